This design comes from an exercise in tuning for small area and few clock cycles per item on the open sky130 flow, not from production work.
RTL that was checked went through simulation tests only; none was proved equivalent to the original.
The runs stand in the order in which they began. Some may have run side by side, so a run need not build on the results above it, and the first need not be the original design.
Some runs may be left out. An edit can pass the tests and still lose a function that they never use.
The RTL of run 11 was laid out without a check of its function.
No activity file was given, so power comes from the tool's default toggle rates.

--- design/flow/config.mk ---
export PLATFORM = sky130hd
export DESIGN_NAME = encrypt_v2
export DESIGN_NICKNAME = encrypt_v2
export VERILOG_FILES = /design/flow/design.v
export SDC_FILE = /design/flow/constraint.sdc
export NUM_CORES = 4
export LEC_CHECK = 0
export CAP_MARGIN = 20
export CORE_MARGIN = 2
export CORE_UTILIZATION = 40
export PLACE_DENSITY = 0.6
export SLEW_MARGIN = 20
--- design/flow/constraint.sdc ---
create_clock -name core_clock -period 5.0 [get_ports {clk}]
set_input_delay 1.0000 -clock core_clock [delete_from_list [all_inputs] [get_ports {clk}]]
set_output_delay 1.0000 -clock core_clock [all_outputs]
set_load 0.01 [all_outputs]
--- design/flow/design.v ---
module split_0( output wire [  3 : 0 ] r0,
                output wire [  3 : 0 ] r1,
                output wire [  3 : 0 ] r2,
                output wire [  3 : 0 ] r3,
                output wire [  3 : 0 ] r4,
                output wire [  3 : 0 ] r5,
                output wire [  3 : 0 ] r6,
                output wire [  3 : 0 ] r7,
		output wire [  3 : 0 ] r8,
                output wire [  3 : 0 ] r9,
                output wire [  3 : 0 ] rA,
                output wire [  3 : 0 ] rB,
                output wire [  3 : 0 ] rC,
                output wire [  3 : 0 ] rD,
                output wire [  3 : 0 ] rE,
                output wire [  3 : 0 ] rF,
                 input wire [ 63 : 0 ]  x );
  assign { rF, rE, rD, rC, rB, rA, r9, r8,
           r7, r6, r5, r4, r3, r2, r1, r0 } = x;
endmodule
module merge_0( output wire [ 63 : 0 ]  r,
                 input wire [  3 : 0 ] x0,
                 input wire [  3 : 0 ] x1,
                 input wire [  3 : 0 ] x2,
                 input wire [  3 : 0 ] x3,
                 input wire [  3 : 0 ] x4,
                 input wire [  3 : 0 ] x5,
                 input wire [  3 : 0 ] x6,
                 input wire [  3 : 0 ] x7,
                 input wire [  3 : 0 ] x8,
                 input wire [  3 : 0 ] x9,
                 input wire [  3 : 0 ] xA,
                 input wire [  3 : 0 ] xB,
                 input wire [  3 : 0 ] xC,
                 input wire [  3 : 0 ] xD,
                 input wire [  3 : 0 ] xE,
                 input wire [  3 : 0 ] xF );
  assign r = { xF, xE, xD, xC, xB, xA, x9, x8,
               x7, x6, x5, x4, x3, x2, x1, x0 };
endmodule
module key_addition( output wire [ 63 : 0 ] r,
		      input wire [ 63 : 0 ] x,
		      input wire [ 79 : 0 ] k );
  assign r = x ^ k[ 79 : 16 ];
endmodule
module perm( output wire [ 63 : 0 ] r,
              input wire [ 63 : 0 ] x );
  assign r = { x[ 63 ], x[ 59 ], x[ 55 ], x[ 51 ], 
               x[ 47 ], x[ 43 ], x[ 39 ], x[ 35 ],
               x[ 31 ], x[ 27 ], x[ 23 ], x[ 19 ],
               x[ 15 ], x[ 11 ], x[  7 ], x[  3 ], 
               x[ 62 ], x[ 58 ], x[ 54 ], x[ 50 ], 
               x[ 46 ], x[ 42 ], x[ 38 ], x[ 34 ], 
               x[ 30 ], x[ 26 ], x[ 22 ], x[ 18 ], 
               x[ 14 ], x[ 10 ], x[  6 ], x[  2 ], 
               x[ 61 ], x[ 57 ], x[ 53 ], x[ 49 ], 
               x[ 45 ], x[ 41 ], x[ 37 ], x[ 33 ], 
               x[ 29 ], x[ 25 ], x[ 21 ], x[ 17 ], 
               x[ 13 ], x[  9 ], x[  5 ], x[  1 ], 
               x[ 60 ], x[ 56 ], x[ 52 ], x[ 48 ], 
               x[ 44 ], x[ 40 ], x[ 36 ], x[ 32 ], 
               x[ 28 ], x[ 24 ], x[ 20 ], x[ 16 ], 
               x[ 12 ], x[  8 ], x[  4 ], x[  0 ] };
endmodule
module sbox( output wire [ 3 : 0 ] r,
              input wire [ 3 : 0 ] x );
  assign r[3] = (~x [ 3 ] & ~x [ 1 ] & ~x [ 0 ]) | (~x [ 3 ] & x [ 1 ] & x [ 0 ]) | 
                (~x [ 3 ] & x [ 2 ] & x [ 1 ]) | (x [ 3 ] & ~x [ 2 ] & x [ 1 ]) | 
                (x [ 3 ] & ~x [ 2 ] & x [ 0 ]);
  assign r[2] = (~x [ 3 ] & ~x [ 2 ] & ~x [ 1 ]) | (~x [ 2 ] & x [ 1 ] & ~x [ 0 ]) | 
                (x [ 3 ] & x [ 2 ] & ~x [ 1 ]) | (x [ 3 ] & ~x [ 1 ] & x [ 0 ]) | 
                (~x [ 3 ] & x [ 2 ] & x [ 1 ] & x [ 0 ]);             
  assign r[1] = (~x [ 3 ] & ~x [ 2 ] & x [ 1 ]) | (~x [ 3 ] & x [ 1 ] & ~x [ 0 ]) | 
                (x [ 3 ] & x [ 2 ] & x [ 0 ]) | (x [ 3 ] & ~x [ 2 ] & ~x [ 1 ]) | 
                (~x [ 2 ] & x [ 1 ] & ~x [ 0 ]);            
  assign r[0] = (~x [ 3 ] & ~x [ 2 ] & x [ 0 ]) | (~x [ 3 ] & x [ 1 ] & x [ 0 ]) | 
                (x [ 3 ] & x [ 2 ] & ~x [ 1 ] & x [ 0 ]) | (x [ 3 ] & ~x [ 2 ] & ~x [ 1 ] & ~x [ 0 ]) | 
                (~x [ 3 ] & x [ 2 ] & ~x [ 1 ] & ~x [ 0 ]) | (x [ 3 ] & x [ 1 ] & ~x [ 0 ]);  
endmodule
module round( output wire [ 63 : 0 ] r, 
               input wire [ 63 : 0 ] x, 
               input wire [ 79 : 0 ] k );
  wire [ 63 : 0 ] k1;   
  wire [  3 : 0 ] sl0;   
  wire [  3 : 0 ] sl1;   
  wire [  3 : 0 ] sl2;   
  wire [  3 : 0 ] sl3;   
  wire [  3 : 0 ] sl4;   
  wire [  3 : 0 ] sl5;   
  wire [  3 : 0 ] sl6;   
  wire [  3 : 0 ] sl7;   
  wire [  3 : 0 ] sl8;   
  wire [  3 : 0 ] sl9;   
  wire [  3 : 0 ] slA;   
  wire [  3 : 0 ] slB;   
  wire [  3 : 0 ] slC;   
  wire [  3 : 0 ] slD;   
  wire [  3 : 0 ] slE;   
  wire [  3 : 0 ] slF;   
  wire [  3 : 0 ] x0;   
  wire [  3 : 0 ] x1;   
  wire [  3 : 0 ] x2;   
  wire [  3 : 0 ] x3;   
  wire [  3 : 0 ] x4;   
  wire [  3 : 0 ] x5;   
  wire [  3 : 0 ] x6;   
  wire [  3 : 0 ] x7;   
  wire [  3 : 0 ] x8;   
  wire [  3 : 0 ] x9;   
  wire [  3 : 0 ] xA;   
  wire [  3 : 0 ] xB;   
  wire [  3 : 0 ] xC;   
  wire [  3 : 0 ] xD;   
  wire [  3 : 0 ] xE;   
  wire [  3 : 0 ] xF;   
  wire [ 63 : 0 ] m1;    
  key_addition ka( .r( k1 ), .x( x ), .k( k ) );    
  split_0 sl( .r0( sl0 ), .r1( sl1 ), .r2( sl2 ), .r3( sl3 ), .r4( sl4 ), .r5( sl5 ),
              .r6( sl6 ), .r7( sl7 ), .r8( sl8 ), .r9( sl9 ), .rA( slA ), .rB( slB ),
              .rC( slC ), .rD( slD ), .rE( slE ), .rF( slF ), .x( k1 ) );    
  sbox s0( .x( sl0 ), .r( x0 ) );   
  sbox s1( .x( sl1 ), .r( x1 ) );   
  sbox s2( .x( sl2 ), .r( x2 ) );   
  sbox s3( .x( sl3 ), .r( x3 ) );   
  sbox s4( .x( sl4 ), .r( x4 ) );   
  sbox s5( .x( sl5 ), .r( x5 ) );   
  sbox s6( .x( sl6 ), .r( x6 ) );   
  sbox s7( .x( sl7 ), .r( x7 ) );   
  sbox s8( .x( sl8 ), .r( x8 ) );   
  sbox s9( .x( sl9 ), .r( x9 ) );   
  sbox sA( .x( slA ), .r( xA ) );   
  sbox sB( .x( slB ), .r( xB ) );   
  sbox sC( .x( slC ), .r( xC ) );   
  sbox sD( .x( slD ), .r( xD ) );   
  sbox sE( .x( slE ), .r( xE ) );   
  sbox sF( .x( slF ), .r( xF ) );    
  merge_0 m( .r( m1 ), .x0( x0 ), .x1( x1 ), .x2( x2 ), .x3( x3 ), .x4( x4 ),
             .x5( x5 ), .x6( x6 ), .x7( x7 ), .x8( x8 ), .x9( x9 ), .xA( xA ),
             .xB( xB ), .xC( xC ), .xD( xD ), .xE( xE ), .xF( xF ) );    
  perm p( .r( r ), .x( m1 ) );
endmodule
module key_schedule( output wire [ 79 : 0 ] r,
                      input wire [ 79 : 0 ] x,
                      input wire [  4 : 0 ] i );
  wire [ 79 : 0 ] t0, t1;   
  wire [ 3 : 0 ] sOut;    
  assign t0 = { x [ 18 : 0 ], x [ 79 : 19 ] };    
  sbox s( .x( t0 [ 79 : 76 ] ), .r( sOut ) );   
  assign t1 = { sOut, t0 [ 75 : 0 ] };    
  assign r = { t1 [ 79 : 20 ], t1 [ 19 : 15 ]^i, t1 [ 14 : 0 ] };
endmodule
module encrypt_v2(  input wire [ 80 - 1 : 0 ]   k,
                    input wire [ 64 - 1 : 0 ]   m,
                   output wire [ 64 - 1 : 0 ]   c,
                    input wire                  clk,
                    input wire                  req,
                   output wire                  ack );
  reg [ 63 : 0 ] current_r;        
  reg [ 79 : 0 ] current_key;      
  reg [ 4 : 0 ] round_counter;     
  reg [ 1 : 0 ] state, nextstate; 
  parameter S0 = 2'b00; 
  parameter S1 = 2'b01; 
  parameter S2 = 2'b10; 
  always @( posedge clk ) begin 
    if ( req == 0 ) 
      state <= S0; 
    else 
      state <= nextstate; 
  end 
  always @( * ) begin 
    if ( req == 1 ) begin 
      case ( state ) 
        S0: nextstate = S1; 
        S1: nextstate = ( round_counter == 31 ) ? S2 : S1; 
        S2: nextstate = S2; 
        default: nextstate = S0; 
      endcase 
    end 
    else
      nextstate = S0; 
  end 
  wire [ 63 : 0 ] rd_output;       
  wire [ 79 : 0 ] key_output;      
  wire [ 63 : 0 ] final_result;
  always @( posedge clk ) begin
    case ( state )
      S0: begin
        round_counter <= 1;
        current_r <= m;            
        current_key <= k;          
      end
      S1: begin
        current_r <= rd_output;           
        current_key <= key_output;        
        round_counter <= round_counter + 1;
      end
      default: ;
  endcase
  end
  key_addition ka( .r( final_result ),
                   .x( current_r ),
                   .k( current_key ) );
  round rd( .r( rd_output ),
            .x( current_r ),
            .k( current_key ) );
  key_schedule ks( .r( key_output ),             
                   .x( current_key ),
                   .i( round_counter ) );
  assign ack = ( state == S2 ) ? 1'b1 : 1'b0;       
  assign c = ( state == S2 ) ? final_result : 64'b0;
endmodule
--- design/flow/run.sh ---
#!/bin/bash
# synth_recipe.tcl (not shown) runs the flow's synth.tcl, then flattens the netlist and writes it again
# the make line also repeats each setting of config.mk as NAME=value (left out here)
make -C /OpenROAD-flow-scripts/flow DESIGN_CONFIG=/design/flow/config.mk WORK_HOME=/design/flow/orfs CLKGATE_MAP_FILE= SYNTH_SCRIPT=/design/flow/synth_recipe.tcl finish
==> implementation parameters, run 1 <==
Parameter                              Value

Status
  Outcome    complete, no violations

Floorplanning
  Width of the chip    154.3 um
  Initial core utilization    41.01%
  FP Rows    54
  Overall die area    23800 sq um
  Die H    154.3 um
  Count of pins on the block boundary    211
  Std-Cell Core Area    22030 sq um

Timing
  Max-slew violation count    0
  Clock period minus final worst setup slack    3694 ps
  Final hold slack    509.0 ps
  Fin. Hold Viols    0
  Worst path setup slack after routing    1306 ps
  Final Cycle Share    73.88%
  Final sum of negative setup slack    0 ps
  Worst slew margin relative to its limit    31.48%
  Actual slew at the worst max-slew pin    1028 ps
  Worst-case clock skew    8.142 ps
  Total setup violations reported at the end of the flow    0
  Highest Clock Rate    0.2707 GHz
  RSZ-0062 raised after global routing    false

Yosys
  Mapped cell area    9034 sq um
  Synth Instances    945
  Number of flip-flops and latches in the synthesized netlist    151
  Share of the yosys chip area belonging to registers    49.97%
  Post-synth EDFFs    149
  Synth warn    1
  Share of synthesized registers carrying an async set or reset    0%
  Synth Net Count    1093
  Post-synth top flop    edfxtp_1
  Syn_area_per_cell    9.559 sq um
  Count of cell types in the netlist    51

CTS
  CTS tree    done
  Clock latency of the later-clocked register in the worst-skew pair    420 ps
  CTS max path bufs    2
  CTS hold repair buffers    0
  # clock sinks    151
  Number of gates resized after cts    0
  Clock root buffer    clkbuf_16
  Number of H-tree levels    4
  Buffers inserted by post-CTS timing repair    0
  Clk pin slew, worst setup/hold paths    70 ps
  Clock buffer count from CTS    17

Finish
  Final Net Count    1287
  Most common cell after layout, fill and taps aside    nand2_1
  Area growth from synthesis to final layout    32.91%
  Most used cells in the layout excluding fill and tap cells    nand2_1 (288), clkdlybuf4s50_1 (210), edfxtp_1 (149)
  Share of layout cells above drive strength 1    6.510%

Power
  Sequential power share    34.3%
  Fraction of power consumed by combinational cells    44.9%
  Cell internal pwr    3.683 mW
  Power density relative to cell area    512.9 nW/um^2
  Clock network fraction of total power    20.8%
  Total net switching power    2.476 mW
  Leakage Power    4.703 nW
  IR drop worst, VDD    0.2464 mV
  Switching part of the total    40.20%

Worst hold path
  Path category of the worst min-delay check    flip-flop to flip-flop

Global route
  Total global-route track usage    21.75%
  Maximum number of pins on one net before global-route repair    101
  Antenna violations before repair    3
  Vias in the first global route    6897
  Total gr overflow    0
  First-pass GRT wire length    38990 um

Detailed routing
  WL per Instance    18.31 um
  Total wire length after detailed routing    26230 um
  Routed via count    7375
  DR vias/cell    5.147
  Number of iterations in the first detailed-routing pass    5
  DRC violation total after the first TritonRoute iteration    527
  DRC violations left    0
  Number of antenna-violating nets in the routed design    0

Placement
  GP Congestion    0.8538
  Number of port buffers    210
  Post-Place Setup Slack    1722 ps
  Detailed placer's ending HPWL    19270 um

Critical path
  Crit start category    flip-flop
  Largest fanout on the critical path    47
  Data required time at the worst endpoint    4000 ps
  Worst EP arrival    2690 ps
  Worst Path Class, Setup    flip-flop to output port
  Crit. End Element    output port

Job
  Number of max-capacitance violations reported    0
-- flip-flops by register name, summed over array words and instances (netlist names) --
| name | count |
|---|---|
| current_key | 80 |
| round_counter | 5 |
| state | 2 |
| current_r | 64 |
-- kinds of logic (layout without fill, tap and decap cells) --
family | Yosys count | count (layout) | synth area share, %
AND/OR/NAND/NOR | 450 | 450 | 20.53
AO/OA/AOI/OAI | 152 | 152 | 10.08
flip-flops | 151 | 151 | 49.97
XOR/XNOR | 130 | 130 | 14.60
buffers and inverters | 44 | 251 | 1.925
multiplexers | 16 | 16 | 2.618
adder cells (fa/ha/maj) | 2 | 2 | 0.2770
other | 0 | 1 | 0
-- power by group through the flow --
stage	clock network (mW)	logic, mW	registers (mW)
floorplan	0	2.00	2.06
global placement	0	2.74	2.13
detailed placement	0	2.75	2.14
CTS	1.30	2.77	2.12
global route	1.35	3.03	2.15
finish	1.28	2.77	2.11
-- routing by layer --
| metal | part of all wire (%) | GRT usage [%] | vias up |
|---|---|---|---|
| met2 | 45 | 34.04 | 254 |
| met5 | 0.091 | 0 | - |
| li1 | - | - | 3679 |
| met1 | 46 | 30.71 | 3417 |
| met4 | 1.6 | 5.556 | 4 |
| met3 | 7.1 | 4.987 | 21 |
-- cell usage after synthesis (4+ instances only) --
cell type	number	share of area, %
o21ai_0	6	0.33
buf_1	9	0.37
xor2_1	43	4.2
o211ai_1	6	0.50
a32oi_1	4	0.39
nand3_1	21	1.2
mux4_2	5	1.2
a31oi_1	13	0.90
o21a_1	5	0.42
o21ai_1	62	3.4
o31ai_1	4	0.33
nand4_1	12	0.83
nand2_1	289	12
mux2i_1	6	0.66
nor2_1	88	3.7
o221ai_1	11	1.1
nor2b_1	15	1.0
buf_2	7	0.39
edfxtp_1	149	50
xnor2_2	16	2.9
clkbuf_1	25	1.0
a21oi_1	29	1.6
xnor2_1	66	6.4
nand2b_1	7	0.48
-- layout make-up --
| class | count | area [sq um] |
|---|---|---|
| Multi-Input combinational cell | 750 | 4363 |
| Clock inverter | 15 | 155.1 |
| Timing Repair Buffer | 216 | 2180 |
| Antenna cell | 1 | 2.502 |
| Inverter | 3 | 16.27 |
| Tap cell | 280 | 350.3 |
| Fill cell | 2007 | 10020 |
| Clock buffer | 17 | 425.4 |
| Sequential cell | 151 | 4514 |
-- worst max-delay path, stage by stage (launching register included) --
cell,delay (ps)
dfxtp_1,500
nand2b_2,610
buf_4,450
nor2b_1,130
clkdlybuf4s50_1,540
-- final timing paths --
path / to / start / slack, ps / cells past startpoint
worst max-delay path: c[55] / state[1] / 1310 / 4
worst min-delay path: current_key[67] / current_key[6] / 510 / 2
worst max register to register: current_r[63] / state[1] / 2470 / 5
worst min register to register: current_key[67] / current_key[6] / 510 / 2
-- metrics by stage --
| stage | utilization (%) | instances | instance area (sq um) | total power, mW |
|---|---|---|---|---|
| 6_report | 54.51 | 1433 | 12010 | 6.159 |
| 5_1_grt | 54.51 | 1433 | 12010 | 6.530 |
| 4_1_cts | 54.37 | 1431 | 11980 | 6.190 |
| 3_5_place_dp | 51.74 | 1399 | 11400 | 4.896 |
| 3_3_place_gp | 51.74 | 1399 | 11400 | 4.873 |
| 2_1_floorplan | - | 945 | 9034 | 4.053 |
Testbench counts, summed over its fixed seeds: cycles 16,888, items 512.
==> run 2: changes to the inputs <==
==> design/flow/design.v (replaced) <==
module perm( output wire [ 63 : 0 ] r,
              input wire [ 63 : 0 ] x );
  genvar j;
  generate
    for ( j = 0; j < 63; j = j + 1 ) begin : g
      assign r[ ( 16 * j ) % 63 ] = x[ j ];
    end
  endgenerate
  assign r[ 63 ] = x[ 63 ];
endmodule
module sbox( output wire [ 3 : 0 ] r,
              input wire [ 3 : 0 ] x );
  assign r[3] = (~x [ 3 ] & ~x [ 1 ] & ~x [ 0 ]) | (~x [ 3 ] & x [ 1 ] & x [ 0 ]) | 
                (~x [ 3 ] & x [ 2 ] & x [ 1 ]) | (x [ 3 ] & ~x [ 2 ] & x [ 1 ]) | 
                (x [ 3 ] & ~x [ 2 ] & x [ 0 ]);
  assign r[2] = (~x [ 3 ] & ~x [ 2 ] & ~x [ 1 ]) | (~x [ 2 ] & x [ 1 ] & ~x [ 0 ]) | 
                (x [ 3 ] & x [ 2 ] & ~x [ 1 ]) | (x [ 3 ] & ~x [ 1 ] & x [ 0 ]) | 
                (~x [ 3 ] & x [ 2 ] & x [ 1 ] & x [ 0 ]);             
  assign r[1] = (~x [ 3 ] & ~x [ 2 ] & x [ 1 ]) | (~x [ 3 ] & x [ 1 ] & ~x [ 0 ]) | 
                (x [ 3 ] & x [ 2 ] & x [ 0 ]) | (x [ 3 ] & ~x [ 2 ] & ~x [ 1 ]) | 
                (~x [ 2 ] & x [ 1 ] & ~x [ 0 ]);            
  assign r[0] = (~x [ 3 ] & ~x [ 2 ] & x [ 0 ]) | (~x [ 3 ] & x [ 1 ] & x [ 0 ]) | 
                (x [ 3 ] & x [ 2 ] & ~x [ 1 ] & x [ 0 ]) | (x [ 3 ] & ~x [ 2 ] & ~x [ 1 ] & ~x [ 0 ]) | 
                (~x [ 3 ] & x [ 2 ] & ~x [ 1 ] & ~x [ 0 ]) | (x [ 3 ] & x [ 1 ] & ~x [ 0 ]);  
endmodule
module sp_layer( output wire [ 63 : 0 ] r,
                  input wire [ 63 : 0 ] x );
  wire [ 63 : 0 ] s;
  genvar j;
  generate
    for ( j = 0; j < 16; j = j + 1 ) begin : g
      sbox sb( .r( s[ 4 * j +: 4 ] ), .x( x[ 4 * j +: 4 ] ) );
    end
  endgenerate
  perm p( .r( r ), .x( s ) );
endmodule
module key_schedule( output wire [ 79 : 0 ] r,
                      input wire [ 79 : 0 ] x,
                      input wire [  4 : 0 ] i );
  wire [ 79 : 0 ] t0;
  wire [  3 : 0 ] s;
  assign t0 = { x[ 18 : 0 ], x[ 79 : 19 ] };
  sbox sb( .r( s ), .x( t0[ 79 : 76 ] ) );
  assign r = { s, t0[ 75 : 20 ], t0[ 19 : 15 ] ^ i, t0[ 14 : 0 ] };
endmodule
module encrypt_v2(  input wire [ 80 - 1 : 0 ]   k,
                    input wire [ 64 - 1 : 0 ]   m,
                   output wire [ 64 - 1 : 0 ]   c,
                    input wire                  clk,
                    input wire                  req,
                   output wire                  ack );
  localparam LR = 2;             
  localparam R  = 1 << LR;
  localparam PW = 5 - LR;        
  reg [ 63 : 0 ]     state;      
  reg [ 79 : 0 ]     key;        
  reg [ PW - 1 : 0 ] phase;      
  reg                done;
  reg                load;       
  wire [ 79 : 0 ] kc [ 0 : R ];
  wire [ 63 : 0 ] xs [ 1 : R ];
  wire [ 63 : 0 ] sp0;
  wire [ PW - 1 : 0 ] phase_n = phase + 1'b1;
  assign kc[ 0 ] = load ? k : key;
  sp_layer sp( .r( sp0 ), .x( state ) );
  assign xs[ 1 ] = ( load ? m : sp0 ) ^ kc[ 0 ][ 79 : 16 ];
  genvar j;
  generate
    for ( j = 1; j < R; j = j + 1 ) begin : stage
      wire [ 63 : 0 ] t;
      key_schedule ks( .r( kc[ j ] ), .x( kc[ j - 1 ] ), .i( { phase, j[ LR - 1 : 0 ] } ) );
      sp_layer sp( .r( t ), .x( xs[ j ] ) );
      assign xs[ j + 1 ] = t ^ kc[ j ][ 79 : 16 ];
    end
  endgenerate
  key_schedule ksl( .r( kc[ R ] ), .x( kc[ R - 1 ] ), .i( { phase_n, { LR { 1'b0 } } } ) );
  always @( posedge clk ) begin
    if ( !done )
      state <= xs[ R ];
    key  <= kc[ R ];
    load <= !req;
    if ( !req ) begin
      phase <= 0;
      done  <= 1'b0;
    end else if ( !done ) begin
      phase <= phase_n;
      done  <= ( phase == { PW { 1'b1 } } );
    end
  end
  assign ack = done;
  assign c   = state;
endmodule
==> run 2 against run 1 <==
  * Fmax is 22% lower
  * Sequential cell count is 2 lower
  * Routed wire length grew to 2.5 times the previous value
  * Area after synthesis is 92% higher
  * Count of clock-buffer cells in the layout is 1 higher
  * Die area is 89% higher
  * Via count is 120% higher
  * Register-to-register slack worse by 2200 ps
  * Critical endpoint is now state[50]
  * Highest routed layer unchanged
==> implementation parameters, run 2 <==
Parameter                              Value

Status
  Outcome    complete, no violations (unchanged)

Yosys
  Synth Net Count    2019 (was 1093)
  Compound-cell area share of the yosys netlist    19.19% (was 10.08%)
  Fraction of synthesized cell area taken by the top area cell type    13.98% (was 49.53%)
  Most area-consuming cells after synthesis    xnor2_1 (14%), edfxtp_1 (11%), dfxtp_1 (9.8%), mux2i_1 (6.1%), xnor2_2 (5.7%) (was edfxtp_1 (50%), nand2_1 (12%), xnor2_1 (6.4%), xor2_1 (4.2%), nor2_1 (3.7%))
  Synth Instances    1871 (was 945)
  Post-synth EDFFs    64 (was 149)
  Library cell with the highest instance count after synthesis    xnor2_1 (was nand2_1)
  Mapped cell area    17360 sq um (was 9034 sq um)
  Syn_area_per_cell    9.277 sq um (was 9.559 sq um)
  Cell types with the highest counts after synthesis    xnor2_1 (277), nor2_1 (150), mux2i_1 (106) (was nand2_1 (289), edfxtp_1 (149), nor2_1 (88))
  Post-synth top flop    dfxtp_1 (was edfxtp_1)
  Count of cell types in the netlist    114 (was 51)
  Library cell with the largest summed area after synthesis    xnor2_1 (was edfxtp_1)
  Largest family of logic cells by synthesized area    XOR/XNOR gates (was simple AND/OR/NAND/NOR gates)
  Share of synthesized registers carrying an async set or reset    0% (unchanged)
  Number of flip-flops and latches in the synthesized netlist    149 (was 151)
  Area share of and/or/nand/nor cells after synthesis    17.29% (was 20.53%)
  Multiplexer share of the synthesized area    10.98% (was 2.618%)
  Synthesized-area fraction occupied by adder cells    0.1442% (was 0.2770%)
  Share of the yosys chip area belonging to registers    20.88% (was 49.97%)
  Synth warn    1 (unchanged)
  Xor-xnor portion of the synthesized cell area    27.06% (was 14.60%)

Finish
  Reg area    3627 sq um (was 4514 sq um)
  Antenna diode instance count    0 (was 1)
  Most used cells in the layout excluding fill and tap cells    xnor2_1 (276), buf_4 (238), clkdlybuf4s50_1 (210) (was nand2_1 (288), clkdlybuf4s50_1 (210), edfxtp_1 (149))
  Number of cells in the finished layout apart from fillers    2889 (was 1433)
  Final Net Count    2439 (was 1287)
  Number of filler cells placed in the layout    4028 (was 2007)
  Area growth from synthesis to final layout    28.26% (was 32.91%)
  Largest Register    key (was current_key)
  Most common cell after layout, fill and taps aside    xnor2_1 (was nand2_1)
  Number of flip-flops under the largest register name    80 (unchanged)
  Area used by multi-input combinational logic    12970 sq um (was 4363 sq um)
  Util after Layout    51.79% (was 54.51%)
  Layout Cell Area excl Fill    22260 sq um (was 12010 sq um)
  Share of layout cells above drive strength 1    20.96% (was 6.510%)
  Largest registers    key: 80 flops, state: 64 flops, phase: 3 flops (was current_key: 80 flops, current_r: 64 flops, round_counter: 5 flops)

Worst hold path
  Endpoint, Worst Hold    key[12] (was current_key[67])
  Startpoint of the most critical hold path    key[8] (was current_key[6])
  Path category of the worst min-delay check    flip-flop to flip-flop (unchanged)
  Hold Path Depth    2 (unchanged)

Floorplanning
  FP Rows    76 (was 54)
  Count of pins on the block boundary    211 (unchanged)
  Initial core utilization    40.38% (was 41.01%)
  Std-Cell Core Area    42980 sq um (was 22030 sq um)
  Width of the chip    212.3 um (was 154.3 um)
  Die H    212.3 um (was 154.3 um)
  Overall die area    45070 sq um (was 23800 sq um)

Critical path
  Worst setup slack for register-to-register paths    280 ps (was 2470 ps)
  Worst Path Class, Setup    flip-flop to flip-flop (was flip-flop to output port)
  Crit. End Element    flip-flop (was output port)
  Data required time at the worst endpoint    5200 ps (was 4000 ps)
  Cell count of the worst reg-to-reg path    17 (was 5)
  Largest fanout on the critical path    7 (was 47)
  Crit start category    flip-flop (unchanged)
  Worst r2r dst    state[50] (was current_r[63])
  Reg2Reg Launch Point    state[0] (was state[1])
  Worst EP arrival    4930 ps (was 2690 ps)

Placement
  Area post-placement    21620 sq um (was 11400 sq um)
  Number of port buffers    210 (unchanged)
  Detailed placer's ending HPWL    54250 um (was 19270 um)
  Post-Place Setup Slack    -95.43 ps (was 1722 ps)
  GP Congestion    0.9466 (was 0.8538)
  Dpl cells    2854 (was 1399)

Timing
  Highest Clock Rate    0.2118 GHz (was 0.2707 GHz)
  Fin. Hold Viols    0 (unchanged)
  Actual slew at the worst max-slew pin    820.8 ps (was 1028 ps)
  Worst-case clock skew    14.58 ps (was 8.142 ps)
  Max-slew violation count    0 (unchanged)
  Clock period minus final worst setup slack    4722 ps (was 3694 ps)
  Worst path setup slack after routing    278.2 ps (was 1306 ps)
  Final Cycle Share    94.44% (was 73.88%)
  RSZ-0062 raised after global routing    false (unchanged)
  Worst slew margin relative to its limit    44.88% (was 31.48%)
  Total setup violations reported at the end of the flow    0 (unchanged)

CTS
  CTS tree    done (unchanged)
  Clock root buffer    clkbuf_16 (unchanged)
  Clock latency of the later-clocked register in the worst-skew pair    460 ps (was 420 ps)
  Number of H-tree levels    4 (unchanged)
  CTS max path bufs    2 (unchanged)
  # clock sinks    149 (was 151)
  Clk pin slew, worst setup/hold paths    70 ps (about the same)
  CTS hold repair buffers    0 (unchanged)
  Clock buffer count from CTS    17 (unchanged)

Detailed routing
  DRC violation total after the first TritonRoute iteration    1212 (was 527)
  Total wire length after detailed routing    65630 um (was 26230 um)
  DR vias/cell    5.552 (was 5.147)
  Routed via count    16041 (was 7375)
  Number of antenna-violating nets in the routed design    0 (unchanged)
  Number of iterations in the first detailed-routing pass    5 (unchanged)
  DRC violations left    0 (unchanged)
  WL per Instance    22.72 um (was 18.31 um)

Global route
  Total global-route track usage    29.02% (was 21.75%)
  Met2 demand-to-capacity share in global routing    46.23% (was 34.04%)
  Met3 routing resource usage after global routing    3.220% (was 4.987%)
  Total gr overflow    0 (unchanged)
  Antenna violations before repair    1 (was 3)
  Vias in the first global route    14809 (was 6897)
  Met1 GRT Util    39.87% (was 30.71%)
  Busiest metal layer after global routing    met2 (unchanged)
  Maximum number of pins on one net before global-route repair    60 (was 101)
  First-pass GRT wire length    93950 um (was 38990 um)

Job
  Number of max-capacitance violations reported    0 (unchanged)
-- run 2: changes by cell type after synthesis, sizes merged, moves of 33 or more --
cell and delta:
xnor2 +261, inv +92, a21oi +46, mux2i +135
nor3 +39, dfxtp +83, nor2 +63, o211ai +33
edfxtp -85, nand2 -189
-- run 2: cell type report --
cell class,instances,area share [%]
clock buffer,18,1.928
clock inverter,14,0.7812
inverter,95,1.602
multi-input combinational,1576,58.25
sequential,149,16.29
tap,585,3.288
timing repair buffer,452,17.86
-- run 2: per-stage QoR --
step | setup TNS [ps] | hold slack, ps
after floorplan | 0 | 496.3
after global placement | -193.5 | 492.3
after detailed placement | -253.6 | 471.7
after CTS | 0 | 502.1
after global routing | 0 | 518.5
final | 0 | 498.3
-- run 2: worst max-delay path by stage --
stage / startpoint / endpoint / slack, ps / cells after the start
6_report: state[0] / state[50] / 280 / 17
5_1_grt: load / state[22] / 9 / 15
4_1_cts: state[0] / state[41] / 270 / 17
3_5_place_dp: k[52] / state[22] / -100 / 15
3_3_place_gp: k[35] / state[50] / -100 / 17
2_1_floorplan: k[40] / state[54] / 890 / 14
-- run 2: cell families after synthesis --
group | count (synthesis)
compound gates | 428
xor+xnor | 426
fa+ha+maj | 2
buf+inv | 146
flops | 149
mux | 159
simple gates | 561
-- run 2: layer usage --
layer | part of all wire [%] | routed length, um | vias to the layer above
li1 | - | - | 7646
met3 | 6.4 | 4213 | 86
met2 | 45 | 29330 | 585
met5 | 0.011 | 7 | -
met1 | 45 | 29230 | 7722
met4 | 4.4 | 2855 | 2
-- run 2: critical path, stage by stage, from the launching register on --
cell and delay [ps]:
edfxtp_1 580, buf_4 290, and3_1 160, o31a_1 420
xnor2_1 390, a21oi_1 140, o32ai_2 290, buf_4 190
xnor2_1 220, xnor3_1 540, xnor2_1 320, buf_4 180
buf_4 120, nor3_1 50, a211oi_1 210, a21oi_1 90
buf_4 160, xnor2_1 120
-- run 2: timing repair --
| action | in CTS | in global routing |
|---|---|---|
| gates resized for setup | 0 | 2 |
| endpoints found under the setup margin | 0 | 2 |
| endpoints found under the hold margin | 0 | 0 |
| buffers inserted | 0 | 3 |
Testbench counts for the RTL of run 2, summed over its fixed seeds: cycles 4,600, items 512.
Power of run 2 is not shown: default switching activity piles up to over one toggle a cycle in this logic, so the estimate is an artifact.
==> run 3: changes to the inputs <==
==> design/flow/flow/run.sh (new file) <==
#!/bin/bash
# Layout flow: the standard synthesis, then the combinational logic between the
# registers is re-mapped by ABC for area (the registers, their names and cell types stay
# as the standard synthesis made them), then the standard layout with 1x port buffers.
set -euo pipefail
W=$(pwd)
F=$W/flow
YOSYS=yosys
if [[ -x $FLOW_HOME/../tools/install/yosys/bin/yosys ]]; then
  YOSYS=$FLOW_HOME/../tools/install/yosys/bin/yosys
fi
LIB=$FLOW_HOME/platforms/$FLOW_PLATFORM/lib/sky130_fd_sc_hd__tt_025C_1v80.lib
R=$W/orfs/results/$FLOW_PLATFORM/encrypt_v2/base

bash standard.sh synth > $W/synth.log 2>&1
cp $R/1_2_yosys.v $W/standard_synth.v

# flip-flop cell types in the standard netlist stay black boxes
FFS=$(grep -oE 'sky130_fd_sc_hd__(dfxtp|edfxtp|dfrtp|dfstp|dfbbp|sdfxtp|dlxtp|conb)[a-z0-9_]*' $W/standard_synth.v | sort -u | tr '\n' ' ')
printf 'set_driving_cell sky130_fd_sc_hd__buf_1\nset_load 5\n' > $W/abc.constr
cat > $W/resyn.ys <<EOT
read_liberty -ignore_miss_func $LIB
setattr -mod -set keep_hierarchy 1 $FFS
read_verilog $W/standard_synth.v
hierarchy -top $FLOW_TOP
flatten
opt_clean
abc -script $F/resyn.abc -liberty $LIB -D 4000 -constr $W/abc.constr -dont_use sky130_fd_sc_hd__probe_p_8 -dont_use sky130_fd_sc_hd__probec_p_8 -dont_use sky130_fd_sc_hd__lpflow_*
opt_clean -purge
hierarchy -top $FLOW_TOP
stat -liberty $LIB
write_verilog -noattr -noexpr -nohex -nodec -selected $W/resyn_all.v
EOT
$YOSYS -s $W/resyn.ys > $W/resyn.log 2>&1
awk -v top="$FLOW_TOP" '$1=="module" && $2 ~ "^"top"\\(" {p=1} p{print} p && /^endmodule/{p=0}' $W/resyn_all.v > $W/resyn.v
grep -q "^module $FLOW_TOP(" $W/resyn.v
cp $W/resyn.v $R/1_2_yosys.v

bash standard.sh finish "BUFFER_PORTS_ARGS=-buffer_cell sky130_fd_sc_hd__buf_1" > $W/layout.log 2>&1
==> design/flow/flow/resyn.abc (new file) <==
strash
&get -n
&st
&dch
&nf -R 1000
&st
&dch
&nf -R 1000
&put
topo
stime -c
buffer -c
upsize -c
dnsize -c
==> design/flow/standard.sh (new file) <==
#!/bin/bash
# synth_recipe.tcl (not shown) runs the flow's synth.tcl, then flattens the netlist and writes it again
# the make line also repeats each setting of config.mk as NAME=value (left out here)
make -C /OpenROAD-flow-scripts/flow DESIGN_CONFIG=/design/flow/config.mk WORK_HOME=/design/flow/orfs CLKGATE_MAP_FILE= SYNTH_SCRIPT=/design/flow/synth_recipe.tcl "${@:-finish}"
removed: design/flow/run.sh
==> run 3 against run 2 <==
  * Global-route usage shrank 0.30 points
  * Non-clock buffer count is 76 lower
  * Clock skew rose by 3.9 ps
  * Routed wire length is 15% lower
  * Count of clock-buffer cells in the layout grew 1
  * Synthesized cell count is 2.6% lower
==> implementation parameters, run 3 <==
Parameter                              Value

Timing
  Highest Clock Rate    0.2100 GHz (was 0.2118 GHz)
  Max-slew violation count    0 (unchanged)
  RSZ-0062 raised after global routing    false (unchanged)
  Final Cycle Share    95.25% (was 94.44%)
  Worst-case clock skew    18.51 ps (was 14.58 ps)
  Fin. Hold Viols    0 (unchanged)
  Worst slew margin relative to its limit    40.81% (was 44.88%)
  Final sum of negative setup slack    0 ps (unchanged)
  Actual slew at the worst max-slew pin    878.5 ps (was 820.8 ps)
  Total setup violations reported at the end of the flow    0 (unchanged)
  Clock period minus final worst setup slack    4763 ps (was 4722 ps)

Finish
  Number of flip-flops under the largest register name    80 (unchanged)
  Most used cells in the layout excluding fill and tap cells    xnor2_1 (355), buf_1 (210), nor2_1 (183) (was xnor2_1 (276), buf_4 (238), clkdlybuf4s50_1 (210))
  Largest Register    key (unchanged)
  Most common cell after layout, fill and taps aside    xnor2_1 (unchanged)
  Antenna diode instance count    0 (unchanged)
  Area growth from synthesis to final layout    21.23% (was 28.26%)
  Share of layout cells above drive strength 1    10.87% (was 20.96%)
  Largest registers    key: 80 flops, state: 64 flops, phase: 3 flops (unchanged)
  Number of filler cells placed in the layout    3491 (was 4028)
  Final Net Count    2331 (was 2439)

Critical path
  Worst setup slack for register-to-register paths    240 ps (was 280 ps)
  Largest fanout on the critical path    58 (was 7)
  Worst Path Class, Setup    flip-flop to flip-flop (unchanged)
  Critical Path Slowest Stage Cell    or4_1 (was edfxtp_1)
  Worst path top cell family by delay    XOR/XNOR gates (unchanged)
  Cell chain of the critical path    buf_12, buf_12, mux2i_1, inv_1, xnor2_1, nand2_1, xnor2_1, xnor2_2, or4_1, o21ai_0, a21oi_1, xnor2_1, nor2_1, o211ai_1, o21ai_0, xnor2_1 (was buf_4, and3_1, o31a_1, xnor2_1, a21oi_1, o32ai_2, buf_4, xnor2_1, xnor3_1, xnor2_1, buf_4, buf_4, nor3_1, a211oi_1, a21oi_1, buf_4, xnor2_1)
  Data required time at the worst endpoint    5180 ps (was 5200 ps)
  Crit start category    flip-flop (unchanged)
  Count of buffering cells on the critical path with inverters included    3 (was 5)
  Crit. End Element    flip-flop (unchanged)
  Most Frequent Cell on Critical Path    xnor2_1 (was buf_4)
  Max incr delay on CP    490 ps (was 580 ps)
  Worst EP arrival    4940 ps (was 4930 ps)

CTS
  CTS tree    done (unchanged)
  CTS max path bufs    2 (unchanged)
  Number of H-tree levels    4 (unchanged)
  Clock latency of the later-clocked register in the worst-skew pair    460 ps (about the same)
  # clock sinks    149 (unchanged)
  Clock root buffer    clkbuf_16 (unchanged)
  Clk pin slew, worst setup/hold paths    60 ps (was 70 ps)
  Clock buffer count from CTS    17 (unchanged)

Global route
  Maximum number of pins on one net before global-route repair    59 (was 60)
  Vias in the first global route    13229 (was 14809)
  Total gr overflow    0 (unchanged)
  Total global-route track usage    28.72% (was 29.02%)
  First-pass GRT wire length    80780 um (was 93950 um)
  Antenna violations before repair    1 (unchanged)

Floorplanning
  Width of the chip    194.8 um (was 212.3 um)
  FP Rows    69 (was 76)
  Count of pins on the block boundary    211 (unchanged)
  Die H    194.8 um (was 212.3 um)
  Initial core utilization    40.72% (was 40.38%)
  Std-Cell Core Area    35740 sq um (was 42980 sq um)
  Overall die area    37930 sq um (was 45070 sq um)

Yosys
  Mapped cell area    14550 sq um (was 17360 sq um)
  Syn_area_per_cell    7.984 sq um (was 9.277 sq um)
  Synth warn    1 (unchanged)
  Synth Instances    1823 (was 1871)
  Synth Net Count    1969 (was 2019)

Placement
  Number of port buffers    210 (unchanged)
  GP Congestion    1.013 (was 0.9466)
  Detailed placer's ending HPWL    45750 um (was 54250 um)

Detailed routing
  DRC violations left    0 (unchanged)
  WL per Instance    20.96 um (was 22.72 um)
  Total wire length after detailed routing    55720 um (was 65630 um)
  Number of antenna-violating nets in the routed design    0 (unchanged)
  Routed via count    14591 (was 16041)
  Number of iterations in the first detailed-routing pass    6 (was 5)
  DRC violation total after the first TritonRoute iteration    1374 (was 1212)
  DR vias/cell    5.487 (was 5.552)

Job
  Number of max-capacitance violations reported    0 (unchanged)

Status
  Outcome    complete, no violations (unchanged)

Worst hold path
  Path category of the worst min-delay check    flip-flop to flip-flop (unchanged)
run 3: cell type report:
class	instances	area (sq um)	area share, %
clock buffers	19	432.9	2.454
clock inverters	13	181.4	1.028
inverters	127	476.7	2.702
multi-input cells	1514	10260	58.17
flip-flops and latches	149	3627	20.56
well taps	461	576.8	3.269
repair buffers	376	2085	11.81
run 3: what timing repair did:
action | 4_1_cts | 5_1_grt
resized for setup | 0 | 6
setup buffers | 0 | 0
endpoints found under the setup margin | 0 | 11
hold buffers | 0 | 0
run 3: path summary, 6_finish.rpt:
path | startpoint | to | cells after the start
max | load | state[60] | 16
min | done | phase[0] | 1
max reg2reg | load | state[60] | 16
min reg2reg | done | phase[0] | 1
run 3: stage by stage:
step                      setup slack, ps  utilization (%)  area, sq um  hold slack (ps)  instances
after floorplan                     859.4                -        14550            500.4       1823
after global placement              298.6            47.53        16990            512.2       2627
after detailed placement            214.6            47.53        16990            517.6       2627
after CTS                           243.0            49.25        17600            533.3       2659
after global routing                15.24            49.36        17640            561.0       2659
final                               237.4            49.36        17640            528.1       2659
run 3: routing by layer:
| metal | track usage [%] | up-vias | part of all wire [%] |
|---|---|---|---|
| met3 | 3.870 | 84 | 6.7 |
| met2 | 45.79 | 562 | 44 |
| met5 | 0 | - | 0.023 |
| met4 | 10.80 | 2 | 3.7 |
| li1 | - | 7063 | - |
| met1 | 39.53 | 6880 | 45 |
Power of run 3 is left out for the same reason.
==> run 4: changes to the inputs <==
--- a/design/flow/design.v
+++ b/design/flow/design.v
@@ -57,12 +57,15 @@
   reg [ PW - 1 : 0 ] phase;      
   reg                done;
-  reg                load;       
+  reg                load_s;     
+  reg                load_k0;    
+  reg                load_k1;    
   wire [ 79 : 0 ] kc [ 0 : R ];
   wire [ 63 : 0 ] xs [ 1 : R ];
   wire [ 63 : 0 ] sp0;
   wire [ PW - 1 : 0 ] phase_n = phase + 1'b1;
-  assign kc[ 0 ] = load ? k : key;
+  assign kc[ 0 ] = { load_k0 ? k[ 79 : 40 ] : key[ 79 : 40 ],
+                     load_k1 ? k[ 39 :  0 ] : key[ 39 :  0 ] };
   sp_layer sp( .r( sp0 ), .x( state ) );
-  assign xs[ 1 ] = ( load ? m : sp0 ) ^ kc[ 0 ][ 79 : 16 ];
+  assign xs[ 1 ] = ( load_s ? m : sp0 ) ^ kc[ 0 ][ 79 : 16 ];
   genvar j;
   generate
@@ -79,5 +82,7 @@
       state <= xs[ R ];
     key  <= kc[ R ];
-    load <= !req;
+    load_s  <= !req;
+    load_k0 <= !req | done;
+    load_k1 <= !req | ( phase == { PW { 1'b1 } } );
     if ( !req ) begin
       phase <= 0;
==> design/flow/flow/run.sh (replaced) <==
#!/bin/bash
# Layout flow: the standard synthesis, then the combinational logic between the
# registers is re-mapped by ABC for area (the registers, their names and cell types stay
# as the standard synthesis made them), then the standard layout with 1x port buffers.
set -euo pipefail
W=$(pwd)
F=$W/flow
YOSYS=yosys
if [[ -x $FLOW_HOME/../tools/install/yosys/bin/yosys ]]; then
  YOSYS=$FLOW_HOME/../tools/install/yosys/bin/yosys
fi
LIB=$FLOW_HOME/platforms/$FLOW_PLATFORM/lib/sky130_fd_sc_hd__tt_025C_1v80.lib
R=$W/orfs/results/$FLOW_PLATFORM/encrypt_v2/base
EXTRA=${EXTRA_MAKE_VARS:-}

bash standard.sh synth > $W/synth.log 2>&1
cp $R/1_2_yosys.v $W/standard_synth.v

# flip-flop cell types in the standard netlist stay black boxes
FFS=$(grep -oE 'sky130_fd_sc_hd__(dfxtp|edfxtp|dfrtp|dfstp|dfbbp|sdfxtp|dlxtp|conb)[a-z0-9_]*' $W/standard_synth.v | sort -u | tr '\n' ' ')
printf 'set_driving_cell sky130_fd_sc_hd__buf_1\nset_load 5\n' > $W/abc.constr

# resyn IN OUT SCRIPT: one ABC pass over the combinational logic of netlist IN
resyn() {
  local in=$1 out=$2 script=$3
  cat > $out.ys <<EOT
read_liberty -ignore_miss_func $LIB
setattr -mod -set keep_hierarchy 1 $FFS
read_verilog $in
hierarchy -top $FLOW_TOP
flatten
opt_clean
abc -script $F/$script.abc -liberty $LIB -D 4000 -constr $W/abc.constr -dont_use sky130_fd_sc_hd__probe_p_8 -dont_use sky130_fd_sc_hd__probec_p_8 -dont_use sky130_fd_sc_hd__lpflow_*
opt_clean -purge
hierarchy -top $FLOW_TOP
tee -o $out.area stat -liberty $LIB
write_verilog -noattr -noexpr -nohex -nodec -selected $out.all
EOT
  $YOSYS -s $out.ys > $out.log 2>&1
  awk -v top="$FLOW_TOP" '$1=="module" && $2 ~ "^"top"\\(" {p=1} p{print} p && /^endmodule/{p=0}' $out.all > $out
  grep -q "^module $FLOW_TOP(" $out
}
area() { grep "Chip area for top module" $1.area | awk '{print $NF}'; }

# pick the smallest of several ABC scripts, twice
best=$W/standard_synth.v
for round in 1 2; do
  if [[ $round == 1 ]]; then scripts="b1 d2 c2 a2"; else scripts="d2 e1 e4"; fi
  for s in $scripts; do resyn $best $W/resyn_${round}_$s.v $s & done
  wait
  cand=$best; carea=1e12
  [[ $round == 2 ]] && carea=$(area $best)
  for s in $scripts; do
    a=$(area $W/resyn_${round}_$s.v)
    echo "round $round script $s area $a" >> $W/resyn_choice.log
    if awk -v a=$a -v b=$carea 'BEGIN{exit !(a<b)}'; then cand=$W/resyn_${round}_$s.v; carea=$a; fi
  done
  best=$cand
  echo "round $round best $best $carea" >> $W/resyn_choice.log
done
cp $best $W/resyn.v
cp $W/resyn.v $R/1_2_yosys.v

bash standard.sh finish "BUFFER_PORTS_ARGS=-buffer_cell sky130_fd_sc_hd__buf_1" $EXTRA > $W/layout.log 2>&1
==> design/flow/flow/a2.abc (new file) <==
strash
&get -n
&st
&dch
&nf -R 1000
&put
topo
stime -c
buffer -c
upsize -c
dnsize -c
==> design/flow/flow/b1.abc (new file) <==
strash
&get -n
&st
&dch
&nf -R 1000
&st
&dch
&nf -R 1000
&put
topo
stime -c
buffer -c
upsize -c
dnsize -c
==> design/flow/flow/c2.abc (new file) <==
strash
&get -n
&st
&dch -x
&nf -R 2000 -E 3
&st
&dch -x
&nf -R 2000 -E 3
&st
&dch -x
&nf -R 2000 -E 3
&put
topo
stime -c
buffer -c
upsize -c
dnsize -c
==> design/flow/flow/d2.abc (new file) <==
strash
&get -n
&st
&dch
&nf -R 1000
&put
strash
dch -f
amap
topo
stime -c
buffer -c
upsize -c
dnsize -c
==> design/flow/flow/e1.abc (new file) <==
strash
dch -f
amap
strash
dch -f
amap
topo
stime -c
buffer -c
upsize -c
dnsize -c
==> design/flow/flow/e4.abc (new file) <==
strash
&get -n
&st
&dch
&nf -R 1000
&put
strash
dch -f
amap -m
topo
stime -c
buffer -c
upsize -c
dnsize -c
removed: design/flow/flow/resyn.abc
==> run 4 against run 3 <==
  * Sequential share of layout area fell by 0.83 points
  * Hold slack improved by 6.6 ps
  * Non-clock buffer count rose by 147
  * Final area rose by 5.3%
  * Via count rose by 26%
  * Die area fell by 2.3%
  * Sequential cell count rose by 2
  * Critical path type unchanged
  * Largest cell class unchanged
==> implementation parameters, run 4 <==
Parameter                              Value

Detailed routing
  Routed via count    18420 (was 14591)
  DR vias/cell    5.676 (was 5.487)
  WL per Instance    21.04 um (was 20.96 um)
  Number of iterations in the first detailed-routing pass    8 (was 6)
  DRC violations left    0 (unchanged)
  Number of antenna-violating nets in the routed design    0 (unchanged)
  Total wire length after detailed routing    68290 um (was 55720 um)
  DRC violation total after the first TritonRoute iteration    1699 (was 1374)

Placement
  Detailed placer's ending HPWL    56810 um (was 45750 um)
  Number of port buffers    210 (unchanged)
  GP Congestion    0.9994 (was 1.013)
  Dpl cells    3200 (was 2627)
  Post-Place Setup Slack    15.47 ps (was 214.6 ps)

Yosys
  Synth warn    1 (unchanged)
  Syn_area_per_cell    6.285 sq um (was 7.984 sq um)
  Synth Instances    2261 (was 1823)
  Synth Net Count    2407 (was 1969)
  Mapped cell area    14210 sq um (was 14550 sq um)

CTS
  Number of H-tree levels    4 (unchanged)
  CTS max path bufs    2 (unchanged)
  Clock buffer count from CTS    17 (unchanged)
  Clock latency of the later-clocked register in the worst-skew pair    460 ps (about the same)
  Clock root buffer    clkbuf_16 (unchanged)
  Clk pin slew, worst setup/hold paths    70 ps (was 60 ps)
  CTS hold repair buffers    0 (unchanged)
  CTS tree    done (unchanged)
  # clock sinks    151 (was 149)

Timing
  Worst slew margin relative to its limit    42.24% (was 40.81%)
  Clock period minus final worst setup slack    4761 ps (was 4763 ps)
  Fin. Hold Viols    0 (unchanged)
  Worst-case clock skew    15.61 ps (was 18.51 ps)
  Total setup violations reported at the end of the flow    0 (unchanged)
  Worst path setup slack after routing    239.1 ps (was 237.4 ps)
  Max-slew violation count    0 (unchanged)
  Actual slew at the worst max-slew pin    855.5 ps (was 878.5 ps)
  Final sum of negative setup slack    0 ps (unchanged)
  RSZ-0062 raised after global routing    true (was false)
  Final Cycle Share    95.22% (was 95.25%)
  Highest Clock Rate    0.2100 GHz (about the same)

Worst hold path
  Hold Path Depth    2 (was 1)
  Path category of the worst min-delay check    flip-flop to flip-flop (unchanged)

Finish
  Most used cells in the layout excluding fill and tap cells    nor2_1 (527), buf_4 (308), inv_1 (276) (was xnor2_1 (355), buf_1 (210), nor2_1 (183))
  Final Net Count    2917 (was 2331)
  Most common cell after layout, fill and taps aside    nor2_1 (was xnor2_1)
  Antenna diode instance count    0 (unchanged)
  Number of cells in the finished layout apart from fillers    3245 (was 2659)
  Largest Register    key (unchanged)
  Share of layout cells above drive strength 1    18.28% (was 10.87%)
  Number of flip-flops under the largest register name    80 (unchanged)
  Area growth from synthesis to final layout    30.79% (was 21.23%)
  Largest registers    key: 80 flops, state: 64 flops, phase: 3 flops (unchanged)

Job
  Number of max-capacitance violations reported    0 (unchanged)

Critical path
  Worst path top cell family by delay    compound AO/OA/AOI/OAI gates (was XOR/XNOR gates)
  Data required time at the worst endpoint    5260 ps (was 5180 ps)
  Cell chain of the critical path    inv_1, nand2_1, o21ai_1, nor2_1, a21oi_1, nor2_1, a21oi_1, nor2_1, a21oi_2, inv_1, nor2_1, inv_1, a32oi_1, a21oi_1, buf_4, o21ai_0, a21oi_1, o21ai_0, buf_4, inv_1, nor3_2, buf_4, a211oi_1, o21ai_0 (was buf_12, buf_12, mux2i_1, inv_1, xnor2_1, nand2_1, xnor2_1, xnor2_2, or4_1, o21ai_0, a21oi_1, xnor2_1, nor2_1, o211ai_1, o21ai_0, xnor2_1)
  Worst EP arrival    5030 ps (was 4940 ps)
  Cell count of the worst reg-to-reg path    24 (was 16)
  Largest fanout on the critical path    6 (was 58)
  Max incr delay on CP    500 ps (was 490 ps)
  Critical Path Slowest Stage Cell    edfxtp_1 (was or4_1)
  Crit start category    flip-flop (unchanged)
  Worst Path Class, Setup    flip-flop to flip-flop (unchanged)
  Crit path depth    24 (was 16)
  Count of buffering cells on the critical path with inverters included    7 (was 3)
  Crit. End Element    flip-flop (unchanged)

Floorplanning
  Initial core utilization    40.24% (was 40.72%)
  Width of the chip    192.5 um (was 194.8 um)
  Count of pins on the block boundary    211 (unchanged)
  Overall die area    37050 sq um (was 37930 sq um)
  Die H    192.5 um (was 194.8 um)
  Std-Cell Core Area    35310 sq um (was 35740 sq um)
  FP Rows    69 (unchanged)

Global route
  Total global-route track usage    36.02% (was 28.72%)
  Antenna violations before repair    2 (was 1)
  Vias in the first global route    15987 (was 13229)
  Maximum number of pins on one net before global-route repair    37 (was 59)
  Total gr overflow    0 (unchanged)
  First-pass GRT wire length    96540 um (was 80780 um)

Status
  Outcome    complete, no violations (unchanged)
[run 4: stage by stage]
stage | utilization [%] | cell area (sq um) | hold slack, ps
2_1_floorplan | - | 14210 | 489.3
3_3_place_gp | 49.99 | 17650 | 517.6
3_5_place_dp | 49.99 | 17650 | 521.6
4_1_cts | 51.63 | 18230 | 534.8
5_1_grt | 52.63 | 18590 | 561.0
6_report | 52.63 | 18590 | 534.6
[run 4: what timing repair did]
item                       4_1_cts  5_1_grt
gates resized for setup          0       67
setup buffers                    0       13
setup endpoints to repair        0       53
[run 4: worst register-to-register path, cell delays in order (launching register included)]
cell and delay, ps:
edfxtp_1 500, inv_1 170, nand2_1 90, o21ai_1 130, nor2_1 70, a21oi_1 150
nor2_1 60, a21oi_1 230, nor2_1 100, a21oi_2 270, inv_1 140, nor2_1 150
inv_1 50, a32oi_1 320, a21oi_1 160, buf_4 170, o21ai_0 300, a21oi_1 150
o21ai_0 340, buf_4 200, inv_1 90, nor3_2 280, buf_4 160, a211oi_1 50
o21ai_0 270
[run 4: worst paths after layout]
path / startpoint / end / slack, ps
worst min register to register: key[24] / key[28] / 530
worst min-delay path: key[24] / key[28] / 530
worst max register to register: state[15] / state[42] / 240
worst max-delay path: state[15] / state[42] / 240
[run 4: per-layer routing]
layer	vias to the layer above	global-route usage, %	share of wire (%)
met3	163	5.728	8.6
met5	-	0	0
met4	0	20.82	6.2
met2	863	55.94	43
li1	9092	-	-
met1	8302	47.32	42
[run 4: final cells by class]
cell class / instances / area (sq um)
fill: 3687 / 16720
multi-input combinational: 1763 / 9382
sequential: 151 / 3666
timing repair buffer: 523 / 3201
inverter: 315 / 1182
tap: 461 / 576.8
clock buffer: 21 / 481.7
clock inverter: 11 / 96.34
Testbench counts for the RTL of run 4, summed over its fixed seeds: cycles 4,600, items 512.
Power of run 4 is not shown: the default activity estimate is doubtful for this run.
==> run 5: changes to the inputs <==
--- a/design/flow/flow/run.sh
+++ b/design/flow/flow/run.sh
@@ -12,5 +12,5 @@
 LIB=$FLOW_HOME/platforms/$FLOW_PLATFORM/lib/sky130_fd_sc_hd__tt_025C_1v80.lib
 R=$W/orfs/results/$FLOW_PLATFORM/encrypt_v2/base
-EXTRA=${EXTRA_MAKE_VARS:-}
+EXTRA="GPL_KEEP_OVERFLOW=0"
 
 bash standard.sh synth > $W/synth.log 2>&1
==> run 5 against run 4 <==
  * Hold slack improved by 9.7 ps
  * Fmax fell by 0.86%
  * Synthesized cell count did not move
  * Count of clock-buffer cells in the layout fell by 2
  * Largest cell class unchanged
  * Final cell count fell by 8.2%
  * Via count fell by 4.8%
  * First-iteration DRC count rose by 14%
  * Non-clock buffer count fell by 266
  * Core utilization fell by 2.9 points
  * Sequential cell count did not move
  * Routed wire length fell by 1.3%
==> implementation parameters, run 5 <==
Parameter                              Value

Global route
  First-pass GRT wire length    92000 um (was 96540 um)
  Vias in the first global route    14658 (was 15987)
  Total gr overflow    0 (unchanged)
  Total global-route track usage    34.42% (was 36.02%)
  Maximum number of pins on one net before global-route repair    58 (was 37)
  Antenna violations before repair    0 (was 2)

Yosys
  Mapped cell area    14210 sq um (unchanged)
  Synth warn    1 (unchanged)
  Synth Instances    2261 (unchanged)
  Synth Net Count    2407 (unchanged)
  Syn_area_per_cell    6.285 sq um (unchanged)

Floorplanning
  FP Rows    69 (unchanged)
  Count of pins on the block boundary    211 (unchanged)
  Overall die area    37050 sq um (unchanged)
  Initial core utilization    40.24% (unchanged)
  Width of the chip    192.5 um (unchanged)
  Std-Cell Core Area    35310 sq um (unchanged)
  Die H    192.5 um (unchanged)

Timing
  Final Cycle Share    96.04% (was 95.22%)
  Total setup violations reported at the end of the flow    0 (unchanged)
  Worst slew margin relative to its limit    19.60% (was 42.24%)
  Fin. Hold Viols    0 (unchanged)
  Final sum of negative setup slack    0 ps (unchanged)
  Actual slew at the worst max-slew pin    1202 ps (was 855.5 ps)
  Worst-case clock skew    18.92 ps (was 15.61 ps)
  Max-slew violation count    0 (unchanged)
  RSZ-0062 raised after global routing    true (unchanged)
  Clock period minus final worst setup slack    4802 ps (was 4761 ps)
  Worst path setup slack after routing    197.8 ps (was 239.1 ps)
  Final hold slack    544.3 ps (was 534.6 ps)
  Highest Clock Rate    0.2082 GHz (was 0.2100 GHz)

CTS
  Clk pin slew, worst setup/hold paths    80 ps (was 70 ps)
  CTS tree    done (unchanged)
  Clock latency of the later-clocked register in the worst-skew pair    460 ps (about the same)
  # clock sinks    151 (unchanged)
  CTS max path bufs    2 (unchanged)
  Clock root buffer    clkbuf_16 (unchanged)
  Clock buffer count from CTS    17 (unchanged)
  Number of H-tree levels    4 (unchanged)

Critical path
  Crit. End Element    flip-flop (unchanged)
  Largest fanout on the critical path    40 (was 6)
  Cell count of the worst reg-to-reg path    20 (was 24)
  Data required time at the worst endpoint    5190 ps (was 5260 ps)
  Worst EP arrival    4990 ps (was 5030 ps)
  Most Frequent Cell on Critical Path    nor2_1
  Critical Path Slowest Stage Cell    dfxtp_4 (was edfxtp_1)
  Max incr delay on CP    500 ps (about the same)
  Cell chain of the critical path    buf_16, inv_8, o22ai_1, inv_1, o21ai_1, inv_1, nor2_1, nor2_1, o21ai_0, nor2_1, a21oi_2, nor2_1, o32ai_4, nor2_1, a21oi_2, inv_1, nor2_1, nor2_1, a211oi_1, o21ai_0 (was inv_1, nand2_1, o21ai_1, nor2_1, a21oi_1, nor2_1, a21oi_1, nor2_1, a21oi_2, inv_1, nor2_1, inv_1, a32oi_1, a21oi_1, buf_4, o21ai_0, a21oi_1, o21ai_0, buf_4, inv_1, nor3_2, buf_4, a211oi_1, o21ai_0)
  Worst Path Class, Setup    flip-flop to flip-flop (unchanged)
  Crit start category    flip-flop (unchanged)

Status
  Outcome    complete, no violations (unchanged)

Detailed routing
  DRC violation total after the first TritonRoute iteration    1938 (was 1699)
  DRC violations left    0 (unchanged)
  Number of antenna-violating nets in the routed design    0 (unchanged)
  DR vias/cell    5.887 (was 5.676)
  Total wire length after detailed routing    67400 um (was 68290 um)
  Number of iterations in the first detailed-routing pass    8 (unchanged)
  Routed via count    17543 (was 18420)
  WL per Instance    22.62 um (was 21.04 um)

Placement
  GP Congestion    1.007 (was 0.9994)
  Number of port buffers    210 (unchanged)
  Post-Place Setup Slack    -1128 ps (was 15.47 ps)
  Detailed placer's ending HPWL    52000 um (was 56810 um)

Worst hold path
  Hold Path Depth    2 (unchanged)
  Path category of the worst min-delay check    flip-flop to flip-flop (unchanged)

Finish
  Number of flip-flops under the largest register name    80 (unchanged)
  Area growth from synthesis to final layout    23.53% (was 30.79%)
  Largest Register    key (unchanged)
  Share of layout cells above drive strength 1    14.57% (was 18.28%)
  Most common cell after layout, fill and taps aside    nor2_1 (unchanged)
  Most used cells in the layout excluding fill and tap cells    nor2_1 (526), inv_1 (276), nand2_1 (228) (was nor2_1 (527), buf_4 (308), inv_1 (276))
  Largest registers    key: 80 flops, state: 64 flops, phase: 3 flops (unchanged)
  Final Net Count    2652 (was 2917)
  Antenna diode instance count    0 (unchanged)

Job
  Number of max-capacitance violations reported    0 (unchanged)
-- run 5: changes by cell type in the layout (fill, tap and decap cells not counted), sizes merged --
cell    change
buf       -267
bufinv      +4
clkbuf      -1
clkinv      -2
inv         +1
-- run 5: per-layer routing --
layer / wire, um / track usage (%) / part of all wire (%)
met5: 0 / 0 / 0
met4: 3742 / 16.24 / 5.6
met3: 6228 / 4.765 / 9.2
met2: 29100 / 53.96 / 43
met1: 28340 / 46.65 / 42
-- run 5: critical path: cells and delay by family, from the launching register on --
| family | cells | cell delay, ps |
|---|---|---|
| AO/OA/AOI/OAI | 8 | 2400 |
| buffers and inverters | 5 | 820 |
| flip-flops | 1 | 500 |
| AND/OR/NAND/NOR | 7 | 770 |
-- run 5: final timing paths --
kind,start,end,slack [ps]
worst max-delay path,load_k1,state[42],200
worst min-delay path,key[63],key[67],540
worst max register to register,load_k1,state[42],200
worst min register to register,key[63],key[67],540
-- run 5: cell type report --
type / count / area (sq um)
clock buffers: 19 / 452.9
clock inverters: 13 / 216.5
fillers: 3581 / 17760
inverters: 315 / 1230
multi-input cells: 1763 / 10120
flip-flops and latches: 151 / 3675
well taps: 461 / 576.8
repair buffers: 257 / 1267
repair inverters: 1 / 11.26
-- run 5: timing repair --
action	CTS	global route
endpoints found under the setup margin	64	63
pin swaps	3	17
cloned	0	2
setup buffers	11	31
resized for setup	65	167
hold buffers	0	0
-- run 5: metrics by stage --
stage | std cells | instance area (sq um) | utilization (%)
after floorplan | 2261 | 14210 | -
after global placement | 2900 | 15330 | 43.43
after detailed placement | 2904 | 15440 | 43.74
after CTS | 2947 | 16530 | 46.80
after global routing | 2980 | 17550 | 49.71
final | 2980 | 17550 | 49.71
Power of run 5 is not shown: the default activity estimate is doubtful for this run.
==> run 6: changes to the inputs <==
--- a/design/flow/config.mk
+++ b/design/flow/config.mk
@@ -8,5 +8,5 @@
 export CAP_MARGIN = 20
 export CORE_MARGIN = 2
-export CORE_UTILIZATION = 40
-export PLACE_DENSITY = 0.6
+export CORE_UTILIZATION = 70
+export PLACE_DENSITY = 0.85
 export SLEW_MARGIN = 20
==> run 6 against run 5 <==
  * The layout now fails its checks (negative setup slack)
  * Sequential cell count is the same
  * Critical path depth is the same
  * Count of clock-buffer cells in the layout grew 1
  * Non-clock buffer count shrank 14
  * Synthesized cell count is the same
  * Core utilization grew 35 points
  * Via count grew 7.6%
  * First-iteration DRC count grew 58%
  * Area after synthesis is the same
  * Highest routed layer unchanged
==> implementation parameters, run 6 <==
Parameter                              Value

Yosys
  Synth warn    1 (unchanged)
  Syn_area_per_cell    6.285 sq um (unchanged)
  Synth Net Count    2407 (unchanged)
  Mapped cell area    14210 sq um (unchanged)
  Synth Instances    2261 (unchanged)

Timing
  RSZ-0062 raised after global routing    true (unchanged)
  Worst slew margin relative to its limit    12.48% (was 19.60%)
  Worst path setup slack after routing    -68.77 ps (was 197.8 ps)
  Actual slew at the worst max-slew pin    1313 ps (was 1202 ps)
  Clock period minus final worst setup slack    5069 ps (was 4802 ps)
  Worst-case clock skew    17.54 ps (was 18.92 ps)
  Fin. Hold Viols    0 (unchanged)
  Total setup violations reported at the end of the flow    4 (was 0)
  Max-slew violation count    0 (unchanged)
  Final Cycle Share    101.4% (was 96.04%)
  Highest Clock Rate    0.1973 GHz (was 0.2082 GHz)
  Final sum of negative setup slack    -123.3 ps (was 0 ps)

Detailed routing
  Number of iterations in the first detailed-routing pass    17 (was 8)
  Number of antenna-violating nets in the routed design    0 (unchanged)
  DRC violations left    0 (unchanged)
  WL per Instance    22.29 um (was 22.62 um)
  DR vias/cell    6.803 (was 5.887)
  Routed via count    18879 (was 17543)
  Total wire length after detailed routing    61870 um (was 67400 um)
  DRC violation total after the first TritonRoute iteration    3067 (was 1938)

Finish
  Most used cells in the layout excluding fill and tap cells    nor2_1 (524), inv_1 (277), nand2_1 (228) (was nor2_1 (526), inv_1 (276), nand2_1 (228))
  Largest Register    key (unchanged)
  Final Net Count    2637 (was 2652)
  Share of layout cells above drive strength 1    12.82% (was 14.57%)
  Most common cell after layout, fill and taps aside    nor2_1 (unchanged)
  Number of flip-flops under the largest register name    80 (unchanged)
  Area growth from synthesis to final layout    19.24% (was 23.53%)
  Largest registers    key: 80 flops, state: 64 flops, phase: 3 flops (unchanged)

Floorplanning
  Width of the chip    146.5 um (was 192.5 um)
  Count of pins on the block boundary    211 (unchanged)
  Overall die area    21450 sq um (was 37050 sq um)
  FP Rows    52 (was 69)
  Std-Cell Core Area    20100 sq um (was 35310 sq um)
  Die H    146.5 um (was 192.5 um)
  Initial core utilization    70.68% (was 40.24%)

Critical path
  Data required time at the worst endpoint    5130 ps (was 5190 ps)
  Worst EP arrival    5200 ps (was 4990 ps)
  Largest fanout on the critical path    40 (unchanged)
  Most Frequent Cell on Critical Path    nor2_1 (unchanged)
  Cell chain of the critical path    buf_16, inv_8, a22o_1, nand2_1, o21ai_1, inv_1, nor2_1, nor2_1, a21oi_1, a21oi_1, inv_1, nor2_1, o32ai_1, nor2_1, a21oi_1, inv_1, nor2_1, a211oi_1, o21ai_0, o21ai_0 (was buf_16, inv_8, o22ai_1, inv_1, o21ai_1, inv_1, nor2_1, nor2_1, o21ai_0, nor2_1, a21oi_2, nor2_1, o32ai_4, nor2_1, a21oi_2, inv_1, nor2_1, nor2_1, a211oi_1, o21ai_0)
  Worst setup slack for register-to-register paths    -70 ps (was 200 ps)
  Crit start category    flip-flop (unchanged)
  Crit. End Element    flip-flop (unchanged)
  Worst Path Class, Setup    flip-flop to flip-flop (unchanged)
  Critical Path Slowest Stage Cell    o32ai_1 (was dfxtp_4)
  Max incr delay on CP    720 ps (was 500 ps)

CTS
  Clock buffer count from CTS    17 (unchanged)
  # clock sinks    151 (unchanged)
  Clock root buffer    clkbuf_16 (unchanged)
  Number of H-tree levels    4 (unchanged)
  CTS max path bufs    2 (unchanged)
  CTS hold repair buffers    0 (unchanged)
  Clk pin slew, worst setup/hold paths    70 ps (was 80 ps)
  CTS tree    done (unchanged)
  Clock latency of the later-clocked register in the worst-skew pair    460 ps (about the same)

Global route
  Maximum number of pins on one net before global-route repair    58 (unchanged)
  Total global-route track usage    52.62% (was 34.42%)
  Antenna violations before repair    2 (was 0)
  First-pass GRT wire length    86530 um (was 92000 um)
  Vias in the first global route    16223 (was 14658)
  Total gr overflow    0 (unchanged)

Status
  Violated Checks    negative setup slack
  Outcome    complete, but fails checks (was complete, no violations)

Placement
  GP Congestion    1.126 (was 1.007)
  Detailed placer's ending HPWL    45040 um (was 52000 um)
  Number of port buffers    210 (unchanged)

Worst hold path
  Path category of the worst min-delay check    flip-flop to flip-flop (unchanged)

Job
  Number of max-capacitance violations reported    0 (unchanged)
## run 6: path summary, 6_finish.rpt
| path | from | endpoint | cells after the start |
|---|---|---|---|
| worst min-delay path | key[63] | key[67] | 2 |
| worst min register to register | key[63] | key[67] | 2 |
| worst max register to register | load_k0 | state[44] | 20 |
| worst max-delay path | load_k0 | state[44] | 20 |
## run 6: per-stage QoR
stage | util [%] | area, sq um | hold WS, ps | std cells | setup slack, ps
detailed placement | 75.62 | 15200 | 551.9 | 2713 | -935.3
CTS | 79.62 | 16010 | 571.3 | 2748 | 10.28
floorplan | - | 14210 | 489.3 | 2261 | 904.8
finish | 84.28 | 16940 | 570.9 | 2775 | -68.77
global route | 84.27 | 16940 | 583.6 | 2774 | -244.0
global placement | 75.09 | 15100 | 508.8 | 2709 | -3443
## run 6: repair_timing
item | CTS | global route
pin swaps | 3 | 14
cloned | 0 | 1
gates resized for setup | 43 | 161
setup endpoints to repair | 64 | 63
buffers inserted | 3 | 25
## run 6: critical path: cells and delay by family (launching register included)
kind | cells | cell delay (ps)
buffers and inverters | 5 | 950
DFF | 1 | 390
AOI/OAI and AO/OA | 9 | 2700
and+or+nand+nor | 6 | 660
## run 6: layout make-up
class,instances,area (sq um)
fillers,1314,3161
inverters,315,1212
well taps,270,337.8
flip-flops and latches,151,3675
repair buffers,243,1122
multi-input cells,1763,9981
clock buffers,20,436.7
clock inverters,12,176.4
diodes,1,2.502
## run 6: layer usage
| layer | GRT usage (%) | part of all wire, % | vias up |
|---|---|---|---|
| met3 | 16.78 | 17 | 515 |
| met2 | 78.92 | 40 | 1658 |
| li1 | - | - | 8528 |
| met5 | 0 | 0 | - |
| met4 | 41.31 | 11 | 0 |
| met1 | 62.40 | 32 | 8178 |
Power of run 6 is not shown: the default activity estimate is doubtful for this run.
==> run 7: changes to the inputs <==
--- a/design/flow/flow/run.sh
+++ b/design/flow/flow/run.sh
@@ -46,5 +46,5 @@
 best=$W/standard_synth.v
 for round in 1 2; do
-  if [[ $round == 1 ]]; then scripts="b1 d2 c2 a2"; else scripts="d2 e1 e4"; fi
+  if [[ $round == 1 ]]; then scripts="b1 d2 c2 a2"; else scripts="d2n e1n e4n"; fi
   for s in $scripts; do resyn $best $W/resyn_${round}_$s.v $s & done
   wait
==> design/flow/flow/d2n.abc (new file) <==
strash
&get -n
&st
&dch
&nf -R 1000
&put
strash
dch -f
amap
topo
stime -c
topo
==> design/flow/flow/e1n.abc (new file) <==
strash
dch -f
amap
strash
dch -f
amap
topo
stime -c
topo
==> design/flow/flow/e4n.abc (new file) <==
strash
&get -n
&st
&dch
&nf -R 1000
&put
strash
dch -f
amap -m
topo
stime -c
topo
--- a/design/flow/config.mk
+++ b/design/flow/config.mk
@@ -8,5 +8,7 @@
 export CAP_MARGIN = 20
 export CORE_MARGIN = 2
-export CORE_UTILIZATION = 70
-export PLACE_DENSITY = 0.85
+export CORE_UTILIZATION = 60
+export CTS_BUF_LIST = sky130_fd_sc_hd__clkbuf_8
+export PLACE_DENSITY = 0.75
+export SETUP_SLACK_MARGIN = 0.03
 export SLEW_MARGIN = 20
==> run 7 against run 6 <==
  * Still fails the layout checks on negative setup slack
  * Count of clock-buffer cells in the layout decreased by 2
  * Sequential share of layout area decreased by 0.64 points
  * Critical endpoint is now state[61]
  * Non-clock buffer count increased by 45
  * Area after synthesis decreased by 4.6%
  * Via count about the same
  * Sequential cell count unchanged
  * Die area increased by 11%
  * Clock skew increased by 2.5 ps
  * Final area increased by 3.0%
  * Largest cell class unchanged
  * Worst setup slack improved by 53 ps
==> implementation parameters, run 7 <==
Parameter                              Value

Critical path
  Cell chain of the critical path    buf_4, buf_4, nor3_1, a2111oi_0, a211oi_1, buf_4, buf_4, a21oi_2, a21oi_2, nor2_1, o32ai_2, nor2_1, a21oi_1, clkinv_1, nor2_1, nor2_1, o32ai_2, nor2_1, a21oi_2, clkinv_1, nor2_2, o21ai_0, o22ai_1, o21ai_0 (was buf_16, inv_8, a22o_1, nand2_1, o21ai_1, inv_1, nor2_1, nor2_1, a21oi_1, a21oi_1, inv_1, nor2_1, o32ai_1, nor2_1, a21oi_1, inv_1, nor2_1, a211oi_1, o21ai_0, o21ai_0)
  Worst path top cell family by delay    compound AO/OA/AOI/OAI gates (unchanged)
  Largest fanout on the critical path    6 (was 40)
  Worst Path Class, Setup    flip-flop to flip-flop (unchanged)
  Crit start category    flip-flop (unchanged)
  Critical Path Slowest Stage Cell    edfxtp_1 (was o32ai_1)
  Data required time at the worst endpoint    5170 ps (was 5130 ps)
  Count of buffering cells on the critical path with inverters included    6 (was 5)
  Max incr delay on CP    590 ps (was 720 ps)
  Most Frequent Cell on Critical Path    nor2_1 (unchanged)
  Worst EP arrival    5180 ps (was 5200 ps)
  Crit. End Element    flip-flop (unchanged)

Global route
  Vias in the first global route    15219 (was 16223)
  Met2 demand-to-capacity share in global routing    70.36% (was 78.92%)
  Total global-route track usage    48.25% (was 52.62%)
  Busiest metal layer after global routing    met2 (unchanged)
  Antenna violations before repair    1 (was 2)
  Met3 routing resource usage after global routing    10.45% (was 16.78%)
  Maximum number of pins on one net before global-route repair    67 (was 58)
  First-pass GRT wire length    86120 um (was 86530 um)
  Total gr overflow    0 (unchanged)
  Met1 GRT Util    63.03% (was 62.40%)

Yosys
  Mapped cell area    13560 sq um (was 14210 sq um)
  Synth Instances    2210 (was 2261)
  Syn_area_per_cell    6.135 sq um (was 6.285 sq um)
  Synth warn    1 (unchanged)
  Synth Net Count    2356 (was 2407)

Finish
  Area growth from synthesis to final layout    28.76% (was 19.24%)
  Number of filler cells placed in the layout    1774 (was 1314)
  Area used by multi-input combinational logic    10280 sq um (was 9981 sq um)
  Final Net Count    2663 (was 2637)
  Most used cells in the layout excluding fill and tap cells    nor2_1 (513), clkinv_1 (297), buf_1 (210) (was nor2_1 (524), inv_1 (277), nand2_1 (228))
  Largest Register    key (unchanged)
  Share of layout cells above drive strength 1    17.31% (was 12.82%)
  Util after Layout    77.82% (was 84.28%)
  Reg area    3675 sq um (unchanged)
  Most common cell after layout, fill and taps aside    nor2_1 (unchanged)
  Largest registers    key: 80 flops, state: 64 flops, phase: 3 flops (unchanged)
  Number of flip-flops under the largest register name    80 (unchanged)

Detailed routing
  WL per Instance    22.68 um (was 22.29 um)
  Total wire length after detailed routing    63880 um (was 61870 um)
  DRC violations left    0 (unchanged)
  Number of iterations in the first detailed-routing pass    9 (was 17)
  Routed via count    18885 (was 18879)
  Number of antenna-violating nets in the routed design    0 (unchanged)
  DRC violation total after the first TritonRoute iteration    2959 (was 3067)
  DR vias/cell    6.704 (was 6.803)

Timing
  Total setup violations reported at the end of the flow    1 (was 4)
  RSZ-0062 raised after global routing    true (unchanged)
  Fin. Hold Viols    0 (unchanged)
  Final Cycle Share    100.3% (was 101.4%)
  Final hold slack    571.9 ps (was 570.9 ps)
  Highest Clock Rate    0.1994 GHz (was 0.1973 GHz)
  Worst-case clock skew    20.07 ps (was 17.54 ps)
  Max-slew violation count    0 (unchanged)
  Actual slew at the worst max-slew pin    1212 ps (was 1313 ps)
  Worst slew margin relative to its limit    19.19% (was 12.48%)
  Clock period minus final worst setup slack    5016 ps (was 5069 ps)
  Worst path setup slack after routing    -15.65 ps (was -68.77 ps)

Floorplanning
  Width of the chip    154.3 um (was 146.5 um)
  Overall die area    23820 sq um (was 21450 sq um)
  Initial core utilization    60.44% (was 70.68%)
  Die H    154.3 um (was 146.5 um)
  Std-Cell Core Area    22430 sq um (was 20100 sq um)
  FP Rows    55 (was 52)
  Count of pins on the block boundary    211 (unchanged)

CTS
  CTS hold repair buffers    0 (unchanged)
  # clock sinks    151 (unchanged)
  CTS tree    done (unchanged)
  Clk pin slew, worst setup/hold paths    100 ps (was 70 ps)
  Clock root buffer    clkbuf_8 (was clkbuf_16)
  Clock buffer count from CTS    17 (unchanged)
  CTS max path bufs    2 (unchanged)
  Clock latency of the later-clocked register in the worst-skew pair    500 ps (was 460 ps)
  Number of H-tree levels    4 (unchanged)

Job
  Number of max-capacitance violations reported    0 (unchanged)

Placement
  Number of port buffers    210 (unchanged)
  GP Congestion    1.054 (was 1.126)
  Detailed placer's ending HPWL    44000 um (was 45040 um)

Status
  Outcome    complete, but fails checks (unchanged)
  Violated Checks    negative setup slack (unchanged)

Worst hold path
  Path category of the worst min-delay check    flip-flop to flip-flop (unchanged)
==> run 7: timing repair <==
action	in CTS	in global routing
endpoints found under the setup margin	64	64
setup buffers	17	61
gates resized for setup	166	320
pin swaps	2	26
==> run 7: worst paths after layout <==
path,cells after the start,endpoint,slack (ps),startpoint
setup / recovery,24,state[61],-20,state[20]
hold / removal,2,key[67],570,key[63]
setup reg to reg,24,state[61],-20,state[20]
hold reg to reg,2,key[67],570,key[63]
==> run 7: layer usage <==
metal,vias to the layer above,part of all wire [%]
li1,8651,-
met5,-,0
met1,8334,35
met4,0,9.6
met3,377,16
met2,1523,40
==> run 7: area by class of cell <==
cell class	instances	area share [%]
Antenna cell	2	0.02867
Clock buffer	18	1.419
Clock inverter	14	0.8026
Timing Repair Buffer	288	8.442
Tap cell	285	2.042
Multi-Input combinational cell	1732	58.87
Inverter	327	7.346
Sequential cell	151	21.05
==> run 7: worst reg2reg max path, cell delays in order, from the launching register on <==
cell and delay (ps):
edfxtp_1 590, buf_4 230, buf_4 120, nor3_1 160
a2111oi_0 90, a211oi_1 260, buf_4 170, buf_4 100
a21oi_2 90, a21oi_2 200, nor2_1 70, o32ai_2 370
nor2_1 70, a21oi_1 220, clkinv_1 170, nor2_1 210
nor2_1 110, o32ai_2 310, nor2_1 90, a21oi_2 220
clkinv_1 180, nor2_2 170, o21ai_0 100, o22ai_1 210
o21ai_0 190
==> run 7: per-stage QoR <==
step	setup slack [ps]	cell area [sq um]	TNS, ps	instances
finish	-15.65	17460	-15.65	2817
detailed placement	-2319	14720	-118220	2705
floorplan	159.1	13570	0	2210
CTS	-35.79	15860	-122.0	2754
global route	-298.0	17450	-3498	2815
global placement	-2206	14710	-112590	2705
Power of run 7 is not shown: the default activity estimate is doubtful for this run.
==> run 8: changes to the inputs <==
--- a/design/flow/flow/run.sh
+++ b/design/flow/flow/run.sh
@@ -46,5 +46,5 @@
 best=$W/standard_synth.v
 for round in 1 2; do
-  if [[ $round == 1 ]]; then scripts="b1 d2 c2 a2"; else scripts="d2n e1n e4n"; fi
+  if [[ $round == 1 ]]; then scripts="b1 d2 c2 a2"; else scripts="d2 e1 e4"; fi
   for s in $scripts; do resyn $best $W/resyn_${round}_$s.v $s & done
   wait
--- a/design/flow/config.mk
+++ b/design/flow/config.mk
@@ -9,6 +9,4 @@
 export CORE_MARGIN = 2
 export CORE_UTILIZATION = 60
-export CTS_BUF_LIST = sky130_fd_sc_hd__clkbuf_8
 export PLACE_DENSITY = 0.75
-export SETUP_SLACK_MARGIN = 0.03
 export SLEW_MARGIN = 20
removed: design/flow/flow/d2n.abc
removed: design/flow/flow/e1n.abc
removed: design/flow/flow/e4n.abc
==> run 8 against run 7 <==
  * The run now finishes clean
  * Non-clock buffer count shrank 40
  * Synthesized cell count grew 2.3%
  * Register-to-register slack gained 180 ps
  * Core utilization shrank 4.6 points
  * Fmax grew 3.8%
  * Worst setup slack gained 180 ps
  * Area after synthesis grew 4.8%
  * Die area grew 4.7%
  * Final area shrank 2.1%
  * Final cell count grew 0.39%
  * First-iteration DRC count shrank 14%
  * Critical path type unchanged
  * Critical endpoint is now state[52]
  * Highest routed layer unchanged
==> implementation parameters, run 8 <==
Parameter                              Value

CTS
  CTS max path bufs    2 (unchanged)
  Clock buffer count from CTS    17 (unchanged)
  CTS tree    done (unchanged)
  # clock sinks    151 (unchanged)
  Clock latency of the later-clocked register in the worst-skew pair    440 ps (was 500 ps)
  Clock root buffer    clkbuf_16 (was clkbuf_8)
  Clk pin slew, worst setup/hold paths    70 ps (was 100 ps)
  Number of H-tree levels    4 (unchanged)

Finish
  Final Net Count    2642 (was 2663)
  Largest Register    key (unchanged)
  Share of layout cells above drive strength 1    13.95% (was 17.31%)
  Area growth from synthesis to final layout    20.23% (was 28.76%)
  Layout Cell Area excl Fill    17080 sq um (was 17460 sq um)
  Number of flip-flops under the largest register name    80 (unchanged)
  Largest registers    key: 80 flops, state: 64 flops, phase: 3 flops (unchanged)
  Most used cells in the layout excluding fill and tap cells    nor2_1 (524), inv_1 (277), nand2_1 (228) (was nor2_1 (513), clkinv_1 (297), buf_1 (210))
  Most common cell after layout, fill and taps aside    nor2_1 (unchanged)
  Antenna diode instance count    0 (was 2)

Worst hold path
  Path category of the worst min-delay check    flip-flop to flip-flop (unchanged)

Yosys
  Mapped cell area    14210 sq um (was 13560 sq um)
  Synth Instances    2261 (was 2210)
  Synth Net Count    2407 (was 2356)
  Syn_area_per_cell    6.285 sq um (was 6.135 sq um)
  Synth warn    1 (unchanged)

Timing
  Highest Clock Rate    0.2070 GHz (was 0.1994 GHz)
  Max-slew violation count    0 (unchanged)
  Total setup violations reported at the end of the flow    0 (was 1)
  Fin. Hold Viols    0 (unchanged)
  Clock period minus final worst setup slack    4831 ps (was 5016 ps)
  Actual slew at the worst max-slew pin    1099 ps (was 1212 ps)
  Final Cycle Share    96.62% (was 100.3%)
  Final sum of negative setup slack    0 ps (was -15.65 ps)
  Worst-case clock skew    13.76 ps (was 20.07 ps)
  RSZ-0062 raised after global routing    true (unchanged)
  Worst slew margin relative to its limit    26.53% (was 19.19%)

Global route
  Antenna violations before repair    2 (was 1)
  Maximum number of pins on one net before global-route repair    58 (was 67)
  First-pass GRT wire length    83390 um (was 86120 um)
  Total gr overflow    0 (unchanged)
  Total global-route track usage    45.24% (was 48.25%)
  Vias in the first global route    14857 (was 15219)

Critical path
  Worst setup slack for register-to-register paths    170 ps (was -20 ps)
  Crit. End Element    flip-flop (unchanged)
  Critical Path Sink    state[52] (was state[61])
  Worst EP arrival    4990 ps (was 5180 ps)
  Largest fanout on the critical path    5 (was 6)
  Data required time at the worst endpoint    5160 ps (was 5170 ps)
  Critical path startpoint    state[7] (was state[20])
  Reg2Reg Launch Point    state[7] (was state[20])
  Cell count of the worst reg-to-reg path    18 (was 24)
  Crit start category    flip-flop (unchanged)
  Worst Path Class, Setup    flip-flop to flip-flop (unchanged)
  Worst r2r dst    state[52] (was state[61])

Detailed routing
  DRC violation total after the first TritonRoute iteration    2531 (was 2959)
  Total wire length after detailed routing    60060 um (was 63880 um)
  DRC violations left    0 (unchanged)
  DR vias/cell    6.434 (was 6.704)
  Number of iterations in the first detailed-routing pass    7 (was 9)
  Number of antenna-violating nets in the routed design    0 (unchanged)
  WL per Instance    21.24 um (was 22.68 um)
  Routed via count    18195 (was 18885)

Floorplanning
  FP Rows    56 (was 55)
  Initial core utilization    60.90% (was 60.44%)
  Width of the chip    157.9 um (was 154.3 um)
  Overall die area    24930 sq um (was 23820 sq um)
  Count of pins on the block boundary    211 (unchanged)
  Std-Cell Core Area    23330 sq um (was 22430 sq um)
  Die H    157.9 um (was 154.3 um)

Job
  Number of max-capacitance violations reported    0 (unchanged)

Status
  Outcome    complete, no violations (was complete, but fails checks)

Placement
  Area post-placement    15260 sq um (was 14720 sq um)
  Detailed placer's ending HPWL    46450 um (was 44000 um)
  GP Congestion    1.044 (was 1.054)
  Number of port buffers    210 (unchanged)
## run 8: layout make-up
type                    count  area [sq um]
repair buffers            248          1159
multi-input cells        1763         10080
well taps                 319         399.1
clock inverters            12         120.1
clock buffers              20         436.7
flip-flops and latches    151          3675
inverters                 315          1214
fillers                  1937          6248
## run 8: worst min-delay path by stage
stage	from	to	slack [ps]	cells after the start
finish	key[24]	key[28]	570	2
detailed placement	done	phase[0]	580	1
global placement	done	phase[0]	540	1
global route	key[63]	key[67]	600	2
CTS	key[19]	key[23]	590	2
floorplan	key[47]	key[51]	490	2
## run 8: what timing repair did
action                     4_1_cts  5_1_grt
setup buffers                    3       31
gates cloned                     0        0
setup endpoints to repair       64       64
pin swaps                        2       23
gates resized for setup         39      183
hold buffers                     0        0
## run 8: stage by stage
stage / std cells / hold WS [ps] / worst slack, ps / util, %
2_1_floorplan: 2261 / 489.3 / 904.8 / -
3_3_place_gp: 2758 / 542.6 / -3261 / 64.96
3_5_place_dp: 2762 / 576.7 / -792.1 / 65.41
4_1_cts: 2797 / 588.7 / 25.71 / 68.59
5_1_grt: 2828 / 596.9 / -171.0 / 73.22
6_report: 2828 / 573.7 / 168.8 / 73.22
## run 8: worst max-delay path, stage by stage (launching register included)
cell	delay (ps)
edfxtp_1	430
inv_1	120
a22oi_2	300
nor2_1	110
a21oi_2	280
o22ai_1	170
a21oi_2	250
inv_1	100
nor2_1	150
a21oi_1	100
o21ai_0	560
nor2_1	170
o32ai_1	610
nor2_1	90
a21oi_1	310
nor2_1	140
a222oi_1	360
buf_4	180
o21ai_0	110
## run 8: routing by layer
layer	track usage (%)	wire, um	up-vias
met4	30.87	4754	0
met2	69.30	25580	1274
met3	9.910	7913	253
li1	-	-	8552
met1	56.86	21820	8116
met5	0	0	-
Power of run 8 is not shown: the default activity estimate is doubtful for this run.
==> run 9: changes to the inputs <==
--- a/design/flow/flow/run.sh
+++ b/design/flow/flow/run.sh
@@ -45,10 +45,10 @@
 # pick the smallest of several ABC scripts, twice
 best=$W/standard_synth.v
-for round in 1 2; do
-  if [[ $round == 1 ]]; then scripts="b1 d2 c2 a2"; else scripts="d2 e1 e4"; fi
+for round in 1 2 3; do
+  if [[ $round == 1 ]]; then scripts="b1 d2 c2 a2"; else scripts="d2 e4 g3 g4"; fi
   for s in $scripts; do resyn $best $W/resyn_${round}_$s.v $s & done
   wait
   cand=$best; carea=1e12
-  [[ $round == 2 ]] && carea=$(area $best)
+  [[ $round != 1 ]] && carea=$(area $best)
   for s in $scripts; do
     a=$(area $W/resyn_${round}_$s.v)
==> design/flow/flow/g3.abc (new file) <==
strash
&get -n
&st
&synch2
&nf -R 1000
&put
strash
dch -f
amap
topo
stime -c
buffer -c
upsize -c
dnsize -c
==> design/flow/flow/g4.abc (new file) <==
strash
&get -n
&st
&if -K 6
&mfs
&st
&dch
&nf -R 1000
&put
strash
dch -f
amap
topo
stime -c
buffer -c
upsize -c
dnsize -c
==> run 9 against run 8 <==
  * Now fails the layout checks on negative setup slack
  * Core utilization is 0.30 points higher
  * Sequential share of layout area is 0.088 points lower
  * Worst setup slack worse by 210 ps
  * Fmax is 4.1% lower
  * Register-to-register slack worse by 210 ps
  * First-iteration DRC count is 1.3% lower
  * Via count is 0.14% higher
  * Global-route usage is 0.90 points higher
  * Count of clock-buffer cells in the layout stayed put
  * Die area is 0.46% lower
  * Final area is 0.41% higher
  * Critical path depth is 6 higher
==> implementation parameters, run 9 <==
Parameter                              Value

Critical path
  Largest fanout on the critical path    5 (unchanged)
  Crit start category    flip-flop (unchanged)
  Crit. End Element    flip-flop (unchanged)
  Worst path top cell family by delay    compound AO/OA/AOI/OAI gates (unchanged)
  Worst EP arrival    5220 ps (was 4990 ps)
  Most Frequent Cell on Critical Path    nor2_1 (unchanged)
  Data required time at the worst endpoint    5180 ps (was 5160 ps)
  Worst setup slack for register-to-register paths    -40 ps (was 170 ps)
  Max incr delay on CP    550 ps (was 610 ps)
  Count of buffering cells on the critical path with inverters included    4 (was 3)
  Cell chain of the critical path    inv_2, nor2_1, a21oi_1, o211ai_1, a21oi_1, nand2_1, o21ai_2, inv_2, nor2_1, nor2_1, o32ai_2, nor2_1, a21oi_2, inv_2, o22ai_1, nor2_1, a21oi_2, o21ai_1, o31ai_4, inv_1, o22ai_1, o22ai_1, a31oi_2, o21ai_0 (was inv_1, a22oi_2, nor2_1, a21oi_2, o22ai_1, a21oi_2, inv_1, nor2_1, a21oi_1, o21ai_0, nor2_1, o32ai_1, nor2_1, a21oi_1, nor2_1, a222oi_1, buf_4, o21ai_0)
  Worst Path Class, Setup    flip-flop to flip-flop (unchanged)
  Critical Path Slowest Stage Cell    edfxtp_1 (was o32ai_1)

Finish
  Most used cells in the layout excluding fill and tap cells    nor2_1 (515), inv_1 (246), buf_1 (210) (was nor2_1 (524), inv_1 (277), nand2_1 (228))
  Most common cell after layout, fill and taps aside    nor2_1 (unchanged)
  Share of layout cells above drive strength 1    15.40% (was 13.95%)
  Area growth from synthesis to final layout    21.28% (was 20.23%)
  Number of flip-flops under the largest register name    80 (unchanged)
  Largest registers    key: 80 flops, state: 64 flops, phase: 3 flops (unchanged)
  Final Net Count    2614 (was 2642)
  Largest Register    key (unchanged)

Detailed routing
  Routed via count    18221 (was 18195)
  DRC violations left    0 (unchanged)
  DR vias/cell    6.505 (was 6.434)
  Number of antenna-violating nets in the routed design    0 (unchanged)
  Number of iterations in the first detailed-routing pass    9 (was 7)
  Total wire length after detailed routing    61220 um (was 60060 um)
  WL per Instance    21.86 um (was 21.24 um)
  DRC violation total after the first TritonRoute iteration    2497 (was 2531)

Floorplanning
  Count of pins on the block boundary    211 (unchanged)
  Std-Cell Core Area    23330 sq um (unchanged)
  Width of the chip    157.5 um (was 157.9 um)
  Die H    157.5 um (was 157.9 um)
  FP Rows    56 (unchanged)
  Initial core utilization    60.62% (was 60.90%)
  Overall die area    24820 sq um (was 24930 sq um)

Global route
  Vias in the first global route    14920 (was 14857)
  Total gr overflow    0 (unchanged)
  First-pass GRT wire length    84550 um (was 83390 um)
  Total global-route track usage    46.13% (was 45.24%)
  Maximum number of pins on one net before global-route repair    63 (was 58)
  Antenna violations before repair    1 (was 2)

Placement
  Post-Place Setup Slack    -1066 ps (was -792.1 ps)
  GP Congestion    1.062 (was 1.044)
  Detailed placer's ending HPWL    46240 um (was 46450 um)
  Number of port buffers    210 (unchanged)

Job
  Number of max-capacitance violations reported    0 (unchanged)

Yosys
  Syn_area_per_cell    6.320 sq um (was 6.285 sq um)
  Synth warn    1 (unchanged)
  Mapped cell area    14140 sq um (was 14210 sq um)
  Synth Net Count    2384 (was 2407)
  Synth Instances    2238 (was 2261)

Status
  Outcome    complete, but fails checks (was complete, no violations)
  Violated Checks    negative setup slack

CTS
  CTS tree    done (unchanged)
  Clock buffer count from CTS    17 (unchanged)
  # clock sinks    151 (unchanged)
  Clk pin slew, worst setup/hold paths    80 ps (was 70 ps)
  CTS hold repair buffers    0 (unchanged)
  Clock latency of the later-clocked register in the worst-skew pair    460 ps (was 440 ps)
  Number of H-tree levels    4 (unchanged)
  CTS max path bufs    2 (unchanged)
  Clock root buffer    clkbuf_16 (unchanged)

Timing
  Clock period minus final worst setup slack    5040 ps (was 4831 ps)
  Final Cycle Share    100.8% (was 96.62%)
  Worst path setup slack after routing    -40.10 ps (was 168.8 ps)
  Worst-case clock skew    18.35 ps (was 13.76 ps)
  Fin. Hold Viols    0 (unchanged)
  Total setup violations reported at the end of the flow    1 (was 0)
  RSZ-0062 raised after global routing    true (unchanged)
  Worst slew margin relative to its limit    28.65% (was 26.53%)
  Max-slew violation count    0 (unchanged)
  Actual slew at the worst max-slew pin    1059 ps (was 1099 ps)
  Highest Clock Rate    0.1984 GHz (was 0.2070 GHz)

Worst hold path
  Path category of the worst min-delay check    flip-flop to flip-flop (unchanged)
[run 9: what timing repair did]
action | in CTS | in global routing
setup buffers | 1 | 26
pin swaps | 0 | 10
gates resized for setup | 57 | 170
endpoints found under the setup margin | 64 | 64
[run 9: final timing paths]
| path | start | to | depth (start not counted) |
|---|---|---|---|
| setup / recovery | state[59] | state[51] | 24 |
| hold / removal | key[23] | key[27] | 1 |
| setup reg to reg | state[59] | state[51] | 24 |
| hold reg to reg | key[23] | key[27] | 1 |
[run 9: per-layer routing]
metal / routed length (um) / GRT usage [%] / up-vias / share of wire, %
li1: - / - / 8486 / -
met1: 22030 / 60.08 / 8160 / 36
met2: 25720 / 69.62 / 1297 / 42
met3: 8660 / 9.058 / 278 / 14
met4: 4806 / 30.04 / 0 / 7.9
met5: 0 / 0 / - / 0
[run 9: per-stage QoR]
stage / hold slack, ps / setup TNS, ps / util (%) / cells / area (sq um)
2_1_floorplan: 488.9 / 0 / - / 2238 / 14140
3_3_place_gp: 531.2 / -170040 / 64.97 / 2737 / 15160
3_5_place_dp: 527.8 / -35670 / 65.43 / 2741 / 15270
4_1_cts: 567.0 / 0 / 69.24 / 2774 / 16160
5_1_grt: 595.4 / -1414 / 73.51 / 2800 / 17150
6_report: 573.5 / -40.10 / 73.52 / 2801 / 17150
[run 9: cell type report]
class / count / area [sq um]
multi-input cells: 1736 / 10110
fillers: 1965 / 6178
flip-flops and latches: 151 / 3675
inverters: 321 / 1259
repair buffers: 241 / 1110
clock buffers: 20 / 489.2
well taps: 319 / 399.1
clock inverters: 12 / 112.6
diodes: 1 / 2.502
Power of run 9 is not shown: the default activity estimate is doubtful for this run.
==> run 10: changes to the inputs <==
--- a/design/flow/flow/run.sh
+++ b/design/flow/flow/run.sh
@@ -45,10 +45,10 @@
 # pick the smallest of several ABC scripts, twice
 best=$W/standard_synth.v
-for round in 1 2 3; do
-  if [[ $round == 1 ]]; then scripts="b1 d2 c2 a2"; else scripts="d2 e4 g3 g4"; fi
+for round in 1 2; do
+  if [[ $round == 1 ]]; then scripts="b1 d2 c2 a2"; else scripts="d2 e1 e4"; fi
   for s in $scripts; do resyn $best $W/resyn_${round}_$s.v $s & done
   wait
   cand=$best; carea=1e12
-  [[ $round != 1 ]] && carea=$(area $best)
+  [[ $round == 2 ]] && carea=$(area $best)
   for s in $scripts; do
     a=$(area $W/resyn_${round}_$s.v)
--- a/design/flow/config.mk
+++ b/design/flow/config.mk
@@ -9,4 +9,5 @@
 export CORE_MARGIN = 2
 export CORE_UTILIZATION = 60
+export CTS_CLUSTER_SIZE = 30
 export PLACE_DENSITY = 0.75
 export SLEW_MARGIN = 20
removed: design/flow/flow/g3.abc
removed: design/flow/flow/g4.abc
==> run 10 against run 9 <==
  * Now clean on timing, DRC and antenna
  * Synthesized cell count increased by 1.0%
  * Highest routed layer unchanged
  * Die area rose by 0.46%
  * Fmax is 4.3% higher
  * Hold slack about the same
  * Area after synthesis increased by 0.47%
==> implementation parameters, run 10 <==
Parameter                              Value

Finish
  Final Net Count    2642 (was 2614)
  Layout Cell Area excl Fill    17080 sq um (was 17150 sq um)
  Antenna diode instance count    0 (was 1)
  Share of layout cells above drive strength 1    13.95% (was 15.40%)
  Number of filler cells placed in the layout    1937 (was 1965)
  Largest Register    key (unchanged)
  Area growth from synthesis to final layout    20.23% (was 21.28%)
  Number of flip-flops under the largest register name    80 (unchanged)
  Largest registers    key: 80 flops, state: 64 flops, phase: 3 flops (unchanged)
  Most used cells in the layout excluding fill and tap cells    nor2_1 (524), inv_1 (277), nand2_1 (228) (was nor2_1 (515), inv_1 (246), buf_1 (210))
  Most common cell after layout, fill and taps aside    nor2_1 (unchanged)

Yosys
  Mapped cell area    14210 sq um (was 14140 sq um)
  Synth Instances    2261 (was 2238)
  Synth Net Count    2407 (was 2384)
  Synth warn    1 (unchanged)
  Syn_area_per_cell    6.285 sq um (was 6.320 sq um)

CTS
  CTS max path bufs    2 (unchanged)
  Clk pin slew, worst setup/hold paths    70 ps (was 80 ps)
  CTS hold repair buffers    0 (unchanged)
  Number of H-tree levels    4 (unchanged)
  # clock sinks    151 (unchanged)
  Clock buffer count from CTS    17 (unchanged)
  Clock latency of the later-clocked register in the worst-skew pair    440 ps (was 460 ps)
  CTS tree    done (unchanged)
  Clock root buffer    clkbuf_16 (unchanged)

Placement
  Area post-placement    15260 sq um (was 15270 sq um)
  GP Congestion    1.044 (was 1.062)
  Detailed placer's ending HPWL    46450 um (was 46240 um)
  Number of port buffers    210 (unchanged)
  Post-Place Setup Slack    -792.1 ps (was -1066 ps)

Critical path
  Cell count of the worst reg-to-reg path    18 (was 24)
  Worst EP arrival    4990 ps (was 5220 ps)
  Crit start category    flip-flop (unchanged)
  Max incr delay on CP    610 ps (was 550 ps)
  Largest fanout on the critical path    5 (unchanged)
  Worst setup slack for register-to-register paths    170 ps (was -40 ps)
  Reg2Reg Launch Point    state[7] (was state[59])
  Worst r2r dst    state[52] (was state[51])
  Cell chain of the critical path    inv_1, a22oi_2, nor2_1, a21oi_2, o22ai_1, a21oi_2, inv_1, nor2_1, a21oi_1, o21ai_0, nor2_1, o32ai_1, nor2_1, a21oi_1, nor2_1, a222oi_1, buf_4, o21ai_0 (was inv_2, nor2_1, a21oi_1, o211ai_1, a21oi_1, nand2_1, o21ai_2, inv_2, nor2_1, nor2_1, o32ai_2, nor2_1, a21oi_2, inv_2, o22ai_1, nor2_1, a21oi_2, o21ai_1, o31ai_4, inv_1, o22ai_1, o22ai_1, a31oi_2, o21ai_0)
  Data required time at the worst endpoint    5160 ps (was 5180 ps)
  Crit. End Element    flip-flop (unchanged)
  Critical Path Slowest Stage Cell    o32ai_1 (was edfxtp_1)
  Critical path startpoint    state[7] (was state[59])
  Worst Path Class, Setup    flip-flop to flip-flop (unchanged)
  Most Frequent Cell on Critical Path    nor2_1 (unchanged)

Detailed routing
  WL per Instance    21.24 um (was 21.86 um)
  Total wire length after detailed routing    60060 um (was 61220 um)
  DR vias/cell    6.434 (was 6.505)
  Number of iterations in the first detailed-routing pass    7 (was 9)
  Routed via count    18195 (was 18221)
  Number of antenna-violating nets in the routed design    0 (unchanged)
  DRC violations left    0 (unchanged)
  DRC violation total after the first TritonRoute iteration    2531 (was 2497)

Floorplanning
  Std-Cell Core Area    23330 sq um (unchanged)
  Overall die area    24930 sq um (was 24820 sq um)
  Width of the chip    157.9 um (was 157.5 um)
  Initial core utilization    60.90% (was 60.62%)
  Count of pins on the block boundary    211 (unchanged)
  Die H    157.9 um (was 157.5 um)
  FP Rows    56 (unchanged)

Timing
  Worst-case clock skew    13.76 ps (was 18.35 ps)
  Total setup violations reported at the end of the flow    0 (was 1)
  Worst slew margin relative to its limit    26.53% (was 28.65%)
  Worst path setup slack after routing    168.8 ps (was -40.10 ps)
  Max-slew violation count    0 (unchanged)
  Clock period minus final worst setup slack    4831 ps (was 5040 ps)
  Fin. Hold Viols    0 (unchanged)
  Actual slew at the worst max-slew pin    1099 ps (was 1059 ps)
  RSZ-0062 raised after global routing    true (unchanged)
  Final hold slack    573.7 ps (was 573.5 ps)
  Highest Clock Rate    0.2070 GHz (was 0.1984 GHz)
  Final Cycle Share    96.62% (was 100.8%)

Status
  Outcome    complete, no violations (was complete, but fails checks)

Global route
  First-pass GRT wire length    83390 um (was 84550 um)
  Total gr overflow    0 (unchanged)
  Vias in the first global route    14857 (was 14920)
  Antenna violations before repair    2 (was 1)
  Total global-route track usage    45.24% (was 46.13%)
  Maximum number of pins on one net before global-route repair    58 (was 63)

Worst hold path
  Startpoint of the most critical hold path    key[24] (was key[23])
  Hold Path Depth    2 (was 1)
  Path category of the worst min-delay check    flip-flop to flip-flop (unchanged)
  Endpoint, Worst Hold    key[28] (was key[27])

Job
  Number of max-capacitance violations reported    0 (unchanged)
-- run 10: worst max path at each step --
stage,endpoint,slack (ps),depth (start not counted)
finish,state[52],170,18
detailed placement,state[59],-790,20
floorplan,state[52],900,19
global placement,state[57],-3260,19
CTS,state[42],30,20
global route,state[26],-170,25
-- run 10: timing repair --
item | 4_1_cts | 5_1_grt
resized for setup | 39 | 183
cloned | 0 | 0
buffers inserted | 3 | 31
pin swaps | 2 | 23
setup endpoints to repair | 64 | 64
-- run 10: layout make-up --
type | instances | area [sq um] | area share [%]
Inverter | 315 | 1214 | 7.104
Sequential cell | 151 | 3675 | 21.51
Multi-Input combinational cell | 1763 | 10080 | 59.01
Clock inverter | 12 | 120.1 | 0.7031
Tap cell | 319 | 399.1 | 2.336
Timing Repair Buffer | 248 | 1159 | 6.782
Clock buffer | 20 | 436.7 | 2.556
-- run 10: routing by layer --
layer	track usage, %	wire [um]	vias to the layer above
li1	-	-	8552
met1	56.86	21820	8116
met2	69.30	25580	1274
met3	9.910	7913	253
met4	30.87	4754	0
met5	0	0	-
-- run 10: per-stage QoR --
stage / TNS [ps] / std cells / utilization, %
floorplan: 0 / 2261 / -
global placement: -183880 / 2758 / 64.96
detailed placement: -30080 / 2762 / 65.41
CTS: 0 / 2797 / 68.59
global route: -1271 / 2828 / 73.22
finish: 0 / 2828 / 73.22
-- run 10: critical path: cells and delay by family, from the launching register on --
kind,cells,cell delay [ps]
AO/OA/AOI/OAI,10,3050
flip-flops,1,430
buffers and inverters,3,400
AND/OR/NAND/NOR,5,660
Power of run 10 is not shown: the default activity estimate is doubtful for this run.
==> run 11: changes to the inputs <==
--- a/design/flow/design.v
+++ b/design/flow/design.v
@@ -57,15 +57,20 @@
   reg [ PW - 1 : 0 ] phase;      
   reg                done;
-  reg                load_s;     
-  reg                load_k0;    
-  reg                load_k1;    
+  reg  [ 3 : 0 ]     ld_s;       
+  reg  [ 3 : 0 ]     ld_k;       
+  wire               last = ( phase == { PW { 1'b1 } } );
   wire [ 79 : 0 ] kc [ 0 : R ];
   wire [ 63 : 0 ] xs [ 1 : R ];
   wire [ 63 : 0 ] sp0;
   wire [ PW - 1 : 0 ] phase_n = phase + 1'b1;
-  assign kc[ 0 ] = { load_k0 ? k[ 79 : 40 ] : key[ 79 : 40 ],
-                     load_k1 ? k[ 39 :  0 ] : key[ 39 :  0 ] };
+  genvar q;
+  generate
+    for ( q = 0; q < 4; q = q + 1 ) begin : ldmux
+      assign kc[ 0 ][ 20 * q +: 20 ] = ld_k[ q ] ? k[ 20 * q +: 20 ] : key[ 20 * q +: 20 ];
+      assign xs[ 1 ][ 16 * q +: 16 ] = ( ld_s[ q ] ? m[ 16 * q +: 16 ] : sp0[ 16 * q +: 16 ] )
+                                      ^ kc[ 0 ][ 16 + 16 * q +: 16 ];
+    end
+  endgenerate
   sp_layer sp( .r( sp0 ), .x( state ) );
-  assign xs[ 1 ] = ( load_s ? m : sp0 ) ^ kc[ 0 ][ 79 : 16 ];
   genvar j;
   generate
@@ -82,7 +87,6 @@
       state <= xs[ R ];
     key  <= kc[ R ];
-    load_s  <= !req;
-    load_k0 <= !req | done;
-    load_k1 <= !req | ( phase == { PW { 1'b1 } } );
+    ld_s <= { !req | done | last, !req | last, !req | done, !req };
+    ld_k <= { !req | ( done & phase[ 2 ] ), !req | ( done & phase[ 1 ] ), !req | ( done & phase[ 0 ] ), !req | ( done & ~phase[ 0 ] ) };
     if ( !req ) begin
       phase <= 0;
--- a/design/flow/config.mk
+++ b/design/flow/config.mk
@@ -9,5 +9,4 @@
 export CORE_MARGIN = 2
 export CORE_UTILIZATION = 60
-export CTS_CLUSTER_SIZE = 30
 export PLACE_DENSITY = 0.75
 export SLEW_MARGIN = 20
==> run 11 against run 10 <==
  * Die area down 1.4%
  * Register-to-register slack got worse by 320 ps
  * Area after synthesis fell by 1.4%
  * Now fails the layout checks on negative setup slack
==> implementation parameters, run 11 <==
Parameter                              Value

Status
  Outcome    complete, but fails checks (was complete, no violations)
  Violated Checks    negative setup slack

Timing
  Final sum of negative setup slack    -618.6 ps (was 0 ps)
  Worst-case clock skew    18.48 ps (was 13.76 ps)
  Clock period minus final worst setup slack    5147 ps (was 4831 ps)
  RSZ-0062 raised after global routing    true (unchanged)
  Fin. Hold Viols    0 (unchanged)
  Total setup violations reported at the end of the flow    13 (was 0)
  Final Cycle Share    102.9% (was 96.62%)
  Highest Clock Rate    0.1943 GHz (was 0.2070 GHz)
  Worst slew margin relative to its limit    32.49% (was 26.53%)
  Actual slew at the worst max-slew pin    1004 ps (was 1099 ps)
  Worst path setup slack after routing    -146.7 ps (was 168.8 ps)
  Final hold slack    601.9 ps (was 573.7 ps)
  Max-slew violation count    0 (unchanged)

Detailed routing
  Number of iterations in the first detailed-routing pass    12 (was 7)
  DRC violations left    0 (unchanged)
  Total wire length after detailed routing    69910 um (was 60060 um)
  Number of antenna-violating nets in the routed design    0 (unchanged)
  WL per Instance    23.82 um (was 21.24 um)
  DRC violation total after the first TritonRoute iteration    3500 (was 2531)
  Routed via count    19804 (was 18195)
  DR vias/cell    6.748 (was 6.434)

Floorplanning
  Overall die area    24580 sq um (was 24930 sq um)
  Count of pins on the block boundary    211 (unchanged)
  Die H    156.8 um (was 157.9 um)
  FP Rows    55 (was 56)
  Width of the chip    156.8 um (was 157.9 um)
  Initial core utilization    61.49% (was 60.90%)
  Std-Cell Core Area    22780 sq um (was 23330 sq um)

Global route
  Total gr overflow    0 (unchanged)
  First-pass GRT wire length    91860 um (was 83390 um)
  Maximum number of pins on one net before global-route repair    43 (was 58)
  Vias in the first global route    15937 (was 14857)
  Total global-route track usage    50.94% (was 45.24%)
  Antenna violations before repair    3 (was 2)

Placement
  GP Congestion    1.071 (was 1.044)
  Dpl cells    2784 (was 2762)
  Area post-placement    15120 sq um (was 15260 sq um)
  Detailed placer's ending HPWL    49210 um (was 46450 um)
  Number of port buffers    210 (unchanged)

Finish
  Largest Register    key (unchanged)
  Reg area    3794 sq um (was 3675 sq um)
  Area growth from synthesis to final layout    32.66% (was 20.23%)
  Most common cell after layout, fill and taps aside    nor2_1 (unchanged)
  Number of cells in the finished layout apart from fillers    2935 (was 2828)
  Final Net Count    2752 (was 2642)
  Share of layout cells above drive strength 1    19.97% (was 13.95%)
  Largest registers    key: 80 flops, state: 64 flops (was key: 80 flops, state: 64 flops, phase: 3 flops)
  Number of filler cells placed in the layout    1583 (was 1937)
  Most used cells in the layout excluding fill and tap cells    nor2_1 (529), inv_1 (302), nand2_1 (212) (was nor2_1 (524), inv_1 (277), nand2_1 (228))
  Layout Cell Area excl Fill    18580 sq um (was 17080 sq um)
  Area used by multi-input combinational logic    10810 sq um (was 10080 sq um)
  Number of flip-flops under the largest register name    80 (unchanged)

Worst hold path
  Hold Path Depth    2 (unchanged)
  Path category of the worst min-delay check    flip-flop to flip-flop (unchanged)

Critical path
  Worst EP arrival    5350 ps (was 4990 ps)
  Largest fanout on the critical path    5 (unchanged)
  Max incr delay on CP    740 ps (was 610 ps)
  Cell count of the worst reg-to-reg path    23 (was 18)
  Critical Path Slowest Stage Cell    a222oi_1 (was o32ai_1)
  Worst Path Class, Setup    flip-flop to flip-flop (unchanged)
  Data required time at the worst endpoint    5200 ps (was 5160 ps)
  Cell chain of the critical path    inv_2, nor2_4, nor2_2, a222oi_1, nor2_1, a21oi_2, nor2_1, a21oi_2, nand2_1, nand2_2, inv_2, a221oi_4, nor2_2, a21oi_2, inv_2, nor2_4, nor2_2, nor3_1, a21oi_1, o21ai_2, o21ai_1, a21oi_1, o21ai_2 (was inv_1, a22oi_2, nor2_1, a21oi_2, o22ai_1, a21oi_2, inv_1, nor2_1, a21oi_1, o21ai_0, nor2_1, o32ai_1, nor2_1, a21oi_1, nor2_1, a222oi_1, buf_4, o21ai_0)
  Crit. End Element    flip-flop (unchanged)
  Crit start category    flip-flop (unchanged)

CTS
  Number of H-tree levels    4 (unchanged)
  Clk pin slew, worst setup/hold paths    80 ps (was 70 ps)
  # clock sinks    156 (was 151)
  Clock latency of the later-clocked register in the worst-skew pair    460 ps (was 440 ps)
  CTS tree    done (unchanged)
  Clock buffer count from CTS    17 (unchanged)
  CTS max path bufs    2 (unchanged)
  Clock root buffer    clkbuf_16 (unchanged)

Yosys
  Mapped cell area    14010 sq um (was 14210 sq um)
  Synth warn    1 (unchanged)
  Synth Instances    2287 (was 2261)
  Syn_area_per_cell    6.124 sq um (was 6.285 sq um)
  Synth Net Count    2433 (was 2407)

Job
  Number of max-capacitance violations reported    0 (unchanged)
==> run 11: final cells by class <==
cell class / count / share of cell area (%)
timing repair inverter: 4 / 0.1481
clock inverter: 14 / 0.7205
tap: 313 / 2.108
inverter: 339 / 7.030
timing repair buffer: 323 / 9.024
antenna: 3 / 0.04040
clock buffer: 18 / 2.310
sequential: 156 / 20.42
multi-input combinational: 1765 / 58.20
==> run 11: worst max-delay path: cells and delay by family, from the launching register on <==
family | cells | cell delay [ps]
DFF | 1 | 490
buffers and inverters | 3 | 290
and+or+nand+nor | 10 | 1170
AOI/OAI and AO/OA | 10 | 2940
==> run 11: metrics by stage <==
stage | utilization (%) | setup slack, ps
6_report | 81.57 | -146.7
5_1_grt | 81.54 | -330.5
4_1_cts | 72.25 | -40.11
3_5_place_dp | 66.36 | -1798
3_3_place_gp | 66.20 | -1708
2_1_floorplan | - | 639.5
==> run 11: worst paths after layout <==
path,from,to,slack (ps)
worst max register to register,state[31],state[41],-150
worst max-delay path,state[31],state[41],-150
worst min register to register,key[41],key[45],600
worst min-delay path,key[41],key[45],600
==> run 11: what timing repair did <==
item | 4_1_cts | 5_1_grt
pin swaps | 5 | 67
gates cloned | 4 | 0
hold buffers | 0 | 0
setup buffers | 21 | 91
gates resized for setup | 152 | 362
setup endpoints to repair | 64 | 64
==> run 11: layer usage <==
layer  global-route usage (%)  up-vias  routed length, um
li1                         -     8756                  -
met1                    62.46     8726              23130
met2                    74.35     1789              27450
met3                    16.87      533              11550
met4                    37.44        0               7785
met5                        0        -                  0
Power of run 11 is not shown: the default activity estimate is doubtful for this run.
==> run 12: changes to the inputs <==
--- a/design/flow/design.v
+++ b/design/flow/design.v
@@ -57,20 +57,12 @@
   reg [ PW - 1 : 0 ] phase;      
   reg                done;
-  reg  [ 3 : 0 ]     ld_s;       
-  reg  [ 3 : 0 ]     ld_k;       
-  wire               last = ( phase == { PW { 1'b1 } } );
+  reg                load;       
   wire [ 79 : 0 ] kc [ 0 : R ];
   wire [ 63 : 0 ] xs [ 1 : R ];
   wire [ 63 : 0 ] sp0;
   wire [ PW - 1 : 0 ] phase_n = phase + 1'b1;
-  genvar q;
-  generate
-    for ( q = 0; q < 4; q = q + 1 ) begin : ldmux
-      assign kc[ 0 ][ 20 * q +: 20 ] = ld_k[ q ] ? k[ 20 * q +: 20 ] : key[ 20 * q +: 20 ];
-      assign xs[ 1 ][ 16 * q +: 16 ] = ( ld_s[ q ] ? m[ 16 * q +: 16 ] : sp0[ 16 * q +: 16 ] )
-                                      ^ kc[ 0 ][ 16 + 16 * q +: 16 ];
-    end
-  endgenerate
+  assign kc[ 0 ] = load ? k : key;
   sp_layer sp( .r( sp0 ), .x( state ) );
+  assign xs[ 1 ] = ( load ? m : sp0 ) ^ kc[ 0 ][ 79 : 16 ];
   genvar j;
   generate
@@ -87,6 +79,5 @@
       state <= xs[ R ];
     key  <= kc[ R ];
-    ld_s <= { !req | done | last, !req | last, !req | done, !req };
-    ld_k <= { !req | ( done & phase[ 2 ] ), !req | ( done & phase[ 1 ] ), !req | ( done & phase[ 0 ] ), !req | ( done & ~phase[ 0 ] ) };
+    load <= !req;
     if ( !req ) begin
       phase <= 0;
==> run 12 against run 11 <==
  * Sequential share of layout area up 0.098 points
  * Worst setup slack better by 4.1 ps
  * Area after synthesis up 1.0%
  * Non-clock buffer count down 54
  * Via count down 4.0%
  * Synthesized cell count down 0.35%
  * Critical path depth up 2
  * Final cell count down 2.2%
  * Still fails the layout checks on negative setup slack
  * Count of clock-buffer cells in the layout up 2
  * Hold slack better by 4.4 ps
  * Routed wire length down 6.7%
==> implementation parameters, run 12 <==
Parameter                              Value

Critical path
  Critical Path Slowest Stage Cell    a211oi_2 (was a222oi_1)
  Worst EP arrival    5320 ps (was 5350 ps)
  Max incr delay on CP    570 ps (was 740 ps)
  Crit. End Element    flip-flop (unchanged)
  Largest fanout on the critical path    16 (was 5)
  Worst Path Class, Setup    flip-flop to flip-flop (unchanged)
  Worst path top cell family by delay    compound AO/OA/AOI/OAI gates (unchanged)
  Count of buffering cells on the critical path with inverters included    7 (was 3)
  Crit start category    flip-flop (unchanged)
  Data required time at the worst endpoint    5180 ps (was 5200 ps)

Timing
  Highest Clock Rate    0.1945 GHz (was 0.1943 GHz)
  Final Cycle Share    102.9% (about the same)
  Worst path setup slack after routing    -142.6 ps (was -146.7 ps)
  Fin. Hold Viols    0 (unchanged)
  RSZ-0062 raised after global routing    true (unchanged)
  Actual slew at the worst max-slew pin    1101 ps (was 1004 ps)
  Max-slew violation count    0 (unchanged)
  Worst-case clock skew    14.04 ps (was 18.48 ps)
  Total setup violations reported at the end of the flow    7 (was 13)
  Worst slew margin relative to its limit    26.63% (was 32.49%)
  Clock period minus final worst setup slack    5143 ps (was 5147 ps)

Yosys
  Syn_area_per_cell    6.207 sq um (was 6.124 sq um)
  Synth Instances    2279 (was 2287)
  Synth Net Count    2425 (was 2433)
  Mapped cell area    14150 sq um (was 14010 sq um)
  Synth warn    1 (unchanged)

Finish
  Largest registers    key: 80 flops, state: 64 flops, phase: 3 flops (was key: 80 flops, state: 64 flops)
  Share of layout cells above drive strength 1    15.06% (was 19.97%)
  Most used cells in the layout excluding fill and tap cells    nor2_1 (478), inv_1 (315), nand2_1 (231) (was nor2_1 (529), inv_1 (302), nand2_1 (212))
  Most common cell after layout, fill and taps aside    nor2_1 (unchanged)
  Util after Layout    75.78% (was 81.57%)
  Area growth from synthesis to final layout    24.99% (was 32.66%)
  Number of flip-flops under the largest register name    80 (unchanged)
  Final Net Count    2682 (was 2752)
  Largest Register    key (unchanged)

CTS
  Clock root buffer    clkbuf_16 (unchanged)
  CTS max path bufs    2 (unchanged)
  Clk pin slew, worst setup/hold paths    70 ps (was 80 ps)
  Clock buffer count from CTS    17 (unchanged)
  Number of H-tree levels    4 (unchanged)
  CTS tree    done (unchanged)
  Clock latency of the later-clocked register in the worst-skew pair    450 ps (was 460 ps)
  # clock sinks    149 (was 156)

Detailed routing
  Total wire length after detailed routing    65210 um (was 69910 um)
  DRC violation total after the first TritonRoute iteration    3222 (was 3500)
  WL per Instance    22.73 um (was 23.82 um)
  DR vias/cell    6.624 (was 6.748)
  Number of iterations in the first detailed-routing pass    10 (was 12)
  Number of antenna-violating nets in the routed design    0 (unchanged)
  Routed via count    19004 (was 19804)
  DRC violations left    0 (unchanged)

Placement
  Number of port buffers    210 (unchanged)
  GP Congestion    1.021 (was 1.071)
  Detailed placer's ending HPWL    46440 um (was 49210 um)

Floorplanning
  Width of the chip    157.5 um (was 156.8 um)
  Std-Cell Core Area    23330 sq um (was 22780 sq um)
  Initial core utilization    60.63% (was 61.49%)
  Die H    157.5 um (was 156.8 um)
  FP Rows    56 (was 55)
  Overall die area    24820 sq um (was 24580 sq um)
  Count of pins on the block boundary    211 (unchanged)

Global route
  Antenna violations before repair    0 (was 3)
  Total global-route track usage    48.12% (was 50.94%)
  Vias in the first global route    15441 (was 15937)
  First-pass GRT wire length    88040 um (was 91860 um)
  Met2 demand-to-capacity share in global routing    68.02% (was 74.35%)
  Maximum number of pins on one net before global-route repair    39 (was 43)
  Busiest metal layer after global routing    met2 (unchanged)
  Met1 GRT Util    61.52% (was 62.46%)
  Met3 routing resource usage after global routing    13.02% (was 16.87%)
  Total gr overflow    0 (unchanged)

Status
  Violated Checks    negative setup slack (unchanged)
  Outcome    complete, but fails checks (unchanged)

Worst hold path
  Path category of the worst min-delay check    flip-flop to flip-flop (unchanged)

Job
  Number of max-capacitance violations reported    0 (unchanged)
==> run 12: path summary, 6_finish.rpt <==
check        from   endpoint  slack, ps  cells past startpoint
min reg2reg  done       done        610                      2
min          done       done        610                      2
max reg2reg  load  state[39]       -140                     25
max          load  state[39]       -140                     25
==> run 12: routing by layer <==
layer | vias up | wire (um)
met2 | 1582 | 26320
met3 | 377 | 10280
met1 | 8391 | 22490
li1 | 8654 | -
met4 | 0 | 6115
met5 | - | 0
==> run 12: worst min-delay path, stage by stage, from the launching register on <==
cell and delay (ps):
dfxtp_1 390, nor2_1 130, nor2_1 50
==> run 12: area by class of cell <==
cell class,instances,area (sq um)
inverters,338,1299
fillers,1898,5652
diodes,1,2.502
well taps,319,399.1
clock inverters,12,167.7
flip-flops and latches,149,3627
clock buffers,20,456.7
repair buffers,269,1473
repair inverters,2,22.52
multi-input cells,1759,10230
==> run 12: repair_timing <==
item | in CTS | in global routing
pin swaps | 13 | 26
gates cloned | 5 | 4
hold buffers | 0 | 0
gates resized for setup | 90 | 203
endpoints found under the setup margin | 64 | 63
setup buffers | 10 | 37
==> run 12: stage by stage <==
step                instances  setup WS [ps]  cell area, sq um  hold slack, ps  TNS [ps]
floorplan                2279          895.9             14150           488.9         0
global placement         2775          -7193             15100           549.4   -720260
detailed placement       2780          -1496             15220           585.2    -64450
CTS                      2827         -4.746             16440           594.5    -6.202
global route             2868         -175.3             17680           613.7     -2326
finish                   2869         -142.6             17680           606.3    -437.4
Testbench counts for the RTL of run 12, summed over its fixed seeds: cycles 4,600, items 512.
Power of run 12 is not shown: the default activity estimate is doubtful for this run.

re-timing with driven ports:
In the flow no input, the clock included, has a driving cell. The finished layouts below were timed again as built, in two steps.
Step 1 assumes that a clkbuf_16 drives the clock port and a buf_2 every other input.
Step 2 adds t to the input delays and takes it off the output delays; t is the mean of the earliest and latest rising clock arrival at the registers after step 1. Input paths then give back, and output paths get back, about the clock's delay inside the block.
Three values: ideal, step 1, step 2; two values: the first two.
| run | shift t [ns] | setup WS [ns] | worst hold slack (ns) | worst setup path at the end |
|---|---|---|---|---|
| run 1 | 0.466 | 1.306 / 1.257 / 1.723 | 0.509 / 0.509 / 0.509 | register to output |
| run 2 | 0.508 | 0.278 / 0.278 / -0.141 | 0.498 / 0.498 / 0.498 | input to register |
| run 3 | 0.506 | 0.237 / 0.237 / 0.170 | 0.528 / 0.528 / 0.528 | input to register |
| run 4 | 0.508 | 0.239 / 0.239 / 0.062 | 0.535 / 0.535 / 0.535 | input to register |
| run 5 | 0.510 | 0.198 / 0.198 / -0.033 | 0.544 / 0.544 / 0.544 | input to register |
| run 6 | 0.502 | -0.069 / -0.069 / -0.212 | 0.571 / 0.571 / 0.571 | input to register |
| run 7 | 0.539 | -0.016 / -0.016 / -0.274 | 0.572 / 0.572 / 0.572 | input to register |
| run 8 | 0.492 | 0.169 / 0.169 / -0.086 | 0.574 / 0.574 / 0.574 | input to register |
| run 9 | 0.500 | -0.040 / -0.040 / -0.105 | 0.573 / 0.573 / 0.573 | input to register |
| run 10 | 0.492 | 0.169 / 0.169 / -0.086 | 0.574 / 0.574 / 0.574 | input to register |
| run 11 | 0.510 | -0.147 / -0.147 / -0.248 | 0.602 / 0.602 / 0.602 | input to register |
| run 12 | 0.496 | -0.143 / -0.143 / -0.250 | 0.606 / 0.606 / 0.606 | input to register |
With both steps, setup timing fails in run 2, run 5, run 8 and run 10, where it was met with ideal ports. The setup slack of run 2, which loses most, moves by 0.000 ns with the drivers and by -0.419 ns with both steps.
